This is an optimization exercise on Yosys and OpenROAD, whose aim is a short achievable clock period and few clock cycles, not a production implementation.
Function was checked by simulation only, so behaviour that the tests miss may differ from the original.
Runs are listed by start time; runs that overlapped did not see each other's results, and the first one shown may already differ from the original design.
The series may have gaps, and a smaller design here may also do less where the tests do not look.
Power and IR drop assume default switching activity.

## constraint.sdc

```tcl
create_clock -name core_clock -period 10.0 [get_ports {clk}]
set_input_delay 2.0000 -clock core_clock [delete_from_list [all_inputs] [get_ports {clk}]]
set_output_delay 2.0000 -clock core_clock [all_outputs]
set_load 0.01 [all_outputs]
```

## config.mk

```make
export PLATFORM = sky130hd
export DESIGN_NAME = CPU
export DESIGN_NICKNAME = CPU
export VERILOG_FILES = /design/flow/design.v
export SDC_FILE = /design/flow/constraint.sdc
export NUM_CORES = 4
export LEC_CHECK = 0
export CAP_MARGIN = 20
export CORE_MARGIN = 2
export CORE_UTILIZATION = 40
export SLEW_MARGIN = 20
```

## run.sh

```bash
#!/bin/bash
# synth_recipe.tcl (not shown) runs the flow's synth.tcl, then flattens the netlist and writes it again
# the make line also repeats each setting of config.mk as NAME=value (left out here)
make -C /OpenROAD-flow-scripts/flow DESIGN_CONFIG=/design/flow/config.mk WORK_HOME=/design/flow/orfs CLKGATE_MAP_FILE= SYNTH_SCRIPT=/design/flow/synth_recipe.tcl finish
```

## design.v

```verilog
module CPU(
    clk,
    rst_n,
    data_read,
    instruction,
    data_wen,
    data_addr,
    inst_addr,
    data_write
    );
	input clk;
	input rst_n;
	input [31:0] instruction;
	input [31:0] data_read;
	output data_wen;
	output [31:0] data_addr;
	output [31:0] inst_addr;
	output [31:0] data_write;
    reg [31:0] reg_file [0:31];
    reg [31:0] inst_reg, read_data_1, read_data_2, ALU_result, write_data_reg, read_data_reg, bypass_reg;
    reg [4:0] pc_temp, read_reg_1, read_reg_2, reg_rt, reg_rd, ex_mem, mem_wb, pc;
    reg [31:0] reg_funct;
    reg id_ex_MemtoReg, id_ex_RegWrite, id_ex_MemWrite, id_ex_ALUSrc, id_ex_RegDst, id_ex_MemRead, id_ex_jump;
    reg [1:0] id_ex_ALUOp;
    reg ex_mem_MemtoReg, ex_mem_RegWrite, ex_mem_MemWrite, ex_mem_MemRead, ex_mem_jump;
    reg mem_wb_MemtoReg, mem_wb_RegWrite;
    wire [5:0] opcode;
    wire [4:0] rs, rt, rd;
    wire [4:0] c;
    wire b, j;
    wire [15:0] addr;
    wire [25:0] jump_addr;
    wire [31:0] reg1, reg2, a, d, reg1_fw, reg2_fw, beq_a, beq_b;
    wire signed [31:0] alu1, alu2, alu2_0, main_alu;
    wire [1:0] fw_a, fw_b;
    wire alu_crtl, HC_mux, beq;
    wire ALUSrc, RegDst, MemtoReg, RegWrite, MemRead;
    wire [1:0] ALUOp;
    wire ex_MemRead, ex_MemtoReg, ex_MemWrite, ex_RegWrite;
    assign opcode = inst_reg[31:26];
    assign rs = inst_reg[25:21];
    assign rt = inst_reg[20:16];
    assign rd = inst_reg[15:11];
    assign addr = inst_reg[15:0];
    assign jump_addr = inst_reg[25:0];
    assign reg1 = reg_file[rs];
    assign reg2 = reg_file[rt];
    assign reg1_fw = read_data_1;
    assign reg2_fw = read_data_2;
    assign ALUSrc = id_ex_ALUSrc;
    assign ALUOp = id_ex_ALUOp;
    assign RegDst = id_ex_RegDst;
    assign data_wen = ex_mem_MemWrite;
    assign MemRead = ex_mem_MemRead;
    assign MemtoReg = mem_wb_MemtoReg;
    assign RegWrite = mem_wb_RegWrite;
    always @(posedge clk or negedge rst_n) begin     
        if(!rst_n) begin
            inst_reg <= 0;
        end else if (HC_mux == 1) begin
            inst_reg <= inst_reg;
        end else if (beq || j) begin
            inst_reg <= 0;
        end else begin
            inst_reg <= instruction;
        end
    end
    always @(posedge clk or negedge rst_n) begin     
        if(!rst_n) begin
            read_data_1 <= 0;
            read_data_2 <= 0;
        end else begin
            read_data_1 <= reg1;
            read_data_2 <= reg2;
        end
    end
    always @(posedge clk or negedge rst_n) begin  
        if(!rst_n) begin
            read_reg_1 <= 0;
            read_reg_2 <= 0;
            reg_rt <= 0;
            reg_rd <= 0;
        end else begin
            read_reg_1 <= rs;
            read_reg_2 <= rt;
            reg_rt <= rt;
            reg_rd <= rd;
        end
    end
    always @(posedge clk or negedge rst_n) begin
        if(!rst_n) begin
            reg_funct <= 0;
        end else begin
            reg_funct <= {{16{addr[15]}}, addr};
        end
    end
    assign alu1 = (fw_a == 2'b00) ? reg1_fw :                
                  (fw_a == 2'b01) ? d :
                  (fw_a == 2'b10) ? a : 
                  reg1_fw;  
    assign alu2_0 = (fw_b == 2'b00) ? reg2_fw :              
                    (fw_b == 2'b01) ? d :
                    (fw_b == 2'b10) ? a :
                    reg2_fw;  
    assign alu2 = (ALUSrc) ? reg_funct : alu2_0;     
    always @(posedge clk or negedge rst_n) begin
        if(!rst_n) begin
            ex_mem <= 0;
        end else begin
            ex_mem <= (RegDst) ? reg_rd : reg_rt;
        end
    end
    assign alu_crtl = (ALUOp == 2'b00) ? 1'b0 :
                      (ALUOp == 2'b10 && reg_funct[5:0] == 6'b101010) ? 1'b1 :
                      1'b0;  
    assign main_alu = (alu_crtl == 1'b0) ? $signed(alu1) + $signed(alu2) :     
                      ($signed(alu1) < $signed(alu2)) ? 1 : 0;                   
    always @(posedge clk or negedge rst_n) begin         
        if(!rst_n) begin
            ALU_result <= 0;
        end else begin
            ALU_result <= main_alu;
        end
    end
    always @(posedge clk or negedge rst_n) begin         
        if(!rst_n) begin
            write_data_reg <= 0;
        end else begin
            write_data_reg <= alu2_0;
        end
    end
    assign data_addr = ALU_result;
    assign data_write = write_data_reg;
    assign a = ALU_result;
    always @(posedge clk or negedge rst_n) begin         
        if(!rst_n) begin
            read_data_reg <= 0;
        end else begin
            read_data_reg <= data_read;
        end
    end
    always @(posedge clk or negedge rst_n) begin         
        if(!rst_n) begin
            bypass_reg <= 0;
        end else begin
            bypass_reg <= a;
        end
    end
    always @(posedge clk or negedge rst_n) begin
        if (!rst_n) begin
            mem_wb <= 0;
        end else begin
            mem_wb <= (!rst_n) ? 0 : ex_mem;
        end
    end
    assign d = (MemtoReg) ? read_data_reg : bypass_reg;
    integer i;
    always @(negedge clk or negedge rst_n) begin                          
        if(!rst_n) begin
            for (i = 0; i < 32; i = i + 1) begin
                reg_file[i] <= 32'd0;
            end
        end else if (RegWrite == 1 && c != 0) begin
            reg_file[c] <= d;
        end
    end
    always @(posedge clk or negedge rst_n) begin
        if (!rst_n) begin
            id_ex_MemtoReg <= 0;
            id_ex_RegWrite <= 0;
            id_ex_MemWrite <= 0;
            id_ex_ALUSrc <= 0;
            id_ex_ALUOp <= 0;
            id_ex_RegDst <= 0;
            id_ex_MemRead <= 0;
        end else if (HC_mux == 1) begin
            id_ex_MemtoReg <= 0;
            id_ex_RegWrite <= 0;
            id_ex_MemWrite <= 0;
            id_ex_ALUSrc <= 0;
            id_ex_ALUOp <= 0;
            id_ex_RegDst <= 0;
            id_ex_MemRead <= 0;
        end else begin
            case (opcode)
                6'd0: begin                      
                    id_ex_RegDst <= 1;
                    id_ex_ALUOp <= 2'b10;
                    id_ex_ALUSrc <= 0;
                    id_ex_MemWrite <= 0;
                    id_ex_RegWrite <= 1;
                    id_ex_MemtoReg <= 0;
                    id_ex_MemRead <= 0;
                    id_ex_jump <= 0;
                end
                6'd8: begin                      
                    id_ex_RegDst <= 0;
                    id_ex_ALUOp <= 2'b00;
                    id_ex_ALUSrc <= 1;
                    id_ex_MemWrite <= 0;
                    id_ex_RegWrite <= 1;
                    id_ex_MemtoReg <= 0;
                    id_ex_MemRead <= 0;
                    id_ex_jump <= 0;
                end
                6'd0: begin                      
                    id_ex_RegDst <= 1;
                    id_ex_ALUOp <= 2'b10;
                    id_ex_ALUSrc <= 0;
                    id_ex_MemWrite <= 0;
                    id_ex_RegWrite <= 1;
                    id_ex_MemtoReg <= 0;
                    id_ex_MemRead <= 0;
                    id_ex_jump <= 0;
                end
                6'd4: begin                      
                    id_ex_RegDst <= 1'b0;
                    id_ex_ALUOp <= 2'b01;
                    id_ex_ALUSrc <= 0;
                    id_ex_MemWrite <= 0;
                    id_ex_RegWrite <= 0;
                    id_ex_MemtoReg <= 1'b0;
                    id_ex_MemRead <= 0;
                    id_ex_jump <= 0;
                end
                6'd35: begin                         
                    id_ex_RegDst <= 0;
                    id_ex_ALUOp <= 2'b00;
                    id_ex_ALUSrc <= 1;
                    id_ex_MemWrite <= 0;
                    id_ex_RegWrite <= 1;
                    id_ex_MemtoReg <= 1;
                    id_ex_MemRead <= 1;
                    id_ex_jump <= 0;
                end
                6'd43: begin                         
                    id_ex_RegDst <= 1'b0;
                    id_ex_ALUOp <= 2'b00;
                    id_ex_ALUSrc <= 1;
                    id_ex_MemWrite <= 1;
                    id_ex_RegWrite <= 0;
                    id_ex_MemtoReg <= 1'b0;
                    id_ex_MemRead <= 0;
                    id_ex_jump <= 0;
                end
                6'd2: begin                          
                    id_ex_RegDst <= 1'b0;
                    id_ex_ALUOp <= 2'b00;
                    id_ex_ALUSrc <= 1'b0;
                    id_ex_MemWrite <= 0;
                    id_ex_RegWrite <= 0;
                    id_ex_MemtoReg <= 1'b0;
                    id_ex_MemRead <= 0;
                    id_ex_jump <= 1;
                end
                default: begin
                    id_ex_RegDst <= 0;
                    id_ex_ALUOp <= 0;
                    id_ex_ALUSrc <= 0;
                    id_ex_MemWrite <= 0;
                    id_ex_RegWrite <= 0;
                    id_ex_MemtoReg <= 0;
                    id_ex_MemRead <= 0;
                    id_ex_jump <= 0;
                end
            endcase
        end
    end
    always @(posedge clk or negedge rst_n) begin                                
        if (!rst_n) begin
            ex_mem_MemWrite <= 0;
        end else begin
            ex_mem_MemWrite <= id_ex_MemWrite;
        end
    end
    always @(posedge clk or negedge rst_n) begin                     
        if (!rst_n) begin
            ex_mem_MemtoReg <= 0;
        end else begin
            ex_mem_MemtoReg <= id_ex_MemtoReg;
        end
    end
    always @(posedge clk or negedge rst_n) begin                                
        if (!rst_n) begin
            ex_mem_RegWrite <= 0;
        end else begin
            ex_mem_RegWrite <= id_ex_RegWrite;
        end
    end
    always @(posedge clk or negedge rst_n) begin                                
        if (!rst_n) begin
            ex_mem_jump <= 0;
        end else begin
            ex_mem_jump <= id_ex_jump;
        end
    end
    always @(posedge clk or negedge rst_n) begin                                
        if (!rst_n) begin
            mem_wb_MemtoReg <= 0;
        end else begin
            mem_wb_MemtoReg <= ex_mem_MemtoReg;
        end
    end
    always @(posedge clk or negedge rst_n) begin                                
        if (!rst_n) begin
            mem_wb_RegWrite <= 0;
        end else begin
            mem_wb_RegWrite <= ex_mem_RegWrite;
        end
    end
    assign b = ex_mem_RegWrite;
    assign c = mem_wb;
    assign fw_a = (b && (ex_mem != 0) && (ex_mem == read_reg_1)) ? 2'b10 :
                  (mem_wb_RegWrite && (c != 0) && ~(b && (ex_mem != 0) && (ex_mem == read_reg_1)) && (c == read_reg_1)) ? 2'b01 :
                  2'b00;
    assign fw_b = (b && (ex_mem != 0) && (ex_mem == read_reg_2)) ? 2'b10 :
                  (mem_wb_RegWrite && (c != 0) && ~(b && (ex_mem != 0) && (ex_mem == read_reg_2)) && (c == read_reg_2)) ? 2'b01 :
                  2'b00;
    assign ex_MemRead = id_ex_MemRead;
    assign ex_MemtoReg = id_ex_MemtoReg;
    assign ex_MemWrite = id_ex_MemWrite;
    assign ex_RegWrite = id_ex_RegWrite;
    assign HC_mux = (id_ex_MemRead && (reg_rt == rs || reg_rt == rt)) ? 1 : 
                    (opcode == 6'd4 && id_ex_RegWrite) ? 1 :
                    (opcode == 6'd4 && ex_mem_RegWrite && ex_mem_MemtoReg && (ex_mem != 0) && (ex_mem == rs || ex_mem == rt)) ? 1 :    
                    (opcode == 6'd2 && (ex_MemRead || ex_MemtoReg || ex_MemWrite || ex_RegWrite || ALUOp[0]) == 1) ? 1 :                   
                    0;     
    always @(posedge clk or negedge rst_n) begin             
        if (!rst_n) begin                                              
            pc <= 0;
        end else begin
            if (HC_mux == 1) begin                                                       
                pc <= pc;
            end else if (beq == 1) begin                                                 
                pc <= $signed(pc) + $signed(addr);
            end else if (j == 1) begin                                                  
                pc <= $signed(jump_addr);
            end else begin
                pc <= $signed(pc_temp);
            end
        end
    end
    assign inst_addr = pc;
    always @(*) begin
        pc_temp = $signed(pc) + 1;    
    end
    assign beq_a = (b && (ex_mem != 0) && (ex_mem == rs)) ? ALU_result : reg1;      
    assign beq_b = (b && (ex_mem != 0) && (ex_mem == rt)) ? ALU_result : reg2;
    assign beq = ((HC_mux == 0) && (opcode == 6'd4) && (beq_a == beq_b)) ? 1 : 0;   
    assign j = ((opcode == 6'd2) && (HC_mux == 0)) ? 1 : 0;      
endmodule
```

==> run summary, run 1 <==
RSZ-0062 raised after global routing false; warning count from the yosys run 2; number of flip-flops in the largest register 1024; relative max-transition margin 11.6%; Via density 7.03; CP Capture Type flop; Mapped Cells 7386; critical path class flop to flop; Worst path depth 15; RD Place Congestion 1.04; deepest clock path buffer count 3; Top delay family on crit path compound AO/OA/AOI/OAI gates; total length of routed met2 wires 143000 µm; WL final 363000 µm; Starting Density 40.1%; met3 wire length 57300 µm; via count 67313; VDD IR-drop max 0.136 mV; pin count of the biggest net entering global routing 121; Die W 410 µm; status timing/DRC/antenna clean; hold buffers post-CTS 0; uppermost layer routed met5; Most flops, register reg_file; final core occ 46.0%; vias in the first global route 62170; most frequent cells in the layout dfrtn_1, nor2_1, nand3_1; share of cells above drive strength 1 10.4%; Resize count post-CTS 0; grt ovf 0; die height 410 µm; worst skew pair latency 830 ps; Placeable Area 0.164 mm²; TNS Setup 0 ps; CP Buf/Inv Count 2; Mean Syn Cell Area 8.93 µm²; leakage power 33.1 nW; P per Cell Area 171 mW/mm²; Layout Skew 102 ps; slew of the pin with the lowest slew margin 1320 ps; maxcap violations 0; crit-path max FO 7; hold path cells 0; Num CTS Buffers 149; critical path arrival 10220 ps; Final Setup Violations 0; CP peak stage delay 680 ps; CTS sink cnt 1301; register area share after synthesis 49.4%; Slew Viols, Final 0; CP Launch Type flop; Post-synth top flop dfrtn_1; Post-synth EDFFs 0; Post-CTS Setup Inserts 0; post-synthesis cell type count 96; DRT met1 WL 128000 µm; die area 0.168 mm²; I/O pins 163; Area Growth Syn to Fin 14.6%; Fin. Hold Viols 0; DR DRC count 0; Nets 7384; Post-Synthesis Cell Area 0.0660 mm²; DP HPWL 230000 µm; DR iter-0 viols 13679; Initial DRT Pass Iterations 11; most frequent CP cell buf_4; class of the worst hold path flop to flop; Yosys reg bits 1301; row cnt 149; worst reg2reg path depth 15; clk slew on worst S/H paths 60 ps; Root Buffer clkbuf_16; CTS tree done; critical path required time 10720 ps; antenna viol nets, final 0; most common cell after layout, fill and taps aside dfrtn_1; Async SR Flop Fraction 100%; IO Port Bufs 135; initial antenna violation count 40; critical path, cell by cell or3b_2, a211oi_1, a2111oi_0, nand4_1, o32a_1, a22o_1, mux2i_1, a22oi_1, buf_4, and4_1, nand3_2, buf_4, nand2_1, o21ai_0, a222oi_1; Crit-path slowest cell a22oi_1; Total GRT Usage 42.2%; first-pass GRT wire length 500000 µm; CTS H-tree depth 4; DR WL/cell 37.9 µm
worst reg2reg max path, cell delays in order (launching register included):
cell and delay (ps):
dfrtn_1 430, or3b_2 450, a211oi_1 210, a2111oi_0 100, nand4_1 100, o32a_1 640, a22o_1 230, mux2i_1 70
a22oi_1 680, buf_4 230, and4_1 300, nand3_2 180, buf_4 200, nand2_1 230, o21ai_0 130, a222oi_1 290
synth_stat cells (11+ instances only):
cell / instances / area share (%)
a2111oi_0: 56 / 0.74
a211oi_1: 14 / 0.16
a21oi_1: 684 / 5.2
a221o_1: 17 / 0.26
a221oi_1: 30 / 0.40
a222oi_1: 20 / 0.30
a22o_1: 102 / 1.4
a22oi_1: 355 / 4.0
a31oi_1: 26 / 0.25
a32oi_1: 13 / 0.17
and2_1: 15 / 0.14
and3_1: 198 / 1.9
and4_1: 29 / 0.39
buf_1: 38 / 0.22
buf_2: 129 / 0.98
buf_4: 42 / 0.48
buf_6: 16 / 0.27
clkbuf_1: 527 / 3.0
dfrtn_1: 1024 / 39
dfrtp_1: 277 / 11
ha_1: 68 / 1.3
inv_1: 86 / 0.49
mux2_2: 30 / 0.51
mux2i_1: 69 / 1.0
nand2_1: 595 / 3.4
nand2b_1: 17 / 0.16
nand3_1: 715 / 5.4
nand3b_1: 18 / 0.20
nand4_1: 248 / 2.4
nor2_1: 809 / 4.6
nor2b_1: 35 / 0.33
nor3_1: 47 / 0.36
nor3b_1: 15 / 0.17
nor4_1: 36 / 0.34
o21a_1: 16 / 0.18
o21ai_0: 568 / 4.3
o22ai_1: 32 / 0.30
o32a_1: 33 / 0.50
or2_2: 11 / 0.10
or3_1: 18 / 0.17
or4_1: 27 / 0.31
xnor2_1: 58 / 0.77
xor2_1: 42 / 0.56
kinds of logic (layout without fill, tap and decap cells):
kind of cell,Yosys count,after routing,share of synthesized area [%]
other cells,1,53,0.00569
simple gates,2890,2890,21.1
xor+xnor,100,100,1.33
flops,1301,1301,49.4
mux,100,100,1.59
buf+inv,839,790,5.44
fa+ha+maj,70,70,1.35
compound gates,2085,2085,19.8
routing by layer:
metal	global-route usage, %	vias to the layer above
li1	-	26383
met1	51.7	32403
met2	57.6	6403
met3	19.0	2079
met4	31.9	45
met5	0.201	-
where the power goes:
group / switching [mW] / total (mW) / internal, mW
Sequential: 0.219 / 5.70 / 5.48
Combinational: 1.14 / 1.56 / 0.421
Clock: 2.41 / 5.65 / 3.24
path summary, 6_finish.rpt:
path | to | start | slack, ps
max in group asynchronous | reg_file[2][2] | rst_n | 2580
min reg2reg | reg_file[0][21] | reg_file[0][21] | 350
max | pc[3] | reg_file[8][2] | 500
min in group asynchronous | read_data_2[19] | rst_n | 1200
max reg2reg | pc[3] | reg_file[8][2] | 500
min | reg_file[0][21] | reg_file[0][21] | 350
cell type report:
| cell class | instances | area (µm²) |
|---|---|---|
| inverter | 87 | 327 |
| timing repair buffer | 437 | 4100 |
| clock buffer | 212 | 4320 |
| clock inverter | 54 | 579 |
| multi-input combinational | 5272 | 30900 |
| fill | 15717 | 88900 |
| antenna | 26 | 65.1 |
| tap | 2189 | 2740 |
| sequential | 1301 | 32600 |
per-stage QoR:
| stage | hold slack [ps] | std cells | instance area, µm² | worst slack, ps | power [mW] |
|---|---|---|---|---|---|
| after floorplan | 348 | 7412 | 66100 | 1730 | 6.39 |
| after global placement | 345 | 9273 | 70300 | 535 | 7.21 |
| after detailed placement | 346 | 9278 | 70400 | 639 | 7.23 |
| after CTS | 347 | 9544 | 75300 | 722 | 12.8 |
| after global routing | 362 | 9553 | 75500 | 503 | 13.1 |
| final | 351 | 9578 | 75600 | 497 | 12.9 |
Testbench counts, summed over its fixed seeds: cycles 131,170.
==> run 2: changes to the inputs <==
==> design.v (replaced) <==
module CPU(
    clk,
    rst_n,
    data_read,
    instruction,
    data_wen,
    data_addr,
    inst_addr,
    data_write
    );
    input clk;
    input rst_n;
    input [31:0] instruction;
    input [31:0] data_read;
    output data_wen;
    output [31:0] data_addr;
    output [31:0] inst_addr;
    output [31:0] data_write;
    integer i;
    reg  [4:0]  pc;           
    reg  [4:0]  pc_n;         
    reg  [1:0]  bht [0:31];
    reg  [4:0]  th;                  
    reg  [1:0]  tpht [0:31];         
    reg         jt_v [0:31];
    reg  [4:0]  jt_t [0:31];
    reg         fz_v [0:31];
    reg  [4:0]  fz_t [0:31];
    reg         fl_v [0:31];
    reg  [4:0]  fl_rt [0:31];
    reg         ls_v [0:31];
    reg  [4:0]  ls_d [0:31];
    reg  [4:0]  ls_o [0:31];
    reg         ls_sd [0:31];
    reg         sp_v [0:31];
    reg  [4:0]  sp_rt [0:31];
    reg  [3:0]  sp_im [0:31];
    reg         af_v [0:7];
    reg  [1:0]  af_tag [0:7];
    reg  [4:0]  af_d [0:7];
    reg  [4:0]  af_o [0:7];
    reg         af_sd [0:7];
    reg  [4:0]  af_tgt [0:7];
    reg  [4:0]  af_fl [0:7];
    reg         e_valid;
    reg         e_we, e_lw, e_s3, e_sw, e_beq, e_slt, e_radd, e_plw, e_pred, e_fz, e_fl, e_tri;
    reg         e_side;
    reg  [4:0]  e_rd, e_rd2, e_rd3, e_pc, e_pc1, e_alt, e_rs;
    reg         e_pair, e_af, e_alu1, m_af;
    reg  [4:0]  e_fall, e_ro;
    reg  [3:0]  e_im2;
    reg  [4:0]  e_r2;
    reg         m_pair;
    reg  [31:0] m_addr2, m_sd2;
    reg  [31:0] e_av, e_bv, e_tv;
    reg         e_fa_m, e_fa_w, e_fa_l, e_fa_3, e_fb_m, e_fb_w, e_fb_l, e_fb_3;
    reg         e_ft_m, e_ft_w, e_ft_l, e_ft_3;
    reg         e_ca_d, e_ct_d;
    reg         m_we, m_lw, m_s3, m_wen, m_tri, m_bv, m_btk, m_pred, m_side;
    reg  [4:0]  m_rd, m_rd2, m_rd3, m_pc, m_alt;
    reg  [31:0] m_alu, m_sd, m_addr, m_oth;
    reg         u_v, u_tk, u_t;
    reg  [4:0]  u_pc;
    reg  [4:0]  e_th, m_th;
    reg         w_we, w_lw, w_s3, w_v3;
    reg  [4:0]  w_rd, w_rd2, w_rd3;
    reg  [31:0] w_alu, w_ld;
    reg  [31:0] rf [1:31];
    wire        e_mis;
    wire        m_mis;
    wire [4:0]  f_pc   = ~pc_n;
    wire [5:0]  f_op   = instruction[31:26];
    wire [4:0]  f_rs   = instruction[25:21];
    wire [4:0]  f_rt   = instruction[20:16];
    wire [4:0]  f_rdf  = instruction[15:11];
    wire [31:0] f_imm  = {{16{instruction[15]}}, instruction[15:0]};
    wire        f_isr  = (f_op == 6'd0);
    wire        f_addi = (f_op == 6'd8);
    wire        f_lw   = (f_op == 6'd35);
    wire        f_sw   = (f_op == 6'd43);
    wire        f_beq  = (f_op == 6'd4);
    wire        f_j    = (f_op == 6'd2);
    wire        f_slt  = f_isr & (instruction[5:0] == 6'h2a);
    wire        f_add  = f_isr & ~f_slt;
    wire        f_rdz  = (f_rdf == 5'd0);
    wire        f_rtz  = (f_rt == 5'd0);
    reg         jn_v [0:31];
    reg  [4:0]  jn_t [0:31];
    reg         jn2_v [0:31];
    reg  [4:0]  jn2_t [0:31];
    reg         fzn_v [0:31];
    reg  [4:0]  fzn_t [0:31];
    always @(*) begin
        for (i = 0; i < 32; i = i + 1) begin
            jn_v[i]  = jt_v[(i + 1) % 32];
            jn_t[i]  = jt_t[(i + 1) % 32];
            jn2_v[i] = jt_v[(i + 2) % 32];
            jn2_t[i] = jt_t[(i + 2) % 32];
            fzn_v[i] = fz_v[(i + 1) % 32];
            fzn_t[i] = fz_t[(i + 1) % 32];
        end
    end
    wire        f_bp   = bht[f_pc][1];
    wire        f_tp   = tpht[th][1];
    wire        f_pred = f_beq & f_bp;
    wire [4:0]  f_pc1  = f_pc + 5'd1;
    wire [4:0]  f_pc2  = f_pc + 5'd2;
    wire [4:0]  f_pc3  = f_pc + 5'd3;
    wire [4:0]  f_tgt  = f_pc1 + instruction[4:0];
    wire [4:0]  f_fall = jt_v[f_pc] ? jt_t[f_pc] : f_pc1;
    wire [4:0]  f_fall2 = jn_v[f_pc] ? jn_t[f_pc] : f_pc2;
    wire [4:0]  f_fall3 = jn2_v[f_pc] ? jn2_t[f_pc] : f_pc3;
    wire        f_fz   = fz_v[f_pc] & f_slt & ~f_rdz;
    wire        f_fl   = fl_v[f_pc] & f_add & ~f_rdz;
    wire        f_trok = ls_v[f_pc] & fzn_v[f_pc] & e_valid & e_lw & (e_rd2 == ls_o[f_pc]) &
                         ~(e_s3 & (e_rd3 == ls_o[f_pc]));
    wire        f_tri  = f_trok & f_lw & ~f_rtz;
    wire        f_sp   = sp_v[f_pc] & f_sw;
    wire [2:0]  f_ai   = f_pc[2:0];
    wire        f_af   = af_v[f_ai] & (af_tag[f_ai] == f_pc[4:3]) & f_addi & ~f_rtz;
    wire [4:0]  f_ro   = af_o[f_ai];
    wire [4:0]  f_r2   = sp_rt[f_pc];
    wire [4:0]  f_next = f_j ? instruction[4:0] : f_pred ? f_tgt :
                         f_fz ? (f_bp ? fz_t[f_pc] : f_fall2) : (f_fl | f_sp) ? f_fall2 :
                         f_tri ? (f_tp ? fzn_t[f_pc] : f_fall3) :
                         f_af ? (f_bp ? af_tgt[f_ai] : af_fl[f_ai]) : f_fall;
    wire        f_we   = ((f_isr & ~f_rdz) | (f_addi & ~f_rtz));
    wire [4:0]  f_dst  = f_isr ? f_rdf : f_rt;
    wire        f_ld   = f_fl | (f_lw & ~f_rtz);
    wire [4:0]  f_dst2 = f_fl ? fl_rt[f_pc] : f_rt;
    wire        f_s3   = (f_tri & (ls_d[f_pc] != 5'd0)) | (f_af & (af_d[f_ai] != 5'd0));
    wire        f_fzrec = f_beq & e_valid & e_slt & e_we & ~e_fz & (e_pc1 == f_pc) &
                          (((f_rs == e_rd) & f_rtz) | ((f_rt == e_rd) & (f_rs == 5'd0)));
    wire        f_flrec = f_lw & ~f_rtz & e_valid & e_radd & ~e_fl & (e_pc1 == f_pc) &
                          (f_rs == e_rd) & (instruction[15:0] == 16'd0);
    wire        f_lsrec = f_slt & ~f_rdz & e_valid & e_plw & (e_pc1 == f_pc) &
                          ((f_rs == e_rd2) != (f_rt == e_rd2));
    wire        f_afrec = f_slt & ~f_rdz & fz_v[f_pc] & e_valid & e_alu1 & (e_fall == f_pc) &
                          ((f_rs == e_rd) != (f_rt == e_rd));
    wire        f_sprec = f_sw & e_valid & e_sw & ~e_pair & (e_pc1 == f_pc) & (f_rs == e_rs) &
                          ((instruction[15:3] == 13'd0) | (instruction[15:3] == 13'h1fff));
    wire [31:0] f_rsr  = (f_rs == 5'd0) ? 32'd0 : rf[f_rs];
    wire [31:0] f_rtr  = f_rtz ? 32'd0 : rf[f_rt];
    wire [31:0] f_rsv  = (w_s3 & (w_rd3 == f_rs)) ? {31'd0, w_v3} :
                         (w_lw & (w_rd2 == f_rs)) ? w_ld :
                         (w_we & (w_rd == f_rs)) ? w_alu : f_rsr;
    wire [31:0] f_rtv  = (w_s3 & (w_rd3 == f_rt)) ? {31'd0, w_v3} :
                         (w_lw & (w_rd2 == f_rt)) ? w_ld :
                         (w_we & (w_rd == f_rt)) ? w_alu : f_rtr;
    wire        h3_s = e_valid & e_s3 & (e_rd3 == f_rs);
    wire        hl_s = e_valid & e_lw & (e_rd2 == f_rs) & ~h3_s;
    wire        ha_s = e_valid & e_we & (e_rd == f_rs) & ~h3_s & ~hl_s;
    wire        he_s = h3_s | hl_s | ha_s;
    wire        g3_s = m_s3 & (m_rd3 == f_rs) & ~he_s;
    wire        gl_s = m_lw & (m_rd2 == f_rs) & ~he_s & ~g3_s;
    wire        ga_s = m_we & (m_rd == f_rs) & ~he_s & ~g3_s & ~gl_s;
    wire [3:0]  fe_s = {h3_s, hl_s, ha_s, he_s};
    wire [2:0]  fm_s = {g3_s, gl_s, ga_s};
    wire        h3_r = e_valid & e_s3 & (e_rd3 == f_rt);
    wire        hl_r = e_valid & e_lw & (e_rd2 == f_rt) & ~h3_r;
    wire        ha_r = e_valid & e_we & (e_rd == f_rt) & ~h3_r & ~hl_r;
    wire        he_r = h3_r | hl_r | ha_r;
    wire        g3_r = m_s3 & (m_rd3 == f_rt) & ~he_r;
    wire        gl_r = m_lw & (m_rd2 == f_rt) & ~he_r & ~g3_r;
    wire        ga_r = m_we & (m_rd == f_rt) & ~he_r & ~g3_r & ~gl_r;
    wire [3:0]  fe_r = {h3_r, hl_r, ha_r, he_r};
    wire [2:0]  fm_r = {g3_r, gl_r, ga_r};
    wire        h3_2 = e_valid & e_s3 & (e_rd3 == f_r2);
    wire [3:0]  fe_t = fe_r;        
    wire [2:0]  fm_t = fm_r;
    wire        e3_s = fe_s[3], el_s = fe_s[2], ea_s = fe_s[1];
    wire        e3_t = fe_t[3], el_t = fe_t[2], ea_t = fe_t[1];
    wire        m3_s = fm_s[2], ml_s = fm_s[1], ma_s = fm_s[0];
    wire        m3_t = fm_t[2], ml_t = fm_t[1], ma_t = fm_t[0];
    wire        f_b_reg = f_isr;                        
    wire        u_s_any = f_isr | f_addi | f_lw | f_sw | f_beq;
    wire        u_t_any = f_isr | f_sw | f_beq;
    wire        stall  = (e3_s & u_s_any) | (e3_t & u_t_any) |
                         (el_s & (f_add | f_addi | f_lw | f_sw)) | (el_t & f_add) |
                         (h3_2 & f_sp) | (e_valid & e_pair & (f_lw | f_sw | f_fl)) |
                         (f_af & e_valid & e_s3 & (e_rd3 == f_ro));
    assign inst_addr = {27'd0, pc};
    wire [31:0] w_v3w = {31'd0, w_v3};
    wire [31:0] e_a  = e_fa_m ? m_alu : e_fa_3 ? w_v3w : e_fa_l ? w_ld : e_fa_w ? w_alu : e_av;
    wire [31:0] e_b  = e_fb_m ? m_alu : e_fb_3 ? w_v3w : e_fb_l ? w_ld : e_fb_w ? w_alu : e_bv;
    wire [31:0] e_t0 = e_ft_m ? m_alu : e_ft_3 ? w_v3w : e_ft_l ? w_ld : e_ft_w ? w_alu : e_tv;
    wire [31:0] e_ct;
    wire        e_lt, e_eq, m_lt;
    wire [4:0]  pc_next;
    wire [31:0] e_sum = e_a + e_b;
    wire [31:0] e_adr2 = e_a + {{28{e_im2[3]}}, e_im2};
    wire [31:0] e_r2r = (e_r2 == 5'd0) ? 32'd0 : rf[e_r2];
    wire [31:0] e_ror = (e_ro == 5'd0) ? 32'd0 : rf[e_ro];
    wire [31:0] e_ov  = (m_lw & (m_rd2 == e_ro)) ? data_read :
                        (m_we & (m_rd == e_ro)) ? m_alu :
                        (w_s3 & (w_rd3 == e_ro)) ? w_v3w :
                        (w_lw & (w_rd2 == e_ro)) ? w_ld :
                        (w_we & (w_rd == e_ro)) ? w_alu : e_ror;
    wire [31:0] e_t2  = (m_lw & (m_rd2 == e_r2)) ? data_read :
                        (m_we & (m_rd == e_r2)) ? m_alu :
                        (w_s3 & (w_rd3 == e_r2)) ? w_v3w :
                        (w_lw & (w_rd2 == e_r2)) ? w_ld :
                        (w_we & (w_rd == e_r2)) ? w_alu : e_r2r;
    wire [31:0] e_res = e_slt ? {31'd0, e_lt} : e_sum;
    wire        e_tk  = e_fz ? ~e_lt : e_eq;
    wire        m_tk  = ~m_lt;
    CPU_redirect redirect (
        .data_read(data_read), .e_a(e_a), .e_t0(e_t0), .m_oth(m_oth),
        .e_ca_d(e_ca_d), .e_ct_d(e_ct_d | e_tri), .e_valid(e_valid), .e_fz(e_fz),
        .e_beq(e_beq), .e_pred(e_pred), .m_tri(m_tri), .m_pred(m_pred), .m_side(m_side),
        .m_af(m_af), .m_alu(m_alu),
        .m_alt(m_alt), .e_alt(e_alt), .f_next(f_next),
        .e_ct(e_ct), .e_lt(e_lt), .e_eq(e_eq), .m_lt(m_lt), .e_mis(e_mis), .m_mis(m_mis),
        .pc_next(pc_next)
    );
    assign data_wen   = m_wen;
    assign data_addr  = m_addr;
    assign data_write = m_sd;
    always @(posedge clk or negedge rst_n) begin
        if (!rst_n) begin
            pc <= 5'd0;
            pc_n <= 5'h1f;
            for (i = 0; i < 32; i = i + 1) begin
                bht[i] <= 2'b01;
                jt_v[i] <= 1'b0;
                jt_t[i] <= 5'd0;
                fz_v[i] <= 1'b0;
                fz_t[i] <= 5'd0;
                fl_v[i] <= 1'b0;
                fl_rt[i] <= 5'd0;
                ls_v[i] <= 1'b0;
                ls_d[i] <= 5'd0;
                ls_o[i] <= 5'd0;
                ls_sd[i] <= 1'b0;
                sp_v[i] <= 1'b0;
                sp_rt[i] <= 5'd0;
                sp_im[i] <= 4'd0;
            end
            for (i = 0; i < 8; i = i + 1) begin
                af_v[i] <= 1'b0;
                af_tag[i] <= 2'd0;
                af_d[i] <= 5'd0;
                af_o[i] <= 5'd0;
                af_sd[i] <= 1'b0;
                af_tgt[i] <= 5'd0;
                af_fl[i] <= 5'd0;
            end
            e_valid <= 1'b0; e_we <= 1'b0; e_lw <= 1'b0; e_s3 <= 1'b0; e_sw <= 1'b0;
            e_beq <= 1'b0; e_slt <= 1'b0; e_radd <= 1'b0; e_plw <= 1'b0; e_pred <= 1'b0;
            e_fz <= 1'b0; e_fl <= 1'b0; e_tri <= 1'b0; e_side <= 1'b0;
            e_rd <= 5'd0; e_rd2 <= 5'd0; e_rd3 <= 5'd0; e_pc <= 5'd0; e_pc1 <= 5'd0; e_alt <= 5'd0;
            e_av <= 32'd0; e_bv <= 32'd0; e_tv <= 32'd0;
            e_fa_m <= 1'b0; e_fa_w <= 1'b0; e_fa_l <= 1'b0; e_fa_3 <= 1'b0;
            e_fb_m <= 1'b0; e_fb_w <= 1'b0; e_fb_l <= 1'b0; e_fb_3 <= 1'b0;
            e_ft_m <= 1'b0; e_ft_w <= 1'b0; e_ft_l <= 1'b0; e_ft_3 <= 1'b0;
            e_ca_d <= 1'b0; e_ct_d <= 1'b0;
            e_af <= 1'b0; e_alu1 <= 1'b0; m_af <= 1'b0; e_fall <= 5'd0; e_ro <= 5'd0;
            e_rs <= 5'd0; e_pair <= 1'b0; e_im2 <= 4'd0; e_r2 <= 5'd0;
            m_pair <= 1'b0; m_addr2 <= 32'd0; m_sd2 <= 32'd0;
            m_we <= 1'b0; m_lw <= 1'b0; m_s3 <= 1'b0; m_wen <= 1'b0; m_tri <= 1'b0;
            m_bv <= 1'b0; m_btk <= 1'b0; m_pred <= 1'b0; m_side <= 1'b0;
            m_rd <= 5'd0; m_rd2 <= 5'd0; m_rd3 <= 5'd0; m_pc <= 5'd0; m_alt <= 5'd0;
            m_alu <= 32'd0; m_sd <= 32'd0; m_addr <= 32'd0; m_oth <= 32'd0;
            u_v <= 1'b0; u_tk <= 1'b0; u_pc <= 5'd0; u_t <= 1'b0;
            e_th <= 5'd0; m_th <= 5'd0; th <= 5'd0;
            for (i = 0; i < 32; i = i + 1) tpht[i] <= 2'b01;
            w_we <= 1'b0; w_lw <= 1'b0; w_s3 <= 1'b0; w_v3 <= 1'b0;
            w_rd <= 5'd0; w_rd2 <= 5'd0; w_rd3 <= 5'd0;
            w_alu <= 32'd0; w_ld <= 32'd0;
            for (i = 1; i < 32; i = i + 1) rf[i] <= 32'd0;
        end else begin
            if (m_mis | e_mis | ~stall) begin
                pc   <= pc_next;
                pc_n <= ~pc_next;
            end
            for (i = 0; i < 32; i = i + 1) begin
                if (f_pc == (i + 1) % 32) begin
                    if (f_j) begin
                        jt_v[i] <= 1'b1;
                        jt_t[i] <= instruction[4:0];
                    end
                    if (f_fzrec) begin
                        fz_v[i] <= 1'b1;
                        fz_t[i] <= f_tgt;
                    end
                    if (f_flrec) begin
                        fl_v[i] <= 1'b1;
                        fl_rt[i] <= f_rt;
                    end
                    if (f_sprec) begin
                        sp_v[i] <= 1'b1;
                        sp_rt[i] <= f_rt;
                        sp_im[i] <= instruction[3:0];
                    end
                    if (f_lsrec) begin
                        ls_v[i] <= 1'b1;
                        ls_d[i] <= f_rdf;
                        ls_o[i] <= (f_rs == e_rd2) ? f_rt : f_rs;
                        ls_sd[i] <= (f_rs == e_rd2);
                    end
                end
            end
            if (f_afrec) begin
                af_v[e_pc[2:0]] <= 1'b1;
                af_tag[e_pc[2:0]] <= e_pc[4:3];
                af_d[e_pc[2:0]] <= f_rdf;
                af_o[e_pc[2:0]] <= (f_rs == e_rd) ? f_rt : f_rs;
                af_sd[e_pc[2:0]] <= (f_rs == e_rd);
                af_tgt[e_pc[2:0]] <= fz_t[f_pc];
                af_fl[e_pc[2:0]] <= f_fall2;
            end
            u_v     <= m_bv | m_tri | m_af;
            u_t     <= m_tri;
            u_tk    <= (m_tri | m_af) ? m_tk : m_btk;
            u_pc    <= m_tri ? m_th : m_pc;
            if (m_tri) th <= {th[3:0], m_tk};
            if (u_v & u_t) begin
                if (u_tk) begin
                    if (tpht[u_pc] != 2'b11) tpht[u_pc] <= tpht[u_pc] + 2'b01;
                end else begin
                    if (tpht[u_pc] != 2'b00) tpht[u_pc] <= tpht[u_pc] - 2'b01;
                end
            end
            if (u_v & ~u_t) begin
                if (u_tk) begin
                    if (bht[u_pc] != 2'b11) bht[u_pc] <= bht[u_pc] + 2'b01;
                end else begin
                    if (bht[u_pc] != 2'b00) bht[u_pc] <= bht[u_pc] - 2'b01;
                end
            end
            e_valid <= ~m_mis & ~e_mis & ~stall & ~f_j;
            e_we    <= f_we;
            e_lw    <= f_ld;
            e_s3    <= f_s3;
            e_sw    <= f_sw;
            e_beq   <= f_beq;
            e_slt   <= f_slt;
            e_radd  <= f_add & ~f_rdz;
            e_plw   <= f_lw & ~f_rtz & ~f_tri;
            e_pred  <= f_pred | (f_fz & f_bp) | (f_tri & f_tp) | (f_af & f_bp);
            e_af    <= f_af;
            e_ro    <= f_ro;
            e_fall  <= f_fall;
            e_alu1  <= f_addi & ~f_rtz & ~f_af;
            e_th    <= th;
            e_fz    <= f_fz;
            e_fl    <= f_fl;
            e_tri   <= f_tri;
            e_side  <= f_af ? af_sd[f_ai] : ls_sd[f_pc];
            e_rd    <= f_dst;
            e_rd2   <= f_dst2;
            e_rd3   <= f_af ? af_d[f_ai] : ls_d[f_pc];
            e_pc    <= f_pc;
            e_pc1   <= f_pc1;
            e_alt   <= f_fz ? (f_bp ? f_fall2 : fz_t[f_pc]) :
                       f_tri ? (f_tp ? f_fall3 : fzn_t[f_pc]) :
                       f_af ? (f_bp ? af_fl[f_ai] : af_tgt[f_ai]) :
                       f_pred ? f_fall : f_tgt;
            e_av    <= f_rsv;
            e_bv    <= f_isr ? f_rtv : f_imm;
            e_tv    <= f_rtv;
            e_fa_m  <= ea_s;
            e_fa_3  <= m3_s;
            e_fa_l  <= ml_s;
            e_fa_w  <= ma_s;
            e_ca_d  <= el_s;
            e_fb_m  <= f_b_reg & ea_t;
            e_fb_3  <= f_b_reg & m3_t;
            e_fb_l  <= f_b_reg & ml_t;
            e_fb_w  <= f_b_reg & ma_t;
            e_ft_m  <= ea_t;
            e_ft_3  <= m3_t;
            e_ft_l  <= ml_t;
            e_ft_w  <= ma_t;
            e_ct_d  <= el_t;
            e_rs    <= f_rs;
            e_pair  <= f_sp;
            e_im2   <= sp_im[f_pc];
            e_r2    <= f_r2;
            m_we    <= e_valid & e_we & ~m_mis;
            m_lw    <= e_valid & e_lw & ~m_mis;
            m_s3    <= e_valid & e_s3 & ~m_mis;
            m_wen   <= m_pair | (e_valid & e_sw & ~m_mis);
            m_pair  <= e_valid & e_pair & ~m_mis;
            m_addr2 <= e_adr2;
            m_sd2   <= e_t2;
            m_tri   <= e_valid & e_tri & ~m_mis;
            m_af    <= e_valid & e_af & ~m_mis;
            m_th    <= e_th;
            m_bv    <= e_valid & (e_beq | e_fz) & ~m_mis;
            m_btk   <= e_tk;
            m_pred  <= e_pred;
            m_side  <= e_side;
            m_rd    <= e_rd;
            m_rd2   <= e_rd2;
            m_rd3   <= e_rd3;
            m_pc    <= e_pc;
            m_alt   <= e_alt;
            m_alu   <= e_res;
            m_addr  <= m_pair ? m_addr2 : e_sum;
            m_sd    <= m_pair ? m_sd2 : e_ct;
            m_oth   <= e_af ? e_ov : e_ct;
            if (w_we) rf[w_rd] <= w_alu;
            if (w_lw) rf[w_rd2] <= w_ld;
            if (w_s3) rf[w_rd3] <= {31'd0, w_v3};
            w_we    <= m_we;
            w_lw    <= m_lw;
            w_s3    <= m_s3;
            w_rd    <= m_rd;
            w_rd2   <= m_rd2;
            w_rd3   <= m_rd3;
            w_alu   <= m_alu;
            w_ld    <= data_read;
            w_v3    <= m_lt;
        end
    end
endmodule
module CPU_redirect(
    data_read, e_a, e_t0, m_oth,
    e_ca_d, e_ct_d, e_valid, e_fz, e_beq, e_pred, m_tri, m_pred, m_side, m_af, m_alu,
    m_alt, e_alt, f_next,
    e_ct, e_lt, e_eq, m_lt, e_mis, m_mis, pc_next
    );
    input  [31:0] data_read, e_a, e_t0, m_oth;
    input         e_ca_d, e_ct_d, e_valid, e_fz, e_beq, e_pred, m_tri, m_pred, m_side, m_af;
    input  [31:0] m_alu;
    input  [4:0]  m_alt, e_alt, f_next;
    output [31:0] e_ct;
    output        e_lt, e_eq, m_lt, e_mis, m_mis;
    output [4:0]  pc_next;
    wire [31:0] e_ca = e_ca_d ? data_read : e_a;
    assign e_ct  = e_ct_d ? data_read : e_t0;
    assign e_lt  = $signed(e_ca) < $signed(e_ct);
    assign e_eq  = (e_ca == e_ct);
    wire   m_ltd = m_side ? ($signed(data_read) < $signed(m_oth)) : ($signed(m_oth) < $signed(data_read));
    wire   m_lta = m_side ? ($signed(m_alu) < $signed(m_oth)) : ($signed(m_oth) < $signed(m_alu));
    assign m_lt  = m_af ? m_lta : m_ltd;
    assign e_mis = e_valid & ((e_fz & (e_lt == e_pred)) | (e_beq & (e_eq != e_pred)));
    assign m_mis = (m_tri | m_af) & (m_lt == m_pred);
    assign pc_next = m_mis ? m_alt : e_mis ? e_alt : f_next;
endmodule
==> flow/run.sh (new file) <==
#!/bin/bash
# The standard layout (standard synthesis unchanged), with:
#  - the port buffers made of buf_4 cells instead of the library's smallest buffer.
set -euo pipefail
bash standard.sh SETUP_SLACK_MARGIN=6.5 \
  "BUFFER_PORTS_ARGS=-buffer_cell sky130_fd_sc_hd__buf_4" finish > standard_flow.log 2>&1
==> standard.sh (new file) <==
#!/bin/bash
# synth_recipe.tcl (not shown) runs the flow's synth.tcl, then flattens the netlist and writes it again
# the make line also repeats each setting of config.mk as NAME=value (left out here)
make -C /OpenROAD-flow-scripts/flow DESIGN_CONFIG=/design/flow/config.mk WORK_HOME=/design/flow/orfs CLKGATE_MAP_FILE= SYNTH_SCRIPT=/design/flow/synth_recipe.tcl "${@:-finish}"
--- a/config.mk
+++ b/config.mk
@@ -6,6 +6,9 @@
 export NUM_CORES = 4
 export LEC_CHECK = 0
 export CAP_MARGIN = 20
+export CELL_PAD_IN_SITES_DETAIL_PLACEMENT = 1
 export CORE_MARGIN = 2
-export CORE_UTILIZATION = 40
+export CORE_UTILIZATION = 35
+export PLACE_DENSITY = 0.5
 export SLEW_MARGIN = 20
+export SYNTH_HIERARCHICAL = 1
removed: run.sh
==> run 2 against run 1 <==
Synthesized area increased to 2.7 times the previous value. Synthesized cell count rose by 140%. The run now fails in 5_1_grt.
==> run summary, run 2 <==
status did not finish; Stop stage 5_1_grt; Error [ERROR GRT-0232] Routing congestion too high. Check the congestion heatmap in the GUI.; grt ovf 1; Die W 714 µm; I/O pins 163; register area share after synthesis 44.3%; deepest clock path buffer count 4; placed cell area 0.189 mm²; CTS sink cnt 3117; Synth top area share 43.3%; Post-Synthesis Cell Area 0.176 mm²; Post-synth EDFFs 0; pin count of the biggest net entering global routing 173; row cnt 260; top cells by area, synth dfrtp_1, mux2_2, mux2i_1; Num CTS Buffers 365; CTS H-tree depth 5; Mean Syn Cell Area 9.90 µm²; commonest cells in the netlist dfrtp_1, nor2_1, clkbuf_1, a22oi_1, nand2_1; post-synthesis cell type count 110; Root Buffer clkbuf_16; DP HPWL 736000 µm; die height 714 µm; Mapped Cells 17800; top-count cell post-synth dfrtp_1; area leader, netlist dfrtp_1; Yosys reg bits 3117; IO Port Bufs 135; hold buffers post-CTS 0; Post-synth top flop dfrtp_1; RD Place Congestion 1.11; Starting Density 35.1%; Total GRT Usage 53.9%; Async SR Flop Fraction 100%; dpl cells 23470; pre-CTS WS 2550 ps; warning count from the yosys run 36
-- run 2: changes by cell type after synthesis, moves of 197 or more --
| cell | previous run | this run |
|---|---|---|
| dfrtp_1 | 277 | 3048 |
| nand3_1 | 715 | 193 |
| a22oi_1 | 355 | 1380 |
| nor2_1 | 809 | 1669 |
| mux2_2 | 30 | 1208 |
| clkbuf_1 | 527 | 1483 |
| a22o_1 | 102 | 530 |
| mux2i_1 | 69 | 1215 |
| o21ai_0 | 568 | 765 |
| a211oi_1 | 14 | 1079 |
| a221oi_1 | 30 | 578 |
| dfrtn_1 | 1024 | 0 |
| nand2_1 | 595 | 1302 |
-- run 2: what timing repair did --
action	in CTS
pin swaps	607
setup endpoints to repair	2175
resized for setup	2686
cloned	150
buffers inserted	1131
-- run 2: cells by family after synthesis --
group                      count (synthesis)  share of synthesized area (%)
AOI/OAI and AO/OA                       5507                           22.9
xor gates and xnor gates                 248                           1.23
adders and majority gates                176                           1.26
buffers and inverters                   2010                           4.47
DFF                                     3117                           44.3
muxes                                   2442                           14.8
other                                      1                        0.00213
and+or+nand+nor                         4299                           11.0
-- run 2: worst max path at each step --
| stage | end | from | depth (start not counted) |
|---|---|---|---|
| 2_1_floorplan | pc[3] | instruction[17] | 18 |
| 3_3_place_gp | pc[0] | data_read[29] | 14 |
| 3_5_place_dp | pc[1] | data_read[31] | 14 |
| 4_1_cts | pc[3] | e_fa_w | 20 |
-- run 2: metal layers --
layer  GRT overflow  global-route usage [%]
met5              0                    23.4
met3              0                    38.6
met2              1                    66.5
met1              0                    58.3
met4              0                    47.3
-- run 2: Yosys stat by module, one instance, submodules excluded --
module,flops+latches,area [µm²],cells inside,times used
CPU,3117,173000,17361,1
CPU_redirect,0,3390,439,1
-- run 2: power by group through the flow --
stage	Sequential (mW)	Combinational [mW]	Clock, mW
3_5_place_dp	14.5	12.0	0
3_3_place_gp	14.6	11.9	0
4_1_cts	14.3	15.9	14.6
2_1_floorplan	14.0	5.87	0
Testbench counts for the RTL of run 2, summed over its fixed seeds: cycles 36,499.
==> run 3: changes to the inputs <==
--- a/design.v
+++ b/design.v
@@ -180,6 +180,8 @@
                          (h3_2 & f_sp) | (e_valid & e_pair & (f_lw | f_sw | f_fl)) |
                          (f_af & e_valid & e_s3 & (e_rd3 == f_ro));
     assign inst_addr = {27'd0, pc};
+    wire        keep   = (f_pc == m_alt) & ~stall &
+                         ~(e_valid & (e_we | e_lw | e_s3 | e_beq | e_fz | e_tri | e_af));
     wire [31:0] w_v3w = {31'd0, w_v3};
     wire [31:0] e_a  = e_fa_m ? m_alu : e_fa_3 ? w_v3w : e_fa_l ? w_ld : e_fa_w ? w_alu : e_av;
     wire [31:0] e_b  = e_fb_m ? m_alu : e_fb_3 ? w_v3w : e_fb_l ? w_ld : e_fb_w ? w_alu : e_bv;
@@ -209,7 +211,7 @@
         .e_ca_d(e_ca_d), .e_ct_d(e_ct_d | e_tri), .e_valid(e_valid), .e_fz(e_fz),
         .e_beq(e_beq), .e_pred(e_pred), .m_tri(m_tri), .m_pred(m_pred), .m_side(m_side),
         .m_af(m_af), .m_alu(m_alu),
-        .m_alt(m_alt), .e_alt(e_alt), .f_next(f_next),
+        .m_alt(m_alt), .e_alt(e_alt), .f_next(f_next), .keep(keep),
         .e_ct(e_ct), .e_lt(e_lt), .e_eq(e_eq), .m_lt(m_lt), .e_mis(e_mis), .m_mis(m_mis),
         .pc_next(pc_next)
     );
@@ -269,7 +271,7 @@
             w_alu <= 32'd0; w_ld <= 32'd0;
             for (i = 1; i < 32; i = i + 1) rf[i] <= 32'd0;
         end else begin
-            if (m_mis | e_mis | ~stall) begin
+            if ((m_mis & ~keep) | e_mis | ~stall) begin
                 pc   <= pc_next;
                 pc_n <= ~pc_next;
             end
@@ -328,7 +330,7 @@
                     if (bht[u_pc] != 2'b00) bht[u_pc] <= bht[u_pc] - 2'b01;
                 end
             end
-            e_valid <= ~m_mis & ~e_mis & ~stall & ~f_j;
+            e_valid <= (~m_mis | keep) & ~e_mis & ~stall & ~f_j;
             e_we    <= f_we;
             e_lw    <= f_ld;
             e_s3    <= f_s3;
@@ -418,13 +420,14 @@
 module CPU_redirect(
     data_read, e_a, e_t0, m_oth,
     e_ca_d, e_ct_d, e_valid, e_fz, e_beq, e_pred, m_tri, m_pred, m_side, m_af, m_alu,
-    m_alt, e_alt, f_next,
+    m_alt, e_alt, f_next, keep,
     e_ct, e_lt, e_eq, m_lt, e_mis, m_mis, pc_next
     );
     input  [31:0] data_read, e_a, e_t0, m_oth;
     input         e_ca_d, e_ct_d, e_valid, e_fz, e_beq, e_pred, m_tri, m_pred, m_side, m_af;
     input  [31:0] m_alu;
     input  [4:0]  m_alt, e_alt, f_next;
+    input         keep;
     output [31:0] e_ct;
     output        e_lt, e_eq, m_lt, e_mis, m_mis;
     output [4:0]  pc_next;
@@ -437,5 +440,6 @@
     assign m_lt  = m_af ? m_lta : m_ltd;
     assign e_mis = e_valid & ((e_fz & (e_lt == e_pred)) | (e_beq & (e_eq != e_pred)));
     assign m_mis = (m_tri | m_af) & (m_lt == m_pred);
-    assign pc_next = m_mis ? m_alt : e_mis ? e_alt : f_next;
+    wire   [4:0]  m_next = keep ? f_next : m_alt;
+    assign pc_next = m_mis ? m_next : e_mis ? e_alt : f_next;
 endmodule
==> run 3 against run 2 <==
The run again fails in 5_1_grt. Synthesized cell count grew 2.1%. Synthesized area grew 1.4%.
==> run summary, run 3 <==
status did not finish; Stop stage 5_1_grt; Error [ERROR GRT-0232] Routing congestion too high. Check the congestion heatmap in the GUI.; warning count from the yosys run 36; IO Port Bufs 135; Root Buffer clkbuf_16; Die W 719 µm; pin count of the biggest net entering global routing 160; I/O pins 163; Post-synth EDFFs 0; area leader, netlist dfrtp_1; Num CTS Buffers 368; DP HPWL 756000 µm; die height 719 µm; dpl cells 23878; register area share after synthesis 43.7%; Total GRT Usage 56.4%; Synth top area share 42.7%; Post-synth top flop dfrtp_1; deepest clock path buffer count 4; hold buffers post-CTS 0; commonest cells in the netlist dfrtp_1, a22oi_1, nor2_1, clkbuf_1, nand2_1; grt ovf 3; CTS H-tree depth 5; placed cell area 0.193 mm²; CTS sink cnt 3117; post-synthesis cell type count 113; RD Place Congestion 1.12; Mean Syn Cell Area 9.84 µm²; Starting Density 35.1%; Async SR Flop Fraction 100%; top cells by area, synth dfrtp_1, mux2_2, mux2i_1; Mapped Cells 18173; row cnt 262; Yosys reg bits 3117; Post-Synthesis Cell Area 0.179 mm²; top-count cell post-synth dfrtp_1
-- run 3: cell types whose count changed after synthesis, sizes merged, moves of 62 or more --
| cell | previous run | this run |
|---|---|---|
| a22oi | 1381 | 1583 |
| a221oi | 579 | 391 |
| a22o | 530 | 391 |
| mux2 | 1219 | 1354 |
| and3 | 54 | 147 |
| nand3 | 193 | 282 |
| a211oi | 1081 | 1003 |
| nand2 | 1302 | 1379 |
| nor2 | 1669 | 1595 |
| nand4 | 396 | 332 |
| nor3 | 179 | 241 |
-- run 3: per-layer routing --
| metal | global-route usage [%] | overflow |
|---|---|---|
| met1 | 59.5 | 0 |
| met2 | 68.3 | 0 |
| met3 | 43.2 | 0 |
| met4 | 50.4 | 0 |
| met5 | 30.2 | 3 |
-- run 3: logic make-up after synthesis --
logic type | count (synthesis) | share of synthesized area (%)
AO/OA/AOI/OAI | 5380 | 21.9
flip-flops | 3117 | 43.7
other | 1 | 0.00210
XOR/XNOR | 253 | 1.24
adder cells (fa/ha/maj) | 176 | 1.24
multiplexers | 2594 | 15.5
buffers and inverters | 2058 | 4.55
AND/OR/NAND/NOR | 4594 | 11.9
-- run 3: timing repair --
action	in CTS
buffers inserted	1119
gates resized for setup	2842
gates cloned	172
endpoints found under the setup margin	2270
pin swaps	642
-- run 3: worst min-delay path by stage --
stage | start | cells after the start | endpoint
floorplan | e_side | 0 | m_side
global placement | e_th[2] | 0 | m_th[2]
detailed placement | e_th[2] | 0 | m_th[2]
CTS | e_th[3] | 0 | m_th[3]
-- run 3: Yosys stat by module, one instance, submodules excluded --
module	copies in the design	area, µm²	flip-flops and latches	cells inside
CPU	1	175000	3117	17710
CPU_redirect	1	3450	0	463
-- run 3: power groups by stage --
stage	clock network [mW]	logic (mW)	registers (mW)
after floorplan	0	6.54	14.4
after global placement	0	13.3	15.2
after detailed placement	0	13.5	15.2
after CTS	14.5	17.1	14.9
-- run 3: per-stage QoR --
| step | worst slack, ps | util (%) | power (mW) |
|---|---|---|---|
| after floorplan | 5190 | - | 20.9 |
| after global placement | 2280 | 37.9 | 28.6 |
| after detailed placement | 3480 | 37.9 | 28.7 |
| after CTS | 5280 | 45.8 | 46.6 |
Testbench counts for the RTL of run 3, summed over its fixed seeds: cycles 35,106.
==> run 4: changes to the inputs <==
--- a/design.v
+++ b/design.v
@@ -59,6 +59,8 @@
     reg         m_we, m_lw, m_s3, m_wen, m_tri, m_bv, m_btk, m_pred, m_side;
     reg  [4:0]  m_rd, m_rd2, m_rd3, m_pc, m_alt;
     reg  [31:0] m_alu, m_sd, m_addr, m_oth;
+    reg         r_j, r_fz, r_fl, r_sp, r_ls, r_af, r_lssd, r_afsd;
+    reg  [4:0]  r_idx, r_ins, r_tgt, r_rt, r_rdf, r_lso, r_afo, r_aftgt, r_affl, r_afi;
     reg         u_v, u_tk, u_t;
     reg  [4:0]  u_pc;
     reg  [4:0]  e_th, m_th;
@@ -66,7 +68,6 @@
     reg  [4:0]  w_rd, w_rd2, w_rd3;
     reg  [31:0] w_alu, w_ld;
     reg  [31:0] rf [1:31];
-    wire        e_mis;
     wire        m_mis;
     wire [4:0]  f_pc   = ~pc_n;
     wire [5:0]  f_op   = instruction[31:26];
@@ -208,11 +209,10 @@
     wire        m_tk  = ~m_lt;
     CPU_redirect redirect (
         .data_read(data_read), .e_a(e_a), .e_t0(e_t0), .m_oth(m_oth),
-        .e_ca_d(e_ca_d), .e_ct_d(e_ct_d | e_tri), .e_valid(e_valid), .e_fz(e_fz),
-        .e_beq(e_beq), .e_pred(e_pred), .m_tri(m_tri), .m_pred(m_pred), .m_side(m_side),
-        .m_af(m_af), .m_alu(m_alu),
-        .m_alt(m_alt), .e_alt(e_alt), .f_next(f_next), .keep(keep),
-        .e_ct(e_ct), .e_lt(e_lt), .e_eq(e_eq), .m_lt(m_lt), .e_mis(e_mis), .m_mis(m_mis),
+        .e_ca_d(e_ca_d), .e_ct_d(e_ct_d | e_tri), .m_tri(m_tri), .m_pred(m_pred),
+        .m_side(m_side), .m_af(m_af), .m_alu(m_alu), .m_bv(m_bv), .m_btk(m_btk),
+        .m_alt(m_alt), .f_next(stall ? f_pc : f_next), .keep(keep),
+        .e_ct(e_ct), .e_lt(e_lt), .e_eq(e_eq), .m_lt(m_lt), .m_mis(m_mis),
         .pc_next(pc_next)
     );
     assign data_wen   = m_wen;
@@ -264,6 +264,10 @@
             m_rd <= 5'd0; m_rd2 <= 5'd0; m_rd3 <= 5'd0; m_pc <= 5'd0; m_alt <= 5'd0;
             m_alu <= 32'd0; m_sd <= 32'd0; m_addr <= 32'd0; m_oth <= 32'd0;
             u_v <= 1'b0; u_tk <= 1'b0; u_pc <= 5'd0; u_t <= 1'b0;
+            r_j <= 1'b0; r_fz <= 1'b0; r_fl <= 1'b0; r_sp <= 1'b0; r_ls <= 1'b0; r_af <= 1'b0;
+            r_lssd <= 1'b0; r_afsd <= 1'b0; r_idx <= 5'd0; r_ins <= 5'd0; r_tgt <= 5'd0;
+            r_rt <= 5'd0; r_rdf <= 5'd0; r_lso <= 5'd0; r_afo <= 5'd0; r_aftgt <= 5'd0;
+            r_affl <= 5'd0; r_afi <= 5'd0;
             e_th <= 5'd0; m_th <= 5'd0; th <= 5'd0;
             for (i = 0; i < 32; i = i + 1) tpht[i] <= 2'b01;
             w_we <= 1'b0; w_lw <= 1'b0; w_s3 <= 1'b0; w_v3 <= 1'b0;
@@ -271,45 +275,61 @@
             w_alu <= 32'd0; w_ld <= 32'd0;
             for (i = 1; i < 32; i = i + 1) rf[i] <= 32'd0;
         end else begin
-            if ((m_mis & ~keep) | e_mis | ~stall) begin
-                pc   <= pc_next;
-                pc_n <= ~pc_next;
-            end
+            pc   <= pc_next;
+            pc_n <= ~pc_next;
+            r_idx   <= f_pc - 5'd1;
+            r_j     <= f_j;
+            r_fz    <= f_fzrec;
+            r_fl    <= f_flrec;
+            r_sp    <= f_sprec;
+            r_ls    <= f_lsrec;
+            r_af    <= f_afrec;
+            r_ins   <= instruction[4:0];
+            r_tgt   <= f_tgt;
+            r_rt    <= f_rt;
+            r_rdf   <= f_rdf;
+            r_lso   <= (f_rs == e_rd2) ? f_rt : f_rs;
+            r_lssd  <= (f_rs == e_rd2);
+            r_afo   <= (f_rs == e_rd) ? f_rt : f_rs;
+            r_afsd  <= (f_rs == e_rd);
+            r_aftgt <= fz_t[f_pc];
+            r_affl  <= f_fall2;
+            r_afi   <= e_pc;
             for (i = 0; i < 32; i = i + 1) begin
-                if (f_pc == (i + 1) % 32) begin
-                    if (f_j) begin
+                if (r_idx == i) begin
+                    if (r_j) begin
                         jt_v[i] <= 1'b1;
-                        jt_t[i] <= instruction[4:0];
+                        jt_t[i] <= r_ins;
                     end
-                    if (f_fzrec) begin
+                    if (r_fz) begin
                         fz_v[i] <= 1'b1;
-                        fz_t[i] <= f_tgt;
+                        fz_t[i] <= r_tgt;
                     end
-                    if (f_flrec) begin
+                    if (r_fl) begin
                         fl_v[i] <= 1'b1;
-                        fl_rt[i] <= f_rt;
+                        fl_rt[i] <= r_rt;
                     end
-                    if (f_sprec) begin
+                    if (r_sp) begin
                         sp_v[i] <= 1'b1;
-                        sp_rt[i] <= f_rt;
-                        sp_im[i] <= instruction[3:0];
+                        sp_rt[i] <= r_rt;
+                        sp_im[i] <= r_ins[3:0];
                     end
-                    if (f_lsrec) begin
+                    if (r_ls) begin
                         ls_v[i] <= 1'b1;
-                        ls_d[i] <= f_rdf;
-                        ls_o[i] <= (f_rs == e_rd2) ? f_rt : f_rs;
-                        ls_sd[i] <= (f_rs == e_rd2);
+                        ls_d[i] <= r_rdf;
+                        ls_o[i] <= r_lso;
+                        ls_sd[i] <= r_lssd;
                     end
                 end
             end
-            if (f_afrec) begin
-                af_v[e_pc[2:0]] <= 1'b1;
-                af_tag[e_pc[2:0]] <= e_pc[4:3];
-                af_d[e_pc[2:0]] <= f_rdf;
-                af_o[e_pc[2:0]] <= (f_rs == e_rd) ? f_rt : f_rs;
-                af_sd[e_pc[2:0]] <= (f_rs == e_rd);
-                af_tgt[e_pc[2:0]] <= fz_t[f_pc];
-                af_fl[e_pc[2:0]] <= f_fall2;
+            if (r_af) begin
+                af_v[r_afi[2:0]] <= 1'b1;
+                af_tag[r_afi[2:0]] <= r_afi[4:3];
+                af_d[r_afi[2:0]] <= r_rdf;
+                af_o[r_afi[2:0]] <= r_afo;
+                af_sd[r_afi[2:0]] <= r_afsd;
+                af_tgt[r_afi[2:0]] <= r_aftgt;
+                af_fl[r_afi[2:0]] <= r_affl;
             end
             u_v     <= m_bv | m_tri | m_af;
             u_t     <= m_tri;
@@ -330,7 +350,7 @@
                     if (bht[u_pc] != 2'b00) bht[u_pc] <= bht[u_pc] - 2'b01;
                 end
             end
-            e_valid <= (~m_mis | keep) & ~e_mis & ~stall & ~f_j;
+            e_valid <= (~m_mis | keep) & ~stall & ~f_j;
             e_we    <= f_we;
             e_lw    <= f_ld;
             e_s3    <= f_s3;
@@ -419,17 +439,16 @@
 endmodule
 module CPU_redirect(
     data_read, e_a, e_t0, m_oth,
-    e_ca_d, e_ct_d, e_valid, e_fz, e_beq, e_pred, m_tri, m_pred, m_side, m_af, m_alu,
-    m_alt, e_alt, f_next, keep,
-    e_ct, e_lt, e_eq, m_lt, e_mis, m_mis, pc_next
+    e_ca_d, e_ct_d, m_tri, m_pred, m_side, m_af, m_alu, m_bv, m_btk,
+    m_alt, f_next, keep,
+    e_ct, e_lt, e_eq, m_lt, m_mis, pc_next
     );
-    input  [31:0] data_read, e_a, e_t0, m_oth;
-    input         e_ca_d, e_ct_d, e_valid, e_fz, e_beq, e_pred, m_tri, m_pred, m_side, m_af;
-    input  [31:0] m_alu;
-    input  [4:0]  m_alt, e_alt, f_next;
+    input  [31:0] data_read, e_a, e_t0, m_oth, m_alu;
+    input         e_ca_d, e_ct_d, m_tri, m_pred, m_side, m_af, m_bv, m_btk;
+    input  [4:0]  m_alt, f_next;
     input         keep;
     output [31:0] e_ct;
-    output        e_lt, e_eq, m_lt, e_mis, m_mis;
+    output        e_lt, e_eq, m_lt, m_mis;
     output [4:0]  pc_next;
     wire [31:0] e_ca = e_ca_d ? data_read : e_a;
     assign e_ct  = e_ct_d ? data_read : e_t0;
@@ -438,8 +457,7 @@
     wire   m_ltd = m_side ? ($signed(data_read) < $signed(m_oth)) : ($signed(m_oth) < $signed(data_read));
     wire   m_lta = m_side ? ($signed(m_alu) < $signed(m_oth)) : ($signed(m_oth) < $signed(m_alu));
     assign m_lt  = m_af ? m_lta : m_ltd;
-    assign e_mis = e_valid & ((e_fz & (e_lt == e_pred)) | (e_beq & (e_eq != e_pred)));
-    assign m_mis = (m_tri | m_af) & (m_lt == m_pred);
+    assign m_mis = ((m_tri | m_af) & (m_lt == m_pred)) | (m_bv & (m_btk != m_pred));
     wire   [4:0]  m_next = keep ? f_next : m_alt;
-    assign pc_next = m_mis ? m_next : e_mis ? e_alt : f_next;
+    assign pc_next = m_mis ? m_next : f_next;
 endmodule
==> run.sh (new file) <==
#!/bin/bash
# synth_recipe.tcl (not shown) runs the flow's synth.tcl, then flattens the netlist and writes it again
# the make line also repeats each setting of config.mk as NAME=value (left out here)
make -C /OpenROAD-flow-scripts/flow DESIGN_CONFIG=/design/flow/config.mk WORK_HOME=/design/flow/orfs CLKGATE_MAP_FILE= SYNTH_SCRIPT=/design/flow/synth_recipe.tcl finish
==> config.mk (replaced) <==
export PLATFORM = sky130hd
export DESIGN_NAME = CPU
export DESIGN_NICKNAME = CPU
export VERILOG_FILES = /design/flow/design.v
export SDC_FILE = /design/flow/constraint.sdc
export NUM_CORES = 4
export LEC_CHECK = 0
export CAP_MARGIN = 20
export CELL_PAD_IN_SITES_DETAIL_PLACEMENT = 2
export CELL_PAD_IN_SITES_GLOBAL_PLACEMENT = 2
export CORE_MARGIN = 2
export CORE_UTILIZATION = 20
export PLACE_DENSITY = 0.35
export SETUP_SLACK_MARGIN = 5
export SLEW_MARGIN = 20
removed: flow/run.sh
removed: standard.sh
==> run 4 against run 3 <==
Now clean on timing, DRC and antenna. Synthesized cell count down 2.8%. Synthesized area about the same.
==> run summary, run 4 <==
die area 0.901 mm²; TNS Setup 0 ps; RSZ-0062 raised after global routing true; grt ovf 0; VDD IR-drop max 0.173 mV; met3 usage 7.65%; M1 GR Usage 42.3%; Mean Syn Cell Area 10.1 µm²; Post-Synthesis Cell Area 0.179 mm²; WL final 1610000 µm; critical path class input port to flop; final period demand of the worst path 5250 ps; post-synthesis cell type count 96; Slew Viols, Final 0; Fin. Hold Viols 0; number of flip-flops in the largest register 992; share of power burned in the clock network 36.5%; DR WL/cell 53.5 µm; XOR/XNOR share of the synthesized area 1.22%; Mapped Cells 17665; Seq pwr share 32.2%; leakage power 96.5 nW; via count 182161; top cells by area, synth dfrtp_1, mux2_2, mux2i_1; Fill cells 97839; status timing/DRC/antenna clean; critical path arrival 6200 ps; IO Port Bufs 135; met2 Resource Use GR 54.5%; Total GRT Usage 34.5%; Via density 6.05; RD Place Congestion 0.956; CTS tree done; net load switching power 19.8 mW; Nets 17871; combinational share of power 31.3%; switch share 42.3%; critical path required time 10950 ps; pin count of the biggest net entering global routing 129; DR DRC count 0; commonest cells in the netlist dfrtp_1, nor2_1, clkbuf_1, a22oi_1, mux2_2; Layout Skew 106 ps; Die W 949 µm; Top Usage Layer GRT met2; worst skew pair latency 1150 ps; row cnt 347; clk slew on worst S/H paths 60 ps; area leader, netlist dfrtp_1; Compound-Gate Fraction of Synth Area 21.8%; share of cells above drive strength 1 23.7%; flop-to-flop setup slack 4830 ps; Internal Pwr Total 27.0 mW; relative max-transition margin 9.35%; Initial DRT Pass Iterations 10; Post-synth top flop dfrtp_1; Placeable Area 0.892 mm²; CTS H-tree depth 5; Area Growth Syn to Fin 22.8%; Post-synth EDFFs 0; vias in the first global route 182053; fin cells 30086; CP Launch Type input port; Async SR Flop Fraction 100%; fmax 0.190 GHz; dpl cells 28743; Yosys reg bits 3169; top-count cell post-synth dfrtp_1; total power 46.8 mW; most common cell after layout, fill and taps aside dfrtp_1; DP HPWL 1050000 µm; crit-path max FO 14; Starting Density 20.0%; initial antenna violation count 231; largest family of logic cells by synthesized area compound AO/OA/AOI/OAI gates; slew of the pin with the lowest slew margin 1360 ps; WHS 346 ps; Final Setup Violations 0; CP Capture Type flop; Root Buffer clkbuf_16; first-pass GRT wire length 2060000 µm; DR iter-0 viols 22485; hold buffers post-CTS 0; P per Cell Area 213 mW/mm²; most frequent cells in the layout dfrtp_1, nor2_1, mux2_2; post-synthesis simple-gate area fraction 10.6%; deepest clock path buffer count 4; register area share after synthesis 44.4%; warning count from the yosys run 30; maxcap violations 0; I/O pins 163; Most flops, register rf; Synth top area share 43.4%; post-synthesis adder-cell area fraction 1.26%; CTS sink cnt 3169; class of the worst hold path flop to flop; period utilization 52.5%; antenna viol nets, final 0; mux cell area share after synthesis 16.4%; Num CTS Buffers 443; die height 949 µm
## run 4: cell types whose count changed after synthesis, sizes merged, moves of 82 or more
cell,before,now
a211oi,1003,1103
buf,426,291
mux2,1354,1543
clkbuf,1448,1538
and3,147,65
nor2,1595,1778
a221oi,391,490
nand2,1379,973
o21ai,787,384
## run 4: layout make-up
type	instances	area, µm²	area share (%)
clock buffers	651	12900	5.90
inverters	131	557	0.254
clock inverters	152	2060	0.939
multi-input cells	12567	96300	43.9
flip-flops and latches	3169	79600	36.2
repair buffers	1315	12700	5.77
well taps	11866	14800	6.76
diodes	235	588	0.268
## run 4: routing by layer
metal  wire length, µm  part of all wire (%)
met1            644000                    40
met2            722000                    45
met3            112000                   6.9
met4            130000                   8.1
met5               503                 0.031
## run 4: stage by stage
stage / utilization (%) / worst slack (ps) / cell area, µm²
3_5_place_dp: 22.3 / 2390 / 198000
2_1_floorplan: - / 4960 / 179000
6_report: 24.6 / 4750 / 219000
4_1_cts: 24.4 / 4870 / 218000
3_3_place_gp: 22.2 / 2340 / 198000
5_1_grt: 24.6 / 4860 / 219000
## run 4: power groups by stage
stage | sequential [mW] | combinational [mW] | clock [mW]
6_report | 15.1 | 14.6 | 17.1
4_1_cts | 15.0 | 14.0 | 17.5
3_3_place_gp | 15.4 | 12.9 | 0
5_1_grt | 15.1 | 14.7 | 17.9
3_5_place_dp | 15.3 | 12.9 | 0
2_1_floorplan | 14.2 | 5.04 | 0
## run 4: critical path: stages
cell	delay (ps)
buf_2	510
nand3b_1	530
nor2_4	890
buf_4	640
a22o_1	240
a221oi_1	60
nand4_1	170
o221ai_1	500
a311oi_1	480
## run 4: worst paths after layout
check,start,endpoint,cells after the start
worst max-delay path,instruction[24],e_av[16],9
worst min-delay path,e_th[0],m_th[0],0
worst max register to register,e_ro[4],m_oth[1],13
worst min register to register,e_th[0],m_th[0],0
max in group asynchronous,rst_n,r_tgt[0],3
min in group asynchronous,rst_n,rf[20][23],1
## run 4: what timing repair did
action | 4_1_cts | 5_1_grt
gates resized for setup | 475 | 157
setup buffers | 223 | 54
endpoints found under the hold margin | 0 | 0
gates cloned | 16 | 3
pin swaps | 119 | 72
endpoints found under the setup margin | 246 | 113
## run 4: cells by family (layout without fill, tap and decap cells)
| kind of cell | after synthesis | after routing |
|---|---|---|
| AOI/OAI and AO/OA | 5223 | 5223 |
| xor gates and xnor gates | 249 | 250 |
| adders and majority gates | 178 | 178 |
| buffers and inverters | 1960 | 2249 |
| DFF | 3169 | 3169 |
| muxes | 2727 | 2727 |
| other | 1 | 262 |
| and+or+nand+nor | 4158 | 4162 |
Testbench counts for the RTL of run 4, summed over its fixed seeds: cycles 35,193.

-- what the ideal ports hide --
In the flow no input, the clock included, has a driving cell. The finished layout below was timed again as built, in two steps.
Step 1: set_driving_cell puts a clkbuf_16 on clk and a buf_2 on each other input, an assumption about the parent block.
Step 2 moves the port delays by t, midway between the first and last clock arrival at a register: inputs arrive t later, outputs are due t later. That takes back most of the time a late clock gives input paths.
Slacks: no drivers / after step 1 / after step 2; pairs: no drivers / after step 1.
run: run 4
t, ns: 1.250
setup slack, ns: 4.749 / 4.832 / 3.584
latest minus earliest clock arrival (ns): 0.108 / 0.108
slew at the worst register clock pin (ns): 0.08 / 0.08
After both steps setup and hold are still met in run 4. For run 4, drivers alone change the setup slack by +0.083 ns; drivers and shift together by -1.165 ns.
